This is an optimization exercise on Yosys and OpenROAD, whose aim is small area, not a production implementation.
Function was checked by simulation only, so behaviour that the tests miss may differ from the original.
The runs stand in the order in which they began. Some may have run side by side, so a run need not build on the results above it, and the first need not be the original design.
Not every run is shown, and edits may drop behaviour that the tests do not exercise.
No driver is modelled on the clock port, so clock power and skew are understated where the tree is cut down; a real chip needs a root buffer or a tree.
Power is estimated from default activity; no workload was simulated.

File: flow/run.sh
#!/bin/bash
# synth_recipe.tcl (not shown) runs the flow's synth.tcl, then flattens the netlist and writes it again
# the make line also repeats each setting of config.mk as NAME=value (left out here)
make -C /OpenROAD-flow-scripts/flow DESIGN_CONFIG=/design/flow/config.mk WORK_HOME=/design/flow/orfs CLKGATE_MAP_FILE= SYNTH_SCRIPT=/design/flow/synth_recipe.tcl finish
File: flow/config.mk
export PLATFORM = sky130hd
export DESIGN_NAME = lcd_top
export DESIGN_NICKNAME = lcd_top
export VERILOG_FILES = /design/flow/design.v
export SDC_FILE = /design/flow/constraint.sdc
export NUM_CORES = 4
export LEC_CHECK = 0
export CAP_MARGIN = 20
export CORE_MARGIN = 2
export CORE_UTILIZATION = 40
export SLEW_MARGIN = 20
File: flow/constraint.sdc
create_clock -name core_clock -period 10.0 [get_ports {clk}]
set_input_delay 2.0000 -clock core_clock [delete_from_list [all_inputs] [get_ports {clk}]]
set_output_delay 2.0000 -clock core_clock [all_outputs]
set_load 0.01 [all_outputs]
File: flow/design.v
module bcd_incrementer(
	input wire[3:0] bcd_in,
	input wire enable,
	output wire[3:0] bcd_out,
	output wire carry
);
localparam nine = 4'b1001;
localparam one  = 4'b0001;
localparam zero = 4'b0000;
assign bcd_out = enable == 1'b1 ? bcd_in == nine ? zero : bcd_in + one : bcd_in;
assign carry = enable == 1'b1 ? bcd_in == nine ? 1'b1 : 1'b0 : 1'b0;
endmodule
module bcd_incrementer_5digit(
	bcd_in, 
	bcd_out,
	enable
);
input wire [19:0] bcd_in;
output wire [19:0] bcd_out;
input wire enable;
wire c3, c2, c1, c0;
wire temp;
bcd_incrementer bcd_digit4(
	.bcd_in(bcd_in[3:0]),
	.enable(enable), 
	.bcd_out(bcd_out[3:0]), 
	.carry(c3));
bcd_incrementer bcd_digit3(
	.bcd_in(bcd_in[7:4]),
	.enable(c3), 
	.bcd_out(bcd_out[7:4]), 
	.carry(c2));
bcd_incrementer bcd_digit2(
	.bcd_in(bcd_in[11:8]),
	.enable(c2), 
	.bcd_out(bcd_out[11:8]), 
	.carry(c1));
bcd_incrementer bcd_digit1(
	.bcd_in(bcd_in[15:12]),
	.enable(c1), 
	.bcd_out(bcd_out[15:12]), 
	.carry(c0));
bcd_incrementer bcd_digit0(
	.bcd_in(bcd_in[19:16]),
	.enable(c0), 
	.bcd_out(bcd_out[19:16]), 
	.carry(temp));
endmodule
module lcd_clock_divider(
	clk,
	rst,
	clk_div,
	tick);
input clk;
input rst;
output reg clk_div;
output wire tick;
localparam clk_div_ticks = 8 - 1;
reg  [2:0] counter; 
always @(posedge clk) begin
	if(!rst) begin
		counter <= 0;
		clk_div <= 0;
	end else begin
		counter <= counter+1; 
		if(counter == clk_div_ticks) begin										
			clk_div <= ~clk_div; 
		end
	end
end
assign tick = (counter == clk_div_ticks) && !clk_div;
endmodule
module ram(
	clk, 
	rst,
	read_address,
	d,
	write_address,
	q,
	we
);
	input wire clk;
	input wire rst;
	input [5:0] read_address;
	input [7:0] d;  
	input [5:0] write_address;
	output reg [7:0] q;  
	input  we;
	localparam [511:0] INIT = 512'h7e6e756620736920676f6c697265567e20534d202a30312a205952455645202020206465746e656d6572636e492020204843544157504f54532030302e303030;
	reg [511:0] mem;
	always @(posedge clk) begin
		if(!rst) begin
			mem <= INIT;
			q <= 8'h00;
		end else begin
			if(we) begin
				mem[write_address*8 +: 8] <= d;
			end
			q <= mem[read_address*8 +: 8];
		end
	end
endmodule
module LCD12864 (clk, rst, rs, rw, en, dat, address_out, data_in);  
 input clk;  
 input rst;
 output rs,rw,en;
 output [7:0] dat; 
 output reg [5:0] address_out;  
 input [7:0] data_in;       
 reg [7:0] dat; 
 reg rs;   
 reg [3:0] next;
 wire clk_display; 
 wire display_tick;
 reg [3:0] x;
 localparam  set0=4'h0; 
 localparam  set1=4'h1; 
 localparam  set2=4'h2; 
 localparam  set3=4'h3; 
 localparam  move_to_row1=4'h4; 
 localparam  move_to_row2=4'h5;
 localparam  move_to_row3=4'h6;  
 localparam  row0=4'h7; 
 localparam  row1=4'h8; 
 localparam  row2=4'h9; 
 localparam  row3=4'hA;    
 localparam  loop=4'hF; 
 localparam line0=8'h80;
 localparam line1=8'h90;
 localparam line2=8'h88;
 localparam line3=8'h98;
 localparam SET_8BIT_BASIC_INSTR = 8'b00110000;
 localparam SET_DISP_ON_CURSOR_OFF_BLINK_OFF = 8'b00001100;
 localparam SET_CURSOR_POS = 8'b00000110;
 localparam CLEAR = 8'h1;
 localparam STANDBY = 8'b00000000;
 localparam HOME = 8'b00000010;
 task write_characters_row;
	input [2:0] y;
	input [3:0] next_state;
	begin
		rs <= 1;
		dat <= data_in;
		address_out <= y*16 + x + 1;
		x <= x + 4'h1;
		if(x == 15) begin
			next <= next_state;
		end
	end
 endtask
 task command;
	input [7:0] data;
	input [3:0] next_state;
	begin
		rs <= 0;
		dat <= data;
		next <= next_state;
	end
 endtask
  lcd_clock_divider divider(
	.clk(clk),
	.rst(rst),
	.clk_div(clk_display),
	.tick(display_tick)
 );
always @(posedge clk) 
begin 
 if(!rst) begin
  next <= set0;
  x <= 0;
  address_out <= 0;
  rs <= 0;
  dat <= 0;
 end else if(display_tick) begin
  case(next) 
    set0: begin command(SET_8BIT_BASIC_INSTR, set1); end
    set1: begin command(SET_DISP_ON_CURSOR_OFF_BLINK_OFF, set2); end  
    set2: begin command(SET_CURSOR_POS, set3); end  
    set3: begin command(SET_8BIT_BASIC_INSTR, row0); x <= 0; address_out <= 0; end
	 row0: begin
		write_characters_row(0, move_to_row1);
	 end
    move_to_row1:   begin command(line1, row1); x <= 0; address_out <= 16; end 
	 row1: begin
		write_characters_row(1, move_to_row2);
	 end
    move_to_row2:   begin command(line2, row2); x <= 0; address_out <= 32; end 
	 row2: begin
		write_characters_row(2, move_to_row3);
	 end
    move_to_row3:   begin command(line3, row3); x <= 0; address_out <= 48; end
	 row3: begin
		write_characters_row(3, loop);
	 end
	 loop: begin command(HOME, set0);
	  end
   default:   next <= set0; 
    endcase 
 end 
end 
assign en=clk_display; 
assign rw=0; 
endmodule
module lcd_top (clk, rs, rw, en, dat, led, rst);  
 input clk;  
 output wire [7:0] dat; 
 output wire rs,rw,en; 
 output led;
 input rst;
 reg we;  
 reg [5:0] write_address;
 wire [5:0] read_address;
 reg [7:0] ram_in;
 wire [7:0] ram_out;
reg [19:0] bcd; 
wire [19:0] bcd_out;
reg [2:0] ram_update_address;
localparam PERIOD_10MS = 6;
localparam ASCII_ZERO = 8'h30;
localparam ASCII_DOT = 8'h2E;
reg [2:0] stopwatch_counter;
reg bcd_incrementer_enable;
  ram ram(
   .clk(clk),
	.rst(rst),
	.q(ram_out), 
	.d(ram_in), 
	.write_address(write_address), 
	.read_address(read_address), 
	.we(we)
	);
	LCD12864 lcd(
		.clk(clk),
		.rst(rst),
		.rs(rs), 
		.rw(rw), 
		.en(en), 
		.dat(dat),
		.address_out(read_address),
		.data_in(ram_out)
	);
	bcd_incrementer_5digit incrementer(
		.bcd_in(bcd), 
		.bcd_out(bcd_out),
		.enable(bcd_incrementer_enable)
	);
 always @(posedge clk)
 begin
	if(!rst) begin  
		bcd <= 0;
		stopwatch_counter <= 0;
		bcd_incrementer_enable <= 0;
	end else begin
		stopwatch_counter <= stopwatch_counter + 1;
		bcd_incrementer_enable <= 0;
		if(stopwatch_counter == PERIOD_10MS)
		begin
			stopwatch_counter <= 0;
			bcd_incrementer_enable <= 1;
		end
		bcd <= bcd_out;
	end
 end
 always @(posedge clk)
 begin
	if(!rst) begin
		we <= 0;
		ram_update_address <= 0;
		write_address <= 0;
		ram_in <= 0;
	end else begin
	we <= 1;
	ram_update_address <= ram_update_address + 1;
	write_address <= ram_update_address;
	case((ram_update_address))
		0: ram_in <= bcd[19:16] + ASCII_ZERO;
		1: ram_in <= bcd[15:12] + ASCII_ZERO;
		2: ram_in <= bcd[11:8] + ASCII_ZERO;
		3: ram_in <= ASCII_DOT;
		4: ram_in <= bcd[7:4] + ASCII_ZERO;
		5: ram_in <= bcd[3:0] + ASCII_ZERO;
		6: we <= 0;		
		7: we <= 0;
	endcase
	end
 end
 assign led = !rst;
endmodule  
==> results of run 1 <==
-- cell usage after synthesis, drive strengths merged (12+ instances only) --
cell	instances	area [µm²]
o211ai	15	128
nand3	23	115
dfxtp	584	11700
nor2	89	334
clkbuf	82	309
mux2	12	135
ha	15	188
nor3b	14	105
o21ai	46	230
nand2b	192	1200
a21oi	49	245
mux4	120	2790
nor2b	22	138
and2	258	1610
mux2i	38	380
a2bb2oi	17	149
buf	44	357
and3	23	144
inv	28	105
o22ai	22	138
a211oi	16	120
nand2	83	312
a22oi	20	150
-- worst register-to-register path, stage by stage (launching register included) --
cell,delay [ns]
dfxtp_1,0.46
inv_1,0.11
ha_1,0.23
ha_1,0.53
inv_1,0.17
or4_1,0.72
nand3b_1,0.49
a2bb2oi_1,0.26
nor2_1,0.06
-- final timing paths --
path / startpoint / to / slack, ns / cells after the start
setup / recovery: rst / led / 4.50 / 3
hold / removal: lcd.divider.counter[0] / lcd.divider.counter[0] / 0.42 / 1
setup reg to reg: write_address[0] / ram.mem[33] / 6.80 / 8
hold reg to reg: lcd.divider.counter[0] / lcd.divider.counter[0] / 0.42 / 1
-- flip-flops by register name, indices dropped and copies added, names as in the netlist --
signal                  count
ram.mem                   512
bcd                        20
lcd.dat                     8
ram.q                       8
lcd.address_out             6
ram_in                      6
lcd.next                    4
lcd.x                       4
lcd.divider.counter         3
ram_update_address          3
stopwatch_counter           3
write_address               3
bcd_incrementer_enable      1
lcd.divider.clk_div         1
lcd.rs                      1
we                          1
-- layout by cell type (no fill, tap or decap), types with 5 or more instances in the layout --
cell / instances
a211oi_1: 16
a22oi_1: 20
nand2b_1: 192
xnor2_1: 9
clkdlybuf4s50_1: 11
mux4_2: 97
clkbuf_1: 9
a2bb2oi_1: 17
nor3b_1: 14
nand3_1: 23
or3_1: 5
and3_1: 23
a21oi_1: 49
nor2_1: 89
nor3_1: 9
a31oi_1: 6
buf_4: 9
clkinv_2: 11
inv_1: 27
a221o_1: 11
mux2i_1: 38
mux4_1: 23
o211ai_1: 12
ha_1: 15
xor2_1: 8
o22ai_1: 22
clkbuf_16: 61
and2_1: 258
nor4_1: 6
dfxtp_1: 581
mux2_2: 12
nor2b_1: 22
clkbuf_8: 13
nand2_1: 83
o21ai_0: 44
-- area by class of cell --
| cell class | count | share of cell area [%] |
|---|---|---|
| Clock buffer | 83 | 7.12 |
| Clock inverter | 21 | 0.829 |
| Inverter | 28 | 0.430 |
| Multi-Input combinational cell | 1191 | 39.2 |
| Sequential cell | 584 | 47.9 |
| Timing Repair Buffer | 26 | 1.03 |
| Tap cell | 696 | 3.56 |
-- cell families after synthesis --
kind of cell / after synthesis / synth area share, %
AO/OA/AOI/OAI: 242 / 7.57
XOR/XNOR: 17 / 0.676
flip-flops: 584 / 53.1
multiplexers: 170 / 15.0
other: 1 / 0.0170
adder cells (fa/ha/maj): 15 / 0.852
buffers and inverters: 154 / 3.50
AND/OR/NAND/NOR: 746 / 19.3
-- stage by stage --
stage               instances  power, mW
floorplan                1929       2.46
global placement         2523       2.48
detailed placement       2525       2.48
CTS                      2629       4.67
global route             2629       4.78
finish                   2629       4.62
-- per-layer routing --
layer | vias up | track usage (%)
met5 | - | 0
met4 | 0 | 4.30
met3 | 71 | 2.89
met2 | 194 | 25.9
met1 | 6580 | 21.6
li1 | 6644 | -
-- power by group --
group          switching, mW  internal [mW]  total [mW]
Sequential            0.0115           2.33        2.35
Combinational         0.0645         0.0220      0.0866
Clock                  0.900           1.28        2.18
Total                  0.976           3.64        4.62
==> flow_metrics.tcl, run 1 <==
set metrics [dict create \
    status "complete, no violations" \
    die_w_um 239 \
    routed_via_density 5.13 \
    netlist_area_mm2 0.0220 \
    initial_utilization_pct 40.7 \
    wirelength_um 44300 \
    io_pins 14 \
    setup_tns_ns 0 \
    path_clk_slew_ns 0.06 \
    cts_root_buffer "clkbuf_16" \
    fin_ws_ns 4.50 \
    vias 13500 \
    diodes 0 \
    dieArea_mm2 0.0569 \
    cts_buffers 59 \
    dpl.hpwl_um 27000 \
    max_stage_delay_ns 0.58 \
    maxCapViolCount 0 \
    cts_setup_buffers 0 \
    arrival_ns 3.50 \
    max_slew_margin_pct 39.2 \
    core_mm2 0.0541 \
    timing_hold_violations_final 0 \
    syn_avg_cell_area_um2 11.4 \
    drive_gt1_share_pct 12.2 \
    cts_tree "yes" \
    ys_ff_latch 584 \
    critPathSlowestCell "clkdlybuf4s50_1" \
    seqCellArea_mm2 0.0117 \
    fillers 4902 \
    startpoint_type "input pin" \
    path_cells "buf_8 -> inv_2 -> clkdlybuf4s50_1" \
    place_ws_ns 4.51 \
    die_y_um 239 \
    yosysWarnings 4 \
    wl_per_cell_um 16.8 \
    multi_input_area_mm2 0.00957 \
    route.detailed.drc 0 \
    io_buffer_count 12 \
    core.rowCount 85 \
    ant_nets 0 \
    cts.path.max_buffers 3 \
    grt_overflow 0 \
    critPathBufInv 3 \
    drt_first_pass_iters 5 \
    period_share_pct 55.0 \
    worst_pin_slew_ns 0.912 \
    placed_area_mm2 0.0225 \
    met2WireLength_um 20500 \
    finalMaxSlewViolations 0 \
    worstSetupPathType "in -> out" \
    hp-class "reg -> reg" \
    syn_nets 1946 \
    rsz0062_at_grt "false" \
    synth_enable_flop_cells 0 \
    critPathMaxFanout 112 \
    finalSetupViolCount 0 \
    syn_inst 1929 \
    gp_congestion 0.801 \
    syn_to_final_growth_pct 11.0 \
    fin_util_pct 45.1 \
    cp.required_ns 8.00 \
    holdWs_ns 0.423 \
    fin_area_mm2 0.0244 \
    clock-sinks 584 \
    grt_pass1_wl_um 73200 \
    layout_min_cycle_time_ns 5.50 \
    ctsHoldBuffers 0 \
    met1Wirelength_um 21300 \
    vdd_ir_drop_max_mv 0.125 \
    grt_max_degree 139 \
    grt_pass1_vias 13500 \
    cts-resized-gates 0 \
    antenna_found_initial 0 \
    p_per_area_mw_per_mm2 189 \
    end_kind "output port" \
    power.leakage_nw 8.88 \
    nNetsFinal 1907 \
    wl_met3_um 1610 \
    synth.distinct_cells 70 \
    clock_latency_ns 0.61 \
    htree_levels 2 \
    routed.top_layer "met4" \
    ys_seq_area_share_pct 53.1 \
    fmax_mhz 182 \
    synthFlopType "dfxtp_1" \
    drt_iter0_markers 884 \
    worst_clock_skew_ns 0.0230 \
    synth_async_sr_flop_share_pct 0 \
    cp_top_family "buffers and inverters" \
    grt_usage_pct 15.8 \
]
==> run 2, diff against run 1 <==
==> flow/design.v (replaced) <==
module lcd_top (clk, rs, rw, en, dat, led, rst);
 input clk;
 output [7:0] dat;
 output rs, rw, en;
 output led;
 input rst;
 reg [3:0] s;       
 reg [6:0] p;       
 reg [2:0] c;       
 reg [19:0] B;      
 reg [3:0] D;       
 wire tick = (s == 4'd7);
 wire cnt = (c == 3'd7);
 wire [3:0] d0 = B[3:0], d1 = B[7:4], d2 = B[11:8], d3 = B[15:12], d4 = B[19:16];
 wire n0 = d0[3] & d0[0];
 wire n1 = d1[3] & d1[0];
 wire n2 = d2[3] & d2[0];
 wire n3 = d3[3] & d3[0];
 function [3:0] inc10; input [3:0] x; inc10 = (x[3] & x[0]) ? 4'd0 : x + 4'd1; endfunction
 wire e1 = n0, e2 = n0 & n1, e3 = n0 & n1 & n2, e4 = n0 & n1 & n2 & n3;
 wire z0 = (d0 == 0), z1 = (d1 == 0), z2 = (d2 == 0), z3 = (d3 == 0);
 reg [3:0] sel;
 reg [1:0] dec;
 always @* begin
  sel = d0; dec = 2'd0;
  case (p)
   7'd3: begin sel = d4; dec = {1'b0, z0 & z1 & z2 & z3}; end
   7'd4: begin sel = d3; dec = {1'b0, (c != 3'd7) & z0 & z1 & z2}; end
   7'd5: begin sel = d2; dec = {1'b0, (c != 3'd7) & (c != 3'd6) & z0 & z1}; end
   7'd7: begin sel = d1; dec = {1'b0, (c == 3'd1 || c == 3'd2 || c == 3'd3) & z0}; end
   default: begin sel = d0; dec = (c == 3'd1 || c == 3'd2 || c == 3'd3) ? 2'd2 : 2'd1; end
  endcase
 end
 wire [4:0] diff = {1'b0, sel} - {3'b0, dec};
 wire [3:0] dnext = diff[4] ? diff[3:0] + 4'd10 : diff[3:0];
 always @(posedge clk) begin
  if (!rst) begin
   s <= 0; p <= 7'd127; c <= 0; B <= 0;
  end else begin
   s <= s + 4'd1;
   if (tick) p <= (p == 7'd71) ? 7'd0 : p + 7'd1;
   c <= cnt ? 3'd1 : c + 3'd1;
   if (cnt) begin
    B[3:0] <= inc10(d0);
    if (e1) B[7:4] <= inc10(d1);
    if (e2) B[11:8] <= inc10(d2);
    if (e3) B[15:12] <= inc10(d3);
    if (e4) B[19:16] <= inc10(d4);
   end
  end
 end
 always @(posedge clk)
  if (tick && (p == 7'd3 || p == 7'd4 || p == 7'd5 || p == 7'd7 || p == 7'd8)) D <= dnext;
 reg [8:0] o;
 always @* begin
  case (p)
   7'd0: o = 9'h030; 7'd1: o = 9'h00C; 7'd2: o = 9'h006; 7'd3: o = 9'h030;
   7'd4, 7'd5, 7'd6, 7'd8, 7'd9: o = {5'b1_0011, D};
   7'd7: o = 9'h12E;
   7'd10: o = 9'h120; 7'd11: o = 9'h153; 7'd12: o = 9'h154; 7'd13: o = 9'h14F;
   7'd14: o = 9'h150; 7'd15: o = 9'h157; 7'd16: o = 9'h141; 7'd17: o = 9'h154;
   7'd18: o = 9'h143; 7'd19: o = 9'h148;
   7'd20: o = 9'h090;
   7'd21: o = 9'h120; 7'd22: o = 9'h120; 7'd23: o = 9'h120; 7'd24: o = 9'h149;
   7'd25: o = 9'h16E; 7'd26: o = 9'h163; 7'd27: o = 9'h172; 7'd28: o = 9'h165;
   7'd29: o = 9'h16D; 7'd30: o = 9'h165; 7'd31: o = 9'h16E; 7'd32: o = 9'h174;
   7'd33: o = 9'h165; 7'd34: o = 9'h164; 7'd35: o = 9'h120; 7'd36: o = 9'h120;
   7'd37: o = 9'h088;
   7'd38: o = 9'h120; 7'd39: o = 9'h120; 7'd40: o = 9'h145; 7'd41: o = 9'h156;
   7'd42: o = 9'h145; 7'd43: o = 9'h152; 7'd44: o = 9'h159; 7'd45: o = 9'h120;
   7'd46: o = 9'h12A; 7'd47: o = 9'h131; 7'd48: o = 9'h130; 7'd49: o = 9'h12A;
   7'd50: o = 9'h120; 7'd51: o = 9'h14D; 7'd52: o = 9'h153; 7'd53: o = 9'h120;
   7'd54: o = 9'h098;
   7'd55: o = 9'h17E; 7'd56: o = 9'h156; 7'd57: o = 9'h165; 7'd58: o = 9'h172;
   7'd59: o = 9'h169; 7'd60: o = 9'h16C; 7'd61: o = 9'h16F; 7'd62: o = 9'h167;
   7'd63: o = 9'h120; 7'd64: o = 9'h169; 7'd65: o = 9'h173; 7'd66: o = 9'h120;
   7'd67: o = 9'h166; 7'd68: o = 9'h175; 7'd69: o = 9'h16E; 7'd70: o = 9'h17E;
   7'd71: o = 9'h002;
   default: o = 9'h000;
  endcase
 end
 assign rs = o[8];
 assign dat = o[7:0];
 assign en = s[3];
 assign rw = 1'b0;
 assign led = !rst;
endmodule
==> flow_metrics.tcl, run 2 <==
set metrics [dict create \
    status "complete, no violations" \
    power.leakage_nw 1.34 \
    synth.top_cells.by_area "dfxtp_1, ha_1, nand2_1" \
    htree_levels 2 \
    vdd_ir_drop_max_mv 0.0806 \
    fmax_mhz 168 \
    clock_latency_ns 0.29 \
    yosysWarnings 1 \
    syn_inst 454 \
    gp_congestion 0.973 \
    synth_top_area_cell "dfxtp_1" \
    io_pins 14 \
    startpoint_type "input pin" \
    route.detailed.drc 0 \
    path_clk_slew_ns 0.08 \
    netlist_area_mm2 0.00341 \
    grt_pass1_vias 3123 \
    reg_top3 "B (20), p (7)" \
    final_cell_mix "nand2_1, nor2_1, dfxtp_1" \
    wirelength_um 9420 \
    timing_hold_violations_final 0 \
    multi_input_area_mm2 0.00235 \
    vias 3355 \
    syn_nets 479 \
    end_kind "output port" \
    initial_utilization_pct 41.3 \
    cts_root_buffer "clkbuf_8" \
    ant_nets 0 \
    hp-class "reg -> reg" \
    yosys.area_share.simple_pct 31.6 \
    io_buffer_count 12 \
    ys_seq_area_share_pct 23.5 \
    yosysMostFrequentCell "nand2_1" \
    seqCellArea_um2 801 \
    synth_top_family_by_area "simple AND/OR/NAND/NOR gates" \
    worst_pin_slew_ns 1.10 \
    grt_max_degree 42 \
    largest_reg_flops 20 \
    cts-resized-gates 0 \
    syn_to_final_growth_pct 5.10 \
    drt_iter0_markers 219 \
    dpl.hpwl_um 6720 \
    grt_usage_pct 21.3 \
    core.rowCount 33 \
    finalSetupViolCount 0 \
    arrival_ns 3.96 \
    antenna_found_initial 0 \
    critPathMaxFanout 22 \
    cp.required_ns 8.00 \
    cts_tree "yes" \
    cts_setup_buffers 0 \
    routed_via_density 6.14 \
    period_share_pct 59.6 \
    synth-adder-area-share_pct 8.66 \
    synth.distinct_cells 75 \
    rsz0062_at_grt "false" \
    die_w_um 96.3 \
    worst_clock_skew_ns 0.00396 \
    dieArea_mm2 0.00928 \
    synth_async_sr_flop_share_pct 0 \
    grt_overflow 0 \
    core_mm2 0.00826 \
    fin_ws_ns 4.04 \
    die_y_um 96.3 \
    max_slew_margin_pct 26.7 \
    synth_mux_area_share_pct 1.98 \
    clock-sinks 38 \
    ctsHoldBuffers 0 \
    largest-register "B" \
    p_per_area_mw_per_mm2 86.9 \
    nNetsFinal 465 \
    wl_per_cell_um 17.2 \
    diodes 0 \
    synth-compound-area-share_pct 22.9 \
    cts_buffers 5 \
    setup_tns_ns 0 \
    place_ws_ns 4.07 \
    final_common_cell "nand2_1" \
    ys_ff_latch 38 \
    syn_avg_cell_area_um2 7.51 \
    fillers 873 \
    drive_gt1_share_pct 6.58 \
    synth_commonest_cells "nand2_1, nor2_1, dfxtp_1" \
    maxCapViolCount 0 \
    worstSetupPathType "in -> out" \
    drt_first_pass_iters 5 \
    cts.path.max_buffers 2 \
    yosysTopAreaCellShare_pct 20.0 \
    grt_pass1_wl_um 15600 \
    layout_min_cycle_time_ns 5.96 \
    synthFlopType "dfxtp_1" \
    synth_xor_area_share_pct 3.60 \
    synth_enable_flop_cells 4 \
    finalMaxSlewViolations 0 \
]
==> run 2: changes by cell type after synthesis, moves of 29 or more <==
cell / change
dfxtp_1: -550
mux2i_1: -35
nor2_1: -43
mux4_2: -97
nand2b_1: -189
clkbuf_1: -69
and2_1: -255
a21oi_1: -30
nand2_1: -30
o21ai_0: -29
==> run 2: worst paths after layout <==
check | cells after the start | to | slack, ns | from
worst max-delay path | 3 | led | 4.04 | rst
worst min-delay path | 1 | s[0] | 0.46 | s[0]
worst max register to register | 16 | D[3] | 5.47 | p[1]
worst min register to register | 1 | s[0] | 0.46 | s[0]
==> run 2: final cells by class <==
class                   instances  share of cell area (%)
repair buffers                 14                    3.77
inverters                      22                    2.30
well taps                     105                    3.67
flip-flops and latches         38                    22.3
multi-input cells             359                    65.5
clock inverters                 2                   0.384
clock buffers                   6                    2.03
==> run 2: where the power goes <==
part / leakage (nW) / switching, mW / total, mW / internal, mW
clock network: 0.0452 / 0.0551 / 0.104 / 0.0492
logic: 0.988 / 0.0250 / 0.0457 / 0.0207
registers: 0.312 / 0.00319 / 0.161 / 0.158
total: 1.34 / 0.0833 / 0.312 / 0.228
==> run 2: critical path: stages <==
cell and delay, ns:
clkdlybuf4s50_1 0.66, inv_1 0.63, clkdlybuf4s50_1 0.66
==> run 2: logic make-up (layout without fill, tap and decap cells) <==
kind of cell / after synthesis / in the layout
muxes: 6 / 6
and+or+nand+nor: 203 / 203
DFF: 38 / 38
AOI/OAI and AO/OA: 112 / 112
buffers and inverters: 57 / 44
xor gates and xnor gates: 14 / 14
adders and majority gates: 23 / 23
other: 1 / 1
==> run 2: metrics by stage <==
stage               instance area [µm²]  cells  power (mW)  hold slack, ns  util [%]
floorplan                          3410    454       0.201           0.418         -
global placement                   3500    538       0.209           0.429      42.3
detailed placement                 3500    538       0.211           0.445      42.3
CTS                                3580    546       0.316           0.458      43.4
global route                       3580    546       0.329           0.475      43.4
finish                             3580    546       0.312           0.456      43.4
==> run 2: layer usage <==
metal	part of all wire, %	GRT usage (%)	vias to the layer above
met1	45	28.2	1568
met3	5.9	3.37	27
met4	3.3	8.80	0
li1	-	-	1621
met2	45	34.3	139
met5	0	0	-
==> run 3, diff against run 2 <==
==> flow/design.v (replaced) <==
module lcd_top (clk, rs, rw, en, dat, led, rst);
 input clk;
 output [7:0] dat;
 output rs, rw, en;
 output led;
 input rst;
 localparam [6:0] OFF = 7'd120;    
 localparam [6:0] IDLE = OFF - 7'd1;  
 localparam [6:0] LAST = OFF + 7'd71;
 reg [3:0] s;       
 reg [6:0] p;       
 reg [2:0] c;       
 reg [19:0] B;      
 reg [3:0] D;       
 wire tick = (s == 4'd7);
 wire cnt = (c == 3'd7);
 wire [3:0] d0 = B[3:0], d1 = B[7:4], d2 = B[11:8], d3 = B[15:12], d4 = B[19:16];
 function [3:0] inc10; input [3:0] x; inc10 = (x[3] & x[0]) ? 4'd0 : x + 4'd1; endfunction
 wire e1 = d0[3] & d0[0];
 wire e2 = e1 & d1[3] & d1[0];
 wire e3 = e2 & d2[3] & d2[0];
 wire e4 = e3 & d3[3] & d3[0];
 wire z0 = (d0 == 0), z1 = (d1 == 0), z2 = (d2 == 0), z3 = (d3 == 0);
 wire ph123 = (c == 3'd1) | (c == 3'd2) | (c == 3'd3);
 reg [3:0] sel;
 reg [1:0] dec;
 always @* begin
  case (p)
   OFF+7'd3: begin sel = d4; dec = {1'b0, z0 & z1 & z2 & z3}; end
   OFF+7'd4: begin sel = d3; dec = {1'b0, (c != 3'd7) & z0 & z1 & z2}; end
   OFF+7'd5: begin sel = d2; dec = {1'b0, (c != 3'd7) & (c != 3'd6) & z0 & z1}; end
   OFF+7'd7: begin sel = d1; dec = {1'b0, ph123 & z0}; end
   default: begin sel = d0; dec = ph123 ? 2'd2 : 2'd1; end
  endcase
 end
 wire [4:0] diff = {1'b0, sel} - {3'b0, dec};
 wire [3:0] dnext = diff[4] ? diff[3:0] + 4'd10 : diff[3:0];
 always @(posedge clk) begin
  if (!rst) begin
   s <= 0; p <= IDLE; c <= 0; B <= 0;
  end else begin
   s <= s + 4'd1;
   if (tick) p <= (p == LAST) ? OFF : p + 7'd1;
   c <= cnt ? 3'd1 : c + 3'd1;
   if (cnt) begin
    B[3:0] <= inc10(d0);
    if (e1) B[7:4] <= inc10(d1);
    if (e2) B[11:8] <= inc10(d2);
    if (e3) B[15:12] <= inc10(d3);
    if (e4) B[19:16] <= inc10(d4);
   end
  end
 end
 always @(posedge clk)
  if (tick) D <= dnext;
 reg [8:0] o;
 always @* begin
  case (p)
   OFF+7'd0: o = 9'h030;
   OFF+7'd1: o = 9'h00C;
   OFF+7'd2: o = 9'h006;
   OFF+7'd3: o = 9'h030;
   OFF+7'd7: o = 9'h12E;
   OFF+7'd10: o = 9'h120;
   OFF+7'd11: o = 9'h153;
   OFF+7'd12: o = 9'h154;
   OFF+7'd13: o = 9'h14F;
   OFF+7'd14: o = 9'h150;
   OFF+7'd15: o = 9'h157;
   OFF+7'd16: o = 9'h141;
   OFF+7'd17: o = 9'h154;
   OFF+7'd18: o = 9'h143;
   OFF+7'd19: o = 9'h148;
   OFF+7'd20: o = 9'h090;
   OFF+7'd21: o = 9'h120;
   OFF+7'd22: o = 9'h120;
   OFF+7'd23: o = 9'h120;
   OFF+7'd24: o = 9'h149;
   OFF+7'd25: o = 9'h16E;
   OFF+7'd26: o = 9'h163;
   OFF+7'd27: o = 9'h172;
   OFF+7'd28: o = 9'h165;
   OFF+7'd29: o = 9'h16D;
   OFF+7'd30: o = 9'h165;
   OFF+7'd31: o = 9'h16E;
   OFF+7'd32: o = 9'h174;
   OFF+7'd33: o = 9'h165;
   OFF+7'd34: o = 9'h164;
   OFF+7'd35: o = 9'h120;
   OFF+7'd36: o = 9'h120;
   OFF+7'd37: o = 9'h088;
   OFF+7'd38: o = 9'h120;
   OFF+7'd39: o = 9'h120;
   OFF+7'd40: o = 9'h145;
   OFF+7'd41: o = 9'h156;
   OFF+7'd42: o = 9'h145;
   OFF+7'd43: o = 9'h152;
   OFF+7'd44: o = 9'h159;
   OFF+7'd45: o = 9'h120;
   OFF+7'd46: o = 9'h12A;
   OFF+7'd47: o = 9'h131;
   OFF+7'd48: o = 9'h130;
   OFF+7'd49: o = 9'h12A;
   OFF+7'd50: o = 9'h120;
   OFF+7'd51: o = 9'h14D;
   OFF+7'd52: o = 9'h153;
   OFF+7'd53: o = 9'h120;
   OFF+7'd54: o = 9'h098;
   OFF+7'd55: o = 9'h17E;
   OFF+7'd56: o = 9'h156;
   OFF+7'd57: o = 9'h165;
   OFF+7'd58: o = 9'h172;
   OFF+7'd59: o = 9'h169;
   OFF+7'd60: o = 9'h16C;
   OFF+7'd61: o = 9'h16F;
   OFF+7'd62: o = 9'h167;
   OFF+7'd63: o = 9'h120;
   OFF+7'd64: o = 9'h169;
   OFF+7'd65: o = 9'h173;
   OFF+7'd66: o = 9'h120;
   OFF+7'd67: o = 9'h166;
   OFF+7'd68: o = 9'h175;
   OFF+7'd69: o = 9'h16E;
   OFF+7'd70: o = 9'h17E;
   OFF+7'd71: o = 9'h002;
   OFF+7'd4, OFF+7'd5, OFF+7'd6, OFF+7'd8, OFF+7'd9: o = {5'b1_0011, D};
   default: o = 9'h000;
  endcase
 end
 assign rs = o[8];
 assign dat = o[7:0];
 assign en = s[3];
 assign rw = 1'b0;
 assign led = !rst;
endmodule
==> flow/flow/run.sh (new file) <==
#!/bin/bash
# Own layout flow: the standard synthesis, then the combinational logic of
# that netlist re-mapped by ABC for area (registers kept as they are, same
# names and cells), then the standard layout from floorplan to finish.
set -euo pipefail
W=$PWD
F=$W/flow
R=$W/orfs/results/$FLOW_PLATFORM/lcd_top/base
LIB=$FLOW_HOME/platforms/$FLOW_PLATFORM/lib/sky130_fd_sc_hd__tt_025C_1v80.lib

# 1. standard synthesis
bash standard.sh synth > $W/log_synth_std.txt 2>&1
cp $R/1_2_yosys.v $W/netlist_std.v

# 2. area re-mapping of the combinational logic
DU=$(sed -n '/DONT_USE_CELLS += /,/^$/p' $FLOW_HOME/platforms/$FLOW_PLATFORM/config.mk \
     | grep -o 'sky130_fd_sc_hd__[a-z0-9_]*' | sed 's/^/-dont_use /' | tr '\n' ' ')
FFS=$(grep -o 'sky130_fd_sc_hd__[a-z0-9_]*' $W/netlist_std.v | sort -u | grep -E '__(e?dfxtp|dfrtp|dfstp|dfbbp|edfxbp|dfxbp|sdf)' | tr '\n' ' ' || true)
sed -e "s|@LIB@|$LIB|g" -e "s|@DU@|$DU|g" -e "s|@FFS@|$FFS|g" -e "s|@IN@|$W/netlist_std.v|g" \
    -e "s|@OUT@|$W/netlist_reopt.v|g" -e "s|@ABC@|$F/area.abc|g" -e "s|@STAT@|$W/reopt_stat.txt|g" \
    $F/reopt.ys > $W/reopt.ys
yosys -s $W/reopt.ys > $W/log_reopt.txt 2>&1
cp $W/netlist_reopt.v $R/1_2_yosys.v
rm -f $R/1_synth.odb $R/1_synth.sdc

# 3. standard layout from the re-mapped netlist
bash standard.sh "BUFFER_PORTS_ARGS=-buffer_cell sky130_fd_sc_hd__buf_1" finish > $W/log_layout.txt 2>&1
==> flow/flow/area.abc (new file) <==
strash
&get -n
&deepsyn -T 120
&put
dch
map -a
topo
==> flow/flow/reopt.ys (new file) <==
read_liberty -ignore_miss_func @LIB@
blackbox @FFS@
read_verilog @IN@
hierarchy -top lcd_top
flatten
delete t:$scopeinfo
opt -purge
abc -liberty @LIB@ @DU@ -script @ABC@
opt_clean -purge
setundef -zero
hilomap -singleton -hicell sky130_fd_sc_hd__conb_1 HI -locell sky130_fd_sc_hd__conb_1 LO
insbuf -buf sky130_fd_sc_hd__buf_4 A X
opt_clean -purge
read_liberty -lib @LIB@
tee -o @STAT@ stat -liberty @LIB@
write_verilog -noattr @OUT@
==> flow/standard.sh (new file) <==
#!/bin/bash
# synth_recipe.tcl (not shown) runs the flow's synth.tcl, then flattens the netlist and writes it again
# the make line also repeats each setting of config.mk as NAME=value (left out here)
make -C /OpenROAD-flow-scripts/flow DESIGN_CONFIG=/design/flow/config.mk WORK_HOME=/design/flow/orfs CLKGATE_MAP_FILE= SYNTH_SCRIPT=/design/flow/synth_recipe.tcl "${@:-finish}"
--- a/flow/config.mk
+++ b/flow/config.mk
@@ -7,5 +7,6 @@
 export LEC_CHECK = 0
 export CAP_MARGIN = 20
 export CORE_MARGIN = 2
-export CORE_UTILIZATION = 40
+export CORE_UTILIZATION = 65
+export PLACE_DENSITY = 0.75
 export SLEW_MARGIN = 20
removed: flow/run.sh
==> flow_metrics.tcl, run 3 <==
set metrics [dict create \
    layout_min_cycle_time_ns 8.30 \
    io_pins 14 \
    fmax_mhz 120 \
    end_kind "output port" \
    largest_reg_flops 20 \
    drive_gt1_share_pct 3.12 \
    yosysWarnings 1 \
    met1_usage_pct 42.8 \
    r2r_start "p[0]" \
    syn_to_final_growth_pct 7.34 \
    core_mm2 0.00328 \
    grt_overflow 0 \
    cp.required_ns 8.00 \
    wl_per_cell_um 14.8 \
    startpoint_type "register" \
    worstReg2RegEnd "D[3]" \
    p_per_area_mw_per_mm2 111 \
    grt_max_degree 19 \
    dieArea_mm2 0.00387 \
    reg_top3 "B (20), p (7)" \
    fin_util_pct 71.9 \
    clock_latency_ns 0.36 \
    arrival_ns 6.30 \
    clock-sinks 38 \
    syn_inst 334 \
    htree_levels 2 \
    netlist_area_mm2 0.00220 \
    hp-class "reg -> reg" \
    worst_pin_slew_ns 0.767 \
    gp_congestion 1.05 \
    finalMaxSlewViolations 0 \
    cts_setup_buffers 0 \
    max_slew_margin_pct 48.9 \
    finalSetupViolCount 0 \
    die_w_um 62.2 \
    die_y_um 62.2 \
    r2r_slack_ns 3.84 \
    hold_end "s[0]" \
    grt_usage_pct 33.1 \
    cts_buffers 5 \
    cts_tree "yes" \
    grt_pass1_vias 2261 \
    grt_pass1_wl_um 10300 \
    initial_utilization_pct 67.0 \
    drt_first_pass_iters 5 \
    vias 2386 \
    critPathMaxFanout 12 \
    antenna_found_initial 0 \
    worst_clock_skew_ns 0.00930 \
    diodes 0 \
    use_met2_pct 52.3 \
    nNetsFinal 354 \
    vdd_ir_drop_max_mv 0.0890 \
    ant_nets 0 \
    route.detailed.drc 0 \
    ctsHoldBuffers 0 \
    setup_tns_ns 0 \
    syn_avg_cell_area_um2 6.59 \
    cts-resized-gates 0 \
    period_share_pct 83.0 \
    worstSetupPathType "reg -> out" \
    use_met3_pct 9.60 \
    wirelength_um 5890 \
    io_buffer_count 12 \
    final_cell_mix "nor2_1, clkinv_1, nand2_1" \
    critPathSlowestCell "dfxtp_1" \
    status "complete, no violations" \
    reg2regPathDepth 27 \
    min_path_cells 1 \
    core.rowCount 21 \
    max_stage_delay_ns 0.57 \
    cts_root_buffer "clkbuf_4" \
    fillers 282 \
    maxCapViolCount 0 \
    routed_via_density 5.98 \
    dpl.hpwl_um 4560 \
    syn_nets 336 \
    cts.path.max_buffers 2 \
    path_clk_slew_ns 0.12 \
    power.leakage_nw 0.835 \
    min_from "s[0]" \
    final_common_cell "nor2_1" \
    timing_hold_violations_final 0 \
    largest-register "B" \
    rsz0062_at_grt "false" \
    busiest_layer "met2" \
    drt_iter0_markers 187 \
]
## run 3: critical path, delay by kind of cell, from the launching register on
family | cells | cell delay, ns
and+or+nand+nor | 10 | 1.56
AOI/OAI and AO/OA | 12 | 2.88
buffers and inverters | 6 | 0.93
DFF | 1 | 0.57
## run 3: metal layers
layer	wire length (µm)	vias up	share of wire [%]
met2	2630	146	45
li1	-	1173	-
met4	227	0	3.9
met1	2480	1041	42
met5	0	-	0
met3	550	26	9.3
## run 3: worst max-delay path by stage
stage | startpoint | endpoint | slack [ns] | cells after the start
after floorplan | p[0] | dat[4] | 3.34 | 30
after detailed placement | p[0] | dat[4] | 2.28 | 30
after global placement | p[0] | dat[4] | 2.31 | 30
after global routing | p[0] | dat[4] | 1.02 | 28
after CTS | p[0] | dat[4] | 1.87 | 30
final | p[0] | dat[4] | 1.70 | 28
## run 3: layout make-up
cell class,instances,area (µm²),share of cell area [%]
Tap cell,46,57.6,2.44
Clock buffer,6,51.3,2.17
Sequential cell,38,801,33.9
Clock inverter,2,15.0,0.636
Multi-Input combinational cell,238,1180,49.9
Inverter,57,214,9.06
Timing Repair Buffer,12,45.0,1.91
## run 3: where the power goes
part	total (mW)	internal (mW)	leakage [nW]	switching, mW
combinational	0.0141	0.00445	0.484	0.00970
sequential	0.157	0.156	0.312	0.00162
clock	0.0905	0.0353	0.0392	0.0552
total	0.262	0.196	0.835	0.0665
## run 3: through the flow
step / std cells / area (µm²) / worst slack [ns] / hold slack, ns / power (mW)
after floorplan: 334 / 2200 / 3.34 / 0.409 / 0.171
after global placement: 391 / 2290 / 2.31 / 0.421 / 0.174
after detailed placement: 391 / 2290 / 2.28 / 0.434 / 0.175
after CTS: 399 / 2360 / 1.87 / 0.457 / 0.263
after global routing: 399 / 2360 / 1.02 / 0.479 / 0.272
final: 399 / 2360 / 1.70 / 0.452 / 0.262
==> run 4, diff against run 3 <==
--- a/flow/design.v
+++ b/flow/design.v
@@ -13,42 +13,37 @@
  reg [19:0] B;      
  reg [3:0] D;       
  wire tick = (s == 4'd7);
- wire cnt = (c == 3'd7);
+ wire idle = p[6] & ~p[3];    
  wire [3:0] d0 = B[3:0], d1 = B[7:4], d2 = B[11:8], d3 = B[15:12], d4 = B[19:16];
  function [3:0] inc10; input [3:0] x; inc10 = (x[3] & x[0]) ? 4'd0 : x + 4'd1; endfunction
- wire e1 = d0[3] & d0[0];
- wire e2 = e1 & d1[3] & d1[0];
- wire e3 = e2 & d2[3] & d2[0];
- wire e4 = e3 & d3[3] & d3[0];
- wire z0 = (d0 == 0), z1 = (d1 == 0), z2 = (d2 == 0), z3 = (d3 == 0);
- wire ph123 = (c == 3'd1) | (c == 3'd2) | (c == 3'd3);
- reg [3:0] sel;
- reg [1:0] dec;
+ function [3:0] dec10; input [3:0] x; dec10 = (x == 4'd0) ? 4'd9 : x - 4'd1; endfunction
+ wire z0 = (d0 == 4'd0), z1 = (d1 == 4'd0), z2 = (d2 == 4'd0), z3 = (d3 == 4'd0);
+ wire t3 = (c == 3'd3) & ~idle;
+ wire t5 = (c == 3'd5) & ~idle;
+ wire t6 = (c == 3'd6) & ~idle;
+ wire t7 = (c == 3'd7) & ~idle;
+ reg [3:0] dnext;
  always @* begin
   case (p)
-   OFF+7'd3: begin sel = d4; dec = {1'b0, z0 & z1 & z2 & z3}; end
-   OFF+7'd4: begin sel = d3; dec = {1'b0, (c != 3'd7) & z0 & z1 & z2}; end
-   OFF+7'd5: begin sel = d2; dec = {1'b0, (c != 3'd7) & (c != 3'd6) & z0 & z1}; end
-   OFF+7'd7: begin sel = d1; dec = {1'b0, ph123 & z0}; end
-   default: begin sel = d0; dec = ph123 ? 2'd2 : 2'd1; end
+   OFF+7'd3: dnext = d4;
+   OFF+7'd4: dnext = d3;
+   OFF+7'd5: dnext = d2;
+   OFF+7'd7: dnext = d1;
+   default: dnext = dec10(d0);
   endcase
  end
- wire [4:0] diff = {1'b0, sel} - {3'b0, dec};
- wire [3:0] dnext = diff[4] ? diff[3:0] + 4'd10 : diff[3:0];
  always @(posedge clk) begin
   if (!rst) begin
    s <= 0; p <= IDLE; c <= 0; B <= 0;
   end else begin
    s <= s + 4'd1;
    if (tick) p <= (p == LAST) ? OFF : p + 7'd1;
-   c <= cnt ? 3'd1 : c + 3'd1;
-   if (cnt) begin
-    B[3:0] <= inc10(d0);
-    if (e1) B[7:4] <= inc10(d1);
-    if (e2) B[11:8] <= inc10(d2);
-    if (e3) B[15:12] <= inc10(d3);
-    if (e4) B[19:16] <= inc10(d4);
-   end
+   c <= (c == 3'd7) ? 3'd1 : c + 3'd1;
+   if (t3) B[3:0] <= inc10(d0);
+   if (t3 & d0[3] & d0[0]) B[7:4] <= inc10(d1);
+   if (t5 & z0 & z1) B[11:8] <= inc10(d2);
+   if (t6 & z0 & z1 & z2) B[15:12] <= inc10(d3);
+   if (t7 & z0 & z1 & z2 & z3) B[19:16] <= inc10(d4);
   end
  end
  always @(posedge clk)
==> flow/flow/run.sh (replaced) <==
#!/bin/bash
# Own layout flow: the standard synthesis, then the combinational logic of
# that netlist re-mapped by ABC for area (registers kept as they are, same
# names and cells), then the standard layout from floorplan to finish.
set -euo pipefail
W=$PWD
F=$W/flow
R=$W/orfs/results/$FLOW_PLATFORM/lcd_top/base
DS_T=${DS_T:-240}
LIB=$FLOW_HOME/platforms/$FLOW_PLATFORM/lib/sky130_fd_sc_hd__tt_025C_1v80.lib

# 1. standard synthesis
bash standard.sh synth > $W/log_synth_std.txt 2>&1
cp $R/1_2_yosys.v $W/netlist_std.v

# 2. area re-mapping of the combinational logic
DU=$(sed -n '/DONT_USE_CELLS += /,/^$/p' $FLOW_HOME/platforms/$FLOW_PLATFORM/config.mk \
     | grep -o 'sky130_fd_sc_hd__[a-z0-9_]*' | sed 's/^/-dont_use /' | tr '\n' ' ')
FFS=$(grep -o 'sky130_fd_sc_hd__[a-z0-9_]*' $W/netlist_std.v | sort -u | grep -E '__(e?dfxtp|dfrtp|dfstp|dfbbp|edfxbp|dfxbp|sdf)' | tr '\n' ' ' || true)
# several ABC runs (seeds and mappers) in parallel; the smallest netlist is kept
run_reopt() {  # $1 = tag, $2 = abc script
  sed -e "s|@LIB@|$LIB|g" -e "s|@DU@|$DU|g" -e "s|@FFS@|$FFS|g" -e "s|@IN@|$W/netlist_std.v|g" \
      -e "s|@OUT@|$W/netlist_reopt_$1.v|g" -e "s|@ABC@|$2|g" -e "s|@STAT@|$W/reopt_stat_$1.txt|g" \
      $F/reopt.ys > $W/reopt_$1.ys
  yosys -s $W/reopt_$1.ys > $W/log_reopt_$1.txt 2>&1 || true
}
for v in a b c d; do
  case $v in
    a) sed 's/@S@/0/; s/@T@/'$DS_T'/' $F/area_nf.abc > $W/area_$v.abc ;;
    b) sed 's/@S@/1/; s/@T@/'$DS_T'/' $F/area_nf.abc > $W/area_$v.abc ;;
    c) sed 's/@S@/2/; s/@T@/'$DS_T'/' $F/area_nf.abc > $W/area_$v.abc ;;
    d) sed 's/@S@/0/; s/@T@/'$DS_T'/' $F/area_map.abc > $W/area_$v.abc ;;
  esac
  run_reopt $v $W/area_$v.abc &
done
wait
best=""; bestA=1e18
for v in a b c d; do
  [[ -s $W/reopt_stat_$v.txt && -s $W/netlist_reopt_$v.v ]] || continue
  A=$(grep 'Chip area' $W/reopt_stat_$v.txt | awk '{print $NF}')
  if awk -v a=$A -v b=$bestA 'BEGIN{exit !(a<b)}'; then best=$v; bestA=$A; fi
done
echo "best reopt: $best $bestA" > $W/reopt_choice.txt
if [[ -n "$best" ]]; then cp $W/netlist_reopt_$best.v $W/netlist_reopt.v; else cp $W/netlist_std.v $W/netlist_reopt.v; fi
cp $W/netlist_reopt.v $R/1_2_yosys.v
rm -f $R/1_synth.odb $R/1_synth.sdc

# 3. standard layout from the re-mapped netlist
CTS="-sink_clustering_enable -repair_clock_nets -sink_clustering_size 8 -buf_list sky130_fd_sc_hd__clkbuf_4 -dont_use_dummy_load"
bash standard.sh "BUFFER_PORTS_ARGS=-buffer_cell sky130_fd_sc_hd__buf_1" "CTS_ARGS=$CTS" finish > $W/log_layout.txt 2>&1
==> flow/flow/area_map.abc (new file) <==
strash
&get -n
&deepsyn -T @T@ -S @S@
&put
dch
map -a
topo
==> flow/flow/area_nf.abc (new file) <==
strash
&get -n
&deepsyn -T @T@ -S @S@
&dch -f
&nf -R 1000 -p -C 32
&put
topo
--- a/flow/config.mk
+++ b/flow/config.mk
@@ -6,7 +6,7 @@
 export NUM_CORES = 4
 export LEC_CHECK = 0
 export CAP_MARGIN = 20
-export CORE_MARGIN = 2
-export CORE_UTILIZATION = 65
+export CORE_AREA = 2.3 2.72 57.96 59.84
+export DIE_AREA = 0 0 60.26 62.56
 export PLACE_DENSITY = 0.75
 export SLEW_MARGIN = 20
removed: flow/flow/area.abc
==> flow_metrics.tcl, run 4 <==
set metrics [dict create \
    dpl.hpwl_um 3780 \
    clock-sinks 38 \
    finalMaxSlewViolations 0 \
    max_slew_margin_pct 37.0 \
    maxCapViolCount 0 \
    cts_buffers 5 \
    drive_gt1_share_pct 1.74 \
    min_path_cells 1 \
    hp-class "reg -> reg" \
    period_share_pct 60.0 \
    cts_setup_buffers 0 \
    p_per_area_mw_per_mm2 109 \
    netlist_area_mm2 0.00204 \
    die_y_um 62.6 \
    reg_top3 "B (20), p (7)" \
    power.leakage_nw 0.797 \
    largest-register "B" \
    diodes 0 \
    grt_pass1_wl_um 8820 \
    io_pins 14 \
    drt_first_pass_iters 5 \
    pwr-share-comb_pct 4.1 \
    r2r_start "p[0]" \
    syn_inst 272 \
    syn_avg_cell_area_um2 7.50 \
    place_ws_ns 4.44 \
    hold_end "s[0]" \
    cts_tree "yes" \
    yosysWarnings 1 \
    worstReg2RegEnd "D[2]" \
    grt_usage_pct 30.5 \
    routed_via_density 6.13 \
    cts-resized-gates 0 \
    fin_ws_ns 4.00 \
    wl_per_cell_um 15.4 \
    end_kind "output port" \
    gp_congestion 0.951 \
    cts.path.max_buffers 2 \
    worst_pin_slew_ns 0.943 \
    route.detailed.drc 0 \
    drt_iter0_markers 191 \
    syn_nets 274 \
    fillers 261 \
    grt_max_degree 22 \
    intPower_mw 0.183 \
    largest_reg_flops 20 \
    critPathMaxFanout 19 \
    grt_overflow 0 \
    syn_to_final_growth_pct 6.50 \
    vias 2047 \
    startpoint_type "register" \
    worstSetupPathType "reg -> out" \
    core_mm2 0.00318 \
    layout_min_cycle_time_ns 6.00 \
    r2r_slack_ns 6.18 \
    io_buffer_count 12 \
    seq_power_share_pct 66.9 \
    final_cell_mix "nor2_1, nand2_1, dfxtp_1" \
    finalSetupViolCount 0 \
    switchingPower_mw 0.0537 \
    rsz0062_at_grt "false" \
    arrival_ns 4.00 \
    nNetsFinal 292 \
    path_clk_slew_ns 0.10 \
    dieArea_mm2 0.00377 \
    setup_tns_ns 0 \
    grt_pass1_vias 1899 \
    cp.required_ns 8.00 \
    worst_clock_skew_ns 0.0153 \
    cts_root_buffer "clkbuf_4" \
    antenna_found_initial 0 \
    wirelength_um 5160 \
    core.rowCount 21 \
    initial_utilization_pct 64.2 \
    clock_latency_ns 0.34 \
    fmax_mhz 167 \
    vdd_ir_drop_max_mv 0.124 \
    die_w_um 60.3 \
    min_from "s[0]" \
    status "complete, no violations" \
    final_common_cell "nor2_1" \
    fin_util_pct 68.4 \
    timing_hold_violations_final 0 \
    ctsHoldBuffers 0 \
    htree_levels 2 \
    ant_nets 0 \
    p_sw_share_pct 22.7 \
    holdWs_ns 0.468 \
    reg2regPathDepth 13 \
    p_clk_share_pct 29.0 \
]
## run 4: worst max-delay path, cell delays in order, from the launching register on
cell and delay (ns):
dfxtp_1 0.73, or2_0 0.24, nand2_1 0.15, a2111oi_0 0.55
o22ai_1 0.26, o21bai_1 0.27, nand3_1 0.11, o21ai_0 0.13
a22oi_1 0.39, a21oi_1 0.12, a31oi_1 0.19, a21boi_0 0.25
o21ai_0 0.14, buf_1 0.14
## run 4: metrics by stage
| stage | area, µm² | power, mW | cells |
|---|---|---|---|
| 6_report | 2170 | 0.236 | 334 |
| 5_1_grt | 2170 | 0.246 | 334 |
| 4_1_cts | 2170 | 0.237 | 334 |
| 3_5_place_dp | 2140 | 0.171 | 329 |
| 3_3_place_gp | 2140 | 0.171 | 329 |
| 2_1_floorplan | 2040 | 0.168 | 272 |
## run 4: final cells by class
cell class	count	area [µm²]	area share (%)
clock buffer	5	37.5	1.73
multi-input combinational	224	1200	55.2
inverter	9	33.8	1.55
tap	46	57.6	2.65
sequential	38	801	36.8
timing repair buffer	12	45.0	2.07
## run 4: how the worst max path moves through the flow
| stage | start | end | slack [ns] |
|---|---|---|---|
| after CTS | p[0] | dat[1] | 4.06 |
| after floorplan | p[0] | dat[1] | 5.02 |
| after global placement | p[0] | dat[1] | 4.32 |
| after global routing | p[0] | dat[1] | 3.64 |
| final | p[0] | dat[1] | 4.00 |
| after detailed placement | p[0] | dat[1] | 4.44 |
## run 4: layer usage
layer | global-route usage [%] | vias up | wire (µm)
li1 | - | 1019 | -
met1 | 44.1 | 894 | 2270
met2 | 42.8 | 116 | 2250
met3 | 7.45 | 18 | 490
met4 | 12.5 | 0 | 149
met5 | 0 | - | 0
## run 4: power by group through the flow
stage	Combinational [mW]	Sequential, mW	Clock, mW
2_1_floorplan	0.00688	0.161	0
3_3_place_gp	0.00946	0.161	0
3_5_place_dp	0.00942	0.162	0
4_1_cts	0.00959	0.158	0.0699
5_1_grt	0.0109	0.159	0.0763
6_report	0.00969	0.158	0.0685
==> run 5, diff against run 4 <==
--- a/flow/flow/run.sh
+++ b/flow/flow/run.sh
@@ -24,18 +24,15 @@
       $F/reopt.ys > $W/reopt_$1.ys
   yosys -s $W/reopt_$1.ys > $W/log_reopt_$1.txt 2>&1 || true
 }
-for v in a b c d; do
-  case $v in
-    a) sed 's/@S@/0/; s/@T@/'$DS_T'/' $F/area_nf.abc > $W/area_$v.abc ;;
-    b) sed 's/@S@/1/; s/@T@/'$DS_T'/' $F/area_nf.abc > $W/area_$v.abc ;;
-    c) sed 's/@S@/2/; s/@T@/'$DS_T'/' $F/area_nf.abc > $W/area_$v.abc ;;
-    d) sed 's/@S@/0/; s/@T@/'$DS_T'/' $F/area_map.abc > $W/area_$v.abc ;;
-  esac
+# seeds of ABC's deepsyn; each run is deterministic for its seed and time
+SEEDS="9 2 5 10"
+for v in $SEEDS; do
+  sed 's/@S@/'$v'/; s/@T@/'$DS_T'/' $F/area_nf.abc > $W/area_$v.abc
   run_reopt $v $W/area_$v.abc &
 done
 wait
 best=""; bestA=1e18
-for v in a b c d; do
+for v in $SEEDS; do
   [[ -s $W/reopt_stat_$v.txt && -s $W/netlist_reopt_$v.v ]] || continue
   A=$(grep 'Chip area' $W/reopt_stat_$v.txt | awk '{print $NF}')
   if awk -v a=$A -v b=$bestA 'BEGIN{exit !(a<b)}'; then best=$v; bestA=$A; fi
removed: flow/flow/area_map.abc
==> flow_metrics.tcl, run 5 <==
set metrics [dict create \
    status "complete, no violations" \
    setup_tns_ns 0 \
    cpMostUsedCell "nor2_1" \
    die_y_um 62.6 \
    drt_iter0_markers 176 \
    seq_power_share_pct 67.0 \
    diodes 0 \
    r2r_slack_ns 7.41 \
    ctsHoldBuffers 0 \
    clock-sinks 38 \
    grt_pass1_wl_um 8750 \
    cts_root_buffer "clkbuf_4" \
    finalSetupViolCount 0 \
    ant_nets 0 \
    largest_reg_flops 20 \
    grt_overflow 0 \
    nNetsFinal 295 \
    switchingPower_mw 0.0527 \
    holdWs_ns 0.481 \
    grt_pass1_vias 1865 \
    grt_usage_pct 30.4 \
    cts_buffers 5 \
    route.detailed.drc 0 \
    startpoint_type "register" \
    max_slew_margin_pct 44.4 \
    clock_latency_ns 0.34 \
    drt_first_pass_iters 6 \
    power.leakage_nw 0.821 \
    dpl.hpwl_um 3810 \
    maxCapViolCount 0 \
    p_per_area_mw_per_mm2 109 \
    fmax_mhz 183 \
    hp-class "reg -> reg" \
    initial_utilization_pct 64.1 \
    path_clk_slew_ns 0.10 \
    crit_end "dat[0]" \
    dieArea_mm2 0.00377 \
    wirelength_um 5190 \
    p_clk_share_pct 28.5 \
    r2r_start "p[3]" \
    cts_tree "yes" \
    wl_per_cell_um 15.4 \
    vias 2112 \
    worstSetupPathType "reg -> out" \
    final_common_cell "nor2_1" \
    io_pins 14 \
    arrival_ns 3.46 \
    core_mm2 0.00318 \
    worst_clock_skew_ns 0.0193 \
    yosysWarnings 1 \
    worstReg2RegEnd "B[6]" \
    startpoint "p[0]" \
    syn_avg_cell_area_um2 7.41 \
    routed_via_density 6.27 \
    cp.required_ns 8.00 \
    cts.path.max_buffers 2 \
    netlist_area_mm2 0.00204 \
    placed_area_mm2 0.00213 \
    syn_nets 277 \
    final_cell_mix "nor2_1, nand2_1, dfxtp_1" \
    antenna_found_initial 0 \
    critPathMaxFanout 17 \
    finalMaxSlewViolations 0 \
    critPathSlowestCell "dfxtp_1" \
    p_sw_share_pct 22.4 \
    syn_to_final_growth_pct 6.51 \
    period_share_pct 54.6 \
    core.rowCount 21 \
    fin_area_mm2 0.00217 \
    max_stage_delay_ns 0.71 \
    io_buffer_count 12 \
    timing_hold_violations_final 0 \
    rsz0062_at_grt "false" \
    largest-register "B" \
    cts_setup_buffers 0 \
    drive_gt1_share_pct 1.72 \
    vdd_ir_drop_max_mv 0.108 \
    htree_levels 2 \
    pwr-share-comb_pct 4.5 \
    syn_inst 275 \
    intPower_mw 0.183 \
    die_w_um 60.3 \
    end_kind "output port" \
    power_mw 0.236 \
    worst_pin_slew_ns 0.832 \
    gp_congestion 0.922 \
    reg2regPathDepth 7 \
    reg_top3 "B (20), p (7)" \
    path_cells "clkinv_1 -> nor2_1 -> a211oi_1 -> nand2b_1 -> o21ai_0 -> or2_0 -> a21boi_0 -> nor2_1 -> nor2_1 -> nand2_1 -> nand4_1 -> buf_1" \
    cts-resized-gates 0 \
    grt_max_degree 25 \
    layout_min_cycle_time_ns 5.46 \
]
## run 5: power groups by stage
stage               logic (mW)  registers [mW]  clock network [mW]
detailed placement      0.0104           0.161                   0
floorplan              0.00763           0.161                   0
CTS                     0.0105           0.158              0.0683
global route            0.0122           0.158              0.0754
finish                  0.0106           0.158              0.0670
global placement        0.0104           0.161                   0
## run 5: metal layers
layer  vias to the layer above  GRT usage, %  wire length, µm
met1                       972          42.2             2320
met2                        89          46.7             2400
met4                         0          9.72               76
met3                        11          6.42              395
li1                       1040             -                -
met5                         -             0                0
## run 5: through the flow
| step | cells | util (%) | setup slack [ns] |
|---|---|---|---|
| CTS | 337 | 68.3 | 4.63 |
| floorplan | 275 | - | 5.61 |
| global route | 337 | 68.3 | 4.20 |
| detailed placement | 332 | 67.1 | 4.78 |
| finish | 337 | 68.3 | 4.54 |
| global placement | 332 | 67.1 | 4.82 |
## run 5: critical path: cells and delay by family, from the launching register on
kind / cells / cell delay, ns
DFF: 1 / 0.71
buffers and inverters: 2 / 0.54
AOI/OAI and AO/OA: 3 / 0.68
and+or+nand+nor: 7 / 1.21
## run 5: cell type report
cell class	count	area (µm²)
multi-input combinational	227	1200
fill	289	1010
sequential	38	801
tap	46	57.6
timing repair buffer	12	45.0
clock buffer	5	37.5
inverter	9	33.8
## run 5: worst min path at each step
stage                     depth (start not counted)  endpoint  start  slack [ns]
final                                             1      s[0]   s[0]        0.48
after global routing                              1      s[0]   s[0]        0.50
after CTS                                         1      s[0]   s[0]        0.48
after detailed placement                          1      s[0]   s[0]        0.45
after global placement                            1      s[0]   s[0]        0.44
after floorplan                                   1      s[0]   s[0]        0.42
==> run 6, diff against run 5 <==
--- a/flow/flow/run.sh
+++ b/flow/flow/run.sh
@@ -6,7 +6,7 @@
 W=$PWD
 F=$W/flow
 R=$W/orfs/results/$FLOW_PLATFORM/lcd_top/base
-DS_T=${DS_T:-240}
+DS_T=${DS_T:-20}
 LIB=$FLOW_HOME/platforms/$FLOW_PLATFORM/lib/sky130_fd_sc_hd__tt_025C_1v80.lib
 
 # 1. standard synthesis
@@ -44,4 +44,7 @@
 
 # 3. standard layout from the re-mapped netlist
 CTS="-sink_clustering_enable -repair_clock_nets -sink_clustering_size 8 -buf_list sky130_fd_sc_hd__clkbuf_4 -dont_use_dummy_load"
-bash standard.sh "BUFFER_PORTS_ARGS=-buffer_cell sky130_fd_sc_hd__buf_1" "CTS_ARGS=$CTS" finish > $W/log_layout.txt 2>&1
+ARGS=("BUFFER_PORTS_ARGS=-buffer_cell sky130_fd_sc_hd__buf_1" "CTS_ARGS=$CTS")
+bash standard.sh "${ARGS[@]}" cts > $W/log_layout_to_cts.txt 2>&1
+CTS_DB=$R/4_cts.odb CLK_PORT=clk openroad -no_init -exit $F/noroot.tcl > $W/log_noroot.txt 2>&1 || true
+bash standard.sh "${ARGS[@]}" finish > $W/log_layout.txt 2>&1
==> flow/flow/noroot.tcl (new file) <==
read_db $::env(CTS_DB)
set block [ord::get_db_block]
set clk [$block findNet $::env(CLK_PORT)]
set loads {}
foreach it [$clk getITerms] { lappend loads $it }
set done 0
if {[llength $loads] == 1} {
  set root [[lindex $loads 0] getInst]
  set master [[$root getMaster] getName]
  set out ""
  foreach it [$root getITerms] {
    if {[$it isOutputSignal]} { set out [$it getNet] }
  }
  if {[string match "sky130_fd_sc_hd__clkbuf_*" $master] && $out ne "" && $out ne "NULL"} {
    set sinks {}
    foreach it [$out getITerms] { if {[$it getInst] ne $root} { lappend sinks $it } }
    set allbuf 1
    foreach it $sinks { if {![string match "sky130_fd_sc_hd__clkbuf_*" [[[$it getInst] getMaster] getName]]} { set allbuf 0 } }
    if {[llength $sinks] <= 4 && $allbuf && [llength [$out getBTerms]] == 0} {
      foreach it $sinks { $it disconnect; $it connect $clk }
      odb::dbInst_destroy $root
      odb::dbNet_destroy $out
      set done 1
    }
  }
}
puts "noroot: removed root buffer: $done"
write_db $::env(CTS_DB)
==> flow_metrics.tcl, run 6 <==
set metrics [dict create \
    netlist_area_mm2 0.00210 \
    clock-sinks 38 \
    die_y_um 62.6 \
    yosysWarnings 1 \
    syn_inst 277 \
    fmax_mhz 181 \
    grt_pass1_vias 1903 \
    drt_first_pass_iters 6 \
    wl_met3_um 434 \
    drt_iter0_markers 238 \
    met2WireLength_um 2260 \
    startpoint_type "input pin" \
    holdWs_ns 0.470 \
    largest_reg_flops 20 \
    worst_pin_slew_ns 0.888 \
    drive_gt1_share_pct 1.37 \
    status "complete, no violations" \
    fillers 269 \
    r2r_slack_ns 7.29 \
    routed.top_layer "met4" \
    nNetsFinal 296 \
    setup_tns_ns 0 \
    dieArea_mm2 0.00377 \
    core_mm2 0.00318 \
    wirelength_um 5190 \
    initial_utilization_pct 66.1 \
    dpl.hpwl_um 3780 \
    largest-register "B" \
    critPathMaxFanout 20 \
    grt_overflow 0 \
    met1Wirelength_um 2400 \
    core.rowCount 21 \
    cts-resized-gates 0 \
    io_pins 14 \
    period_share_pct 55.2 \
    path_clk_slew_ns 0.09 \
    routed_via_density 6.48 \
    finalSetupViolCount 0 \
    min_path_cells 1 \
    end_kind "output port" \
    grt_max_degree 22 \
    reg_top3 "B (20), p (7)" \
    syn_nets 279 \
    worstSetupPathType "in -> out" \
    cts_setup_buffers 0 \
    arrival_ns 3.52 \
    fin_util_pct 70.0 \
    layout_min_cycle_time_ns 5.52 \
    p_per_area_mw_per_mm2 110 \
    cp.required_ns 8.00 \
    wl_per_cell_um 15.3 \
    finalMaxSlewViolations 0 \
    power.leakage_nw 0.778 \
    final_cell_mix "nand2_1, nor2_1, dfxtp_1" \
    vdd_ir_drop_max_mv 0.110 \
    timing_hold_violations_final 0 \
    rsz0062_at_grt "false" \
    max_slew_margin_pct 40.6 \
    clock_latency_ns 0.17 \
    route.detailed.drc 0 \
    power_mw 0.244 \
    grt_usage_pct 29.4 \
    syn_avg_cell_area_um2 7.58 \
    antenna_found_initial 0 \
    vias 2190 \
    io_buffer_count 12 \
    gp_congestion 1.07 \
    ant_nets 0 \
    ctsHoldBuffers 0 \
    diodes 0 \
    final_common_cell "nand2_1" \
    reg2regPathDepth 9 \
    grt_pass1_wl_um 8740 \
    syn_to_final_growth_pct 5.96 \
    die_w_um 60.3 \
    maxCapViolCount 0 \
    hp-class "reg -> reg" \
    worst_clock_skew_ns 0.0352 \
]
run 6: changes by cell type in the layout (fill, tap and decap cells not counted), moves of 4 or more:
cell | previous run | this run
a32o_1 | 0 | 4
o21ai_0 | 27 | 22
nor4_1 | 1 | 6
and3_1 | 7 | 2
a21oi_1 | 30 | 24
nand2_1 | 36 | 41
run 6: critical path, cell delays in order:
cell and delay, ns:
buf_1 0.59, clkinv_1 0.65, buf_1 0.27
run 6: power by group:
group,switching [mW],internal [mW]
sequential,0.00757,0.160
clock,0.0362,0.0192
combinational,0.0125,0.00858
run 6: layout make-up:
class | count | area, µm² | area share [%]
Multi-Input combinational cell | 228 | 1250 | 56.4
Sequential cell | 38 | 801 | 36.0
Tap cell | 46 | 57.6 | 2.59
Timing Repair Buffer | 12 | 45.0 | 2.02
Inverter | 10 | 37.5 | 1.69
Clock buffer | 4 | 30.0 | 1.35
run 6: per-layer routing:
layer	up-vias	global-route usage, %
met3	12	6.00
met2	120	42.4
li1	1083	-
met5	-	0
met4	0	8.61
met1	975	44.0
run 6: path summary, 6_finish.rpt:
| path | from | end |
|---|---|---|
| setup reg to reg | p[3] | B[18] |
| hold reg to reg | s[0] | s[0] |
| setup / recovery | rst | led |
| hold / removal | s[0] | s[0] |
run 6: stage by stage:
stage	area, µm²	setup WS, ns	cells
5_1_grt	2230	4.37	338
3_3_place_gp	2200	4.57	334
4_1_cts	2230	4.52	339
6_report	2230	4.48	338
2_1_floorplan	2100	5.66	277
3_5_place_dp	2200	4.57	334
==> run 7, diff against run 6 <==
--- a/flow/flow/run.sh
+++ b/flow/flow/run.sh
@@ -6,7 +6,7 @@
 W=$PWD
 F=$W/flow
 R=$W/orfs/results/$FLOW_PLATFORM/lcd_top/base
-DS_T=${DS_T:-20}
+DS_T=${DS_T:-240}
 LIB=$FLOW_HOME/platforms/$FLOW_PLATFORM/lib/sky130_fd_sc_hd__tt_025C_1v80.lib
 
 # 1. standard synthesis
==> flow_metrics.tcl, run 7 <==
set metrics [dict create \
    vias 2115 \
    syn_nets 277 \
    worst_pin_slew_ns 0.827 \
    max_slew_margin_pct 44.8 \
    period_share_pct 52.7 \
    r2r_slack_ns 7.39 \
    antenna_found_initial 0 \
    arrival_ns 3.27 \
    hold_end "s[1]" \
    cp.required_ns 8.00 \
    intPower_mw 0.179 \
    fmax_mhz 190 \
    yosysWarnings 1 \
    wirelength_um 5170 \
    dpl.hpwl_um 3810 \
    path_clk_slew_ns 0.10 \
    largest-register "B" \
    clock-sinks 38 \
    gp_congestion 0.922 \
    worstReg2RegEnd "B[6]" \
    setup_tns_ns 0 \
    maxCapViolCount 0 \
    grt_usage_pct 29.9 \
    grt_max_degree 25 \
    grt_pass1_vias 1859 \
    timing_hold_violations_final 0 \
    worst_clock_skew_ns 0.0220 \
    end_kind "output port" \
    reg_top3 "B (20), p (7)" \
    drive_gt1_share_pct 1.38 \
    p_clk_share_pct 24.9 \
    final_cell_mix "nor2_1, nand2_1, dfxtp_1" \
    r2r_start "p[3]" \
    die_w_um 60.3 \
    io_pins 14 \
    syn_avg_cell_area_um2 7.41 \
    vdd_ir_drop_max_mv 0.109 \
    place_ws_ns 4.78 \
    dieArea_mm2 0.00377 \
    pwr-share-comb_pct 4.7 \
    power.leakage_nw 0.817 \
    startpoint_type "register" \
    routed_via_density 6.29 \
    wl_per_cell_um 15.4 \
    critPathMaxFanout 17 \
    grt_pass1_wl_um 8690 \
    ant_nets 0 \
    core.rowCount 21 \
    worstSetupPathType "reg -> out" \
    drt_iter0_markers 159 \
    reg2regPathDepth 7 \
    nNetsFinal 294 \
    route.detailed.drc 0 \
    cts_setup_buffers 0 \
    grt_overflow 0 \
    core_mm2 0.00318 \
    power_mw 0.225 \
    hp-class "reg -> reg" \
    syn_to_final_growth_pct 6.14 \
    seq_power_share_pct 70.3 \
    fin_ws_ns 4.73 \
    rsz0062_at_grt "false" \
    initial_utilization_pct 64.1 \
    p_sw_share_pct 20.5 \
    largest_reg_flops 20 \
    die_y_um 62.6 \
    netlist_area_mm2 0.00204 \
    p_per_area_mw_per_mm2 104 \
    diodes 0 \
    io_buffer_count 12 \
    ctsHoldBuffers 0 \
    clock_latency_ns 0.17 \
    min_path_cells 1 \
    switchingPower_mw 0.0460 \
    syn_inst 275 \
    finalSetupViolCount 0 \
    min_from "s[1]" \
    status "complete, no violations" \
    cts-resized-gates 0 \
    drt_first_pass_iters 5 \
    final_common_cell "nor2_1" \
    post-place-cells 332 \
    layout_min_cycle_time_ns 5.27 \
    finalMaxSlewViolations 0 \
    fin_cells 336 \
]
run 7: worst max-delay path: stages (launching register included):
cell and delay (ns):
dfxtp_1 0.70, clkinv_1 0.37, nor2_1 0.38, a211oi_1 0.19, nand2b_1 0.21, o21ai_0 0.15
or2_0 0.29, a21boi_0 0.34, nor2_1 0.08, nor2_1 0.10, nand2_1 0.06, nand4_1 0.09
buf_1 0.16
run 7: worst max-delay path by stage:
stage,slack (ns),endpoint,startpoint,cells past startpoint
CTS,4.63,dat[0],p[0],12
finish,4.73,dat[0],p[0],12
global route,4.39,dat[0],p[0],12
global placement,4.82,led,rst,3
floorplan,5.61,dat[0],p[0],10
detailed placement,4.78,led,rst,3
run 7: metal layers:
metal  vias up  wire length, µm  global-route usage, %
li1       1041                -                      -
met1       968             2320                   42.2
met2        95             2410                   46.7
met3        11              377                   4.55
met4         0               65                   8.89
met5         -                0                      0
run 7: power by group through the flow:
stage | registers (mW) | logic (mW) | clock network, mW
after floorplan | 0.161 | 0.00763 | 0
after global placement | 0.161 | 0.0104 | 0
after detailed placement | 0.161 | 0.0104 | 0
after CTS | 0.158 | 0.0105 | 0.0683
after global routing | 0.158 | 0.0122 | 0.0623
final | 0.158 | 0.0107 | 0.0560
run 7: area by class of cell:
class	instances	area, µm²
repair buffers	12	45.0
multi-input cells	227	1200
clock buffers	4	30.0
well taps	46	57.6
inverters	9	33.8
flip-flops and latches	38	801
fillers	289	1020
run 7: through the flow:
| step | area [µm²] | hold WS [ns] | utilization, % |
|---|---|---|---|
| after global routing | 2160 | 0.497 | 68.0 |
| after CTS | 2170 | 0.475 | 68.3 |
| after detailed placement | 2130 | 0.452 | 67.1 |
| after global placement | 2130 | 0.442 | 67.1 |
| after floorplan | 2040 | 0.419 | - |
| final | 2160 | 0.481 | 68.0 |
==> run 8, diff against run 7 <==
--- a/flow/design.v
+++ b/flow/design.v
@@ -15,8 +15,13 @@
  wire tick = (s == 4'd7);
  wire idle = p[6] & ~p[3];    
  wire [3:0] d0 = B[3:0], d1 = B[7:4], d2 = B[11:8], d3 = B[15:12], d4 = B[19:16];
- function [3:0] inc10; input [3:0] x; inc10 = (x[3] & x[0]) ? 4'd0 : x + 4'd1; endfunction
- function [3:0] dec10; input [3:0] x; dec10 = (x == 4'd0) ? 4'd9 : x - 4'd1; endfunction
+ function [3:0] inc10; input [3:0] x;
+  inc10 = {(x[2] & x[1] & x[0]) | (x[3] & ~x[0]), x[2] ^ (x[1] & x[0]), (x[1] ^ x[0]) & ~x[3], ~x[0]};
+ endfunction
+ function [3:0] dec10; input [3:0] x;
+  dec10 = {~(x[3] | x[2] | x[1] | x[0]) | (x[3] & x[0]), (x[2] & (x[1] | x[0])) | (x[3] & ~x[0]),
+           ~(x[1] ^ x[0]) & (x[3] | x[2] | x[1]), ~x[0]};
+ endfunction
  wire z0 = (d0 == 4'd0), z1 = (d1 == 4'd0), z2 = (d2 == 4'd0), z3 = (d3 == 4'd0);
  wire t3 = (c == 3'd3) & ~idle;
  wire t5 = (c == 3'd5) & ~idle;
--- a/flow/flow/run.sh
+++ b/flow/flow/run.sh
@@ -25,7 +25,7 @@
   yosys -s $W/reopt_$1.ys > $W/log_reopt_$1.txt 2>&1 || true
 }
 # seeds of ABC's deepsyn; each run is deterministic for its seed and time
-SEEDS="9 2 5 10"
+SEEDS="0 3 4 1"
 for v in $SEEDS; do
   sed 's/@S@/'$v'/; s/@T@/'$DS_T'/' $F/area_nf.abc > $W/area_$v.abc
   run_reopt $v $W/area_$v.abc &
==> flow_metrics.tcl, run 8 <==
set metrics [dict create \
    post-place-cells 324 \
    hp-class "reg -> reg" \
    grt_pass1_wl_um 9230 \
    met1_usage_pct 41.1 \
    initial_utilization_pct 63.8 \
    drt_first_pass_iters 5 \
    holdWs_ns 0.469 \
    critPathMaxFanout 20 \
    clock-sinks 38 \
    fin_util_pct 67.7 \
    busiest_layer "met2" \
    layout_min_cycle_time_ns 5.86 \
    use_met3_pct 4.97 \
    fin_cells 328 \
    syn_avg_cell_area_um2 7.59 \
    placed_area_mm2 0.00212 \
    grt_pass1_vias 2028 \
    die_w_um 60.3 \
    worstSetupPathType "reg -> out" \
    cp.required_ns 8.00 \
    power.leakage_nw 0.759 \
    worst_pin_slew_ns 0.847 \
    period_share_pct 58.6 \
    syn_nets 269 \
    cts-resized-gates 0 \
    io_pins 14 \
    die_y_um 62.6 \
    vdd_ir_drop_max_mv 0.0884 \
    path_clk_slew_ns 0.11 \
    status "complete, no violations" \
    final_common_cell "nor2_1" \
    clock_latency_ns 0.17 \
    vias 2053 \
    nNetsFinal 286 \
    netlist_area_mm2 0.00203 \
    fin_area_mm2 0.00215 \
    wirelength_um 5250 \
    yosysWarnings 1 \
    syn_to_final_growth_pct 6.17 \
    dpl.hpwl_um 3820 \
    power_mw 0.225 \
    worst_clock_skew_ns 0.0149 \
    core.rowCount 21 \
    drive_gt1_share_pct 1.42 \
    syn_inst 267 \
    maxCapViolCount 0 \
    core_mm2 0.00318 \
    ctsHoldBuffers 0 \
    p_per_area_mw_per_mm2 105 \
    antenna_found_initial 0 \
    route.detailed.drc 0 \
    drt_iter0_markers 186 \
    arrival_ns 3.86 \
    grt_max_degree 21 \
    finalSetupViolCount 0 \
    place_ws_ns 4.46 \
    end_kind "output port" \
    fmax_mhz 171 \
    routed_via_density 6.26 \
    fin_ws_ns 4.14 \
    gp_congestion 0.985 \
    rsz0062_at_grt "false" \
    cts_setup_buffers 0 \
    grt_usage_pct 31.5 \
    startpoint_type "register" \
    dieArea_mm2 0.00377 \
    grt_overflow 0 \
    max_slew_margin_pct 43.6 \
    setup_tns_ns 0 \
    timing_hold_violations_final 0 \
    use_met2_pct 51.5 \
    final_cell_mix "nor2_1, dfxtp_1, nand2_1" \
    io_buffer_count 12 \
    wl_per_cell_um 16.0 \
    ant_nets 0 \
    finalMaxSlewViolations 0 \
    diodes 0 \
]
## run 8: cell count changes in the layout (fill, tap and decap cells not counted), moves of 3 or more
cell      delta
a221o_1      +3
and3_1       -3
nand2_1      -4
nand3_1      -5
o21ai_0      -3
o211ai_1     +4
nor3b_1      +3
## run 8: cell type report
class,count,area [µm²]
Tap cell,46,57.6
Timing Repair Buffer,12,45.0
Fill cell,271,1030
Inverter,9,33.8
Clock buffer,4,30.0
Sequential cell,38,801
Multi-Input combinational cell,219,1180
## run 8: path summary, 6_finish.rpt
| kind | cells after the start | start | endpoint | slack (ns) |
|---|---|---|---|---|
| worst min-delay path | 2 | c[2] | c[2] | 0.47 |
| worst min register to register | 2 | c[2] | c[2] | 0.47 |
| worst max register to register | 8 | p[2] | D[0] | 7.21 |
| worst max-delay path | 14 | p[1] | dat[1] | 4.14 |
## run 8: power breakdown
part	total, mW	switching [mW]	internal, mW	leakage (nW)
registers	0.158	0.00228	0.156	0.311
logic	0.0108	0.00710	0.00369	0.429
clock network	0.0561	0.0369	0.0192	0.0184
## run 8: routing by layer
layer  part of all wire (%)  wire (µm)  vias to the layer above
met5                      0          0                        -
met4                    3.2        169                        0
met3                    6.1        319                       22
met2                     49       2570                       83
met1                     42       2200                      935
li1                       -          -                     1013
## run 8: critical path, stage by stage, from the launching register on
cell and delay (ns):
dfxtp_1 0.78, clkinv_1 0.29, a21oi_1 0.26, nor3_1 0.09
a21o_1 0.20, a21boi_0 0.14, nor2_1 0.21, o21ai_0 0.17
or2_0 0.32, a22o_1 0.22, a221o_1 0.37, nand2_1 0.10
o21ai_0 0.08, a211o_1 0.32, buf_1 0.14
==> run 9, diff against run 8 <==
--- a/flow/design.v
+++ b/flow/design.v
@@ -18,11 +18,8 @@
  function [3:0] inc10; input [3:0] x;
   inc10 = {(x[2] & x[1] & x[0]) | (x[3] & ~x[0]), x[2] ^ (x[1] & x[0]), (x[1] ^ x[0]) & ~x[3], ~x[0]};
  endfunction
- function [3:0] dec10; input [3:0] x;
-  dec10 = {~(x[3] | x[2] | x[1] | x[0]) | (x[3] & x[0]), (x[2] & (x[1] | x[0])) | (x[3] & ~x[0]),
-           ~(x[1] ^ x[0]) & (x[3] | x[2] | x[1]), ~x[0]};
- endfunction
- wire z0 = (d0 == 4'd0), z1 = (d1 == 4'd0), z2 = (d2 == 4'd0), z3 = (d3 == 4'd0);
+ wire n0 = d0[3] & d0[0];    
+ wire z1 = (d1 == 4'd0), z2 = (d2 == 4'd0), z3 = (d3 == 4'd0);
  wire t3 = (c == 3'd3) & ~idle;
  wire t5 = (c == 3'd5) & ~idle;
  wire t6 = (c == 3'd6) & ~idle;
@@ -34,21 +31,21 @@
    OFF+7'd4: dnext = d3;
    OFF+7'd5: dnext = d2;
    OFF+7'd7: dnext = d1;
-   default: dnext = dec10(d0);
+   default: dnext = d0;
   endcase
  end
  always @(posedge clk) begin
   if (!rst) begin
-   s <= 0; p <= IDLE; c <= 0; B <= 0;
+   s <= 0; p <= IDLE; c <= 0; B <= 20'h00009;
   end else begin
    s <= s + 4'd1;
    if (tick) p <= (p == LAST) ? OFF : p + 7'd1;
    c <= (c == 3'd7) ? 3'd1 : c + 3'd1;
    if (t3) B[3:0] <= inc10(d0);
-   if (t3 & d0[3] & d0[0]) B[7:4] <= inc10(d1);
-   if (t5 & z0 & z1) B[11:8] <= inc10(d2);
-   if (t6 & z0 & z1 & z2) B[15:12] <= inc10(d3);
-   if (t7 & z0 & z1 & z2 & z3) B[19:16] <= inc10(d4);
+   if (t3 & d0[3] & ~d0[0]) B[7:4] <= inc10(d1);
+   if (t5 & n0 & z1) B[11:8] <= inc10(d2);
+   if (t6 & n0 & z1 & z2) B[15:12] <= inc10(d3);
+   if (t7 & n0 & z1 & z2 & z3) B[19:16] <= inc10(d4);
   end
  end
  always @(posedge clk)
--- a/flow/flow/run.sh
+++ b/flow/flow/run.sh
@@ -25,7 +25,7 @@
   yosys -s $W/reopt_$1.ys > $W/log_reopt_$1.txt 2>&1 || true
 }
 # seeds of ABC's deepsyn; each run is deterministic for its seed and time
-SEEDS="0 3 4 1"
+SEEDS="0 4 5 6"
 for v in $SEEDS; do
   sed 's/@S@/'$v'/; s/@T@/'$DS_T'/' $F/area_nf.abc > $W/area_$v.abc
   run_reopt $v $W/area_$v.abc &
==> flow_metrics.tcl, run 9 <==
set metrics [dict create \
    drt_iter0_markers 187 \
    timing_hold_violations_final 0 \
    syn_avg_cell_area_um2 7.72 \
    min_path_cells 1 \
    reg2regPathDepth 23 \
    drt_first_pass_iters 5 \
    critPathBufInv 1 \
    route.detailed.drc 0 \
    worst_pin_slew_ns 0.641 \
    ctsHoldBuffers 0 \
    critPathSlowestCell "dfxtp_1" \
    io_pins 14 \
    r2r_start "p[1]" \
    grt_max_degree 22 \
    p_per_area_mw_per_mm2 104 \
    syn_to_final_growth_pct 6.58 \
    diodes 0 \
    cts-resized-gates 0 \
    setup_tns_ns 0 \
    fmax_mhz 119 \
    holdWs_ns 0.457 \
    gp_congestion 1.02 \
    cpMostUsedCell "a21oi_1" \
    yosysWarnings 1 \
    dpl.hpwl_um 3540 \
    die_w_um 60.3 \
    hp-class "reg -> reg" \
    drive_gt1_share_pct 1.81 \
    grt_usage_pct 27.7 \
    cp.required_ns 8.00 \
    hold_end "s[0]" \
    ant_nets 0 \
    nNetsFinal 281 \
    clock-sinks 38 \
    syn_inst 261 \
    max_stage_delay_ns 0.74 \
    worst_clock_skew_ns 0.0140 \
    min_from "s[0]" \
    rsz0062_at_grt "false" \
    cts_setup_buffers 0 \
    finalSetupViolCount 0 \
    final_common_cell "nand2_1" \
    cp_top_family "compound AO/OA/AOI/OAI gates" \
    wl_per_cell_um 14.9 \
    power.leakage_nw 0.775 \
    finalMaxSlewViolations 0 \
    die_y_um 62.6 \
    worstSetupPathType "reg -> out" \
    layout_min_cycle_time_ns 8.37 \
    worstReg2RegEnd "p[6]" \
    grt_pass1_wl_um 8210 \
    clock_latency_ns 0.16 \
    status "complete, no violations" \
    startpoint_type "register" \
    vias 1988 \
    dieArea_mm2 0.00377 \
    core.rowCount 21 \
    antenna_found_initial 0 \
    end_kind "output port" \
    maxCapViolCount 0 \
    period_share_pct 83.7 \
    path_clk_slew_ns 0.09 \
    critPathMaxFanout 19 \
    core_mm2 0.00318 \
    arrival_ns 6.37 \
    r2r_slack_ns 4.27 \
    vdd_ir_drop_max_mv 0.0739 \
    syn_nets 263 \
    routed_via_density 6.15 \
    wirelength_um 4830 \
    final_cell_mix "nand2_1, dfxtp_1, a21oi_1" \
    netlist_area_mm2 0.00202 \
    max_slew_margin_pct 57.2 \
    io_buffer_count 12 \
    initial_utilization_pct 63.4 \
    grt_pass1_vias 1788 \
    grt_overflow 0 \
]
[run 9: final cells by class]
| class | count | area (µm²) |
|---|---|---|
| well taps | 46 | 57.6 |
| repair buffers | 13 | 52.6 |
| inverters | 9 | 33.8 |
| clock buffers | 4 | 30.0 |
| fillers | 277 | 1030 |
| multi-input cells | 213 | 1170 |
| flip-flops and latches | 38 | 801 |
[run 9: worst max path at each step]
stage	start	to	slack, ns	depth (start not counted)
after floorplan	p[1]	dat[1]	2.90	24
after global placement	p[1]	dat[1]	2.01	25
after detailed placement	p[1]	dat[1]	2.04	25
after CTS	p[1]	dat[1]	1.64	25
after global routing	p[1]	dat[1]	1.16	25
final	p[1]	dat[1]	1.63	25
[run 9: where the power goes]
part	internal [mW]	switching, mW
Combinational	0.00358	0.00669
Sequential	0.156	0.00230
Clock	0.0192	0.0367
[run 9: per-stage QoR]
stage / area [µm²] / power [mW] / std cells / util (%) / setup slack, ns
after floorplan: 2020 / 0.168 / 261 / - / 2.90
after global placement: 2120 / 0.172 / 319 / 66.6 / 2.01
after detailed placement: 2120 / 0.172 / 319 / 66.6 / 2.04
after CTS: 2160 / 0.239 / 324 / 67.8 / 1.64
after global routing: 2150 / 0.232 / 323 / 67.6 / 1.16
final: 2150 / 0.224 / 323 / 67.6 / 1.63
[run 9: routing by layer]
layer | track usage (%) | vias up | wire length [µm]
met5 | 0 | - | 0
met4 | 7.50 | 0 | 70
met3 | 6.42 | 8 | 312
met2 | 40.4 | 77 | 2120
met1 | 40.9 | 910 | 2320
li1 | - | 993 | -
==> run 10, diff against run 9 <==
--- a/flow/design.v
+++ b/flow/design.v
@@ -13,17 +13,16 @@
  reg [19:0] B;      
  reg [3:0] D;       
  wire tick = (s == 4'd7);
- wire idle = p[6] & ~p[3];    
  wire [3:0] d0 = B[3:0], d1 = B[7:4], d2 = B[11:8], d3 = B[15:12], d4 = B[19:16];
  function [3:0] inc10; input [3:0] x;
   inc10 = {(x[2] & x[1] & x[0]) | (x[3] & ~x[0]), x[2] ^ (x[1] & x[0]), (x[1] ^ x[0]) & ~x[3], ~x[0]};
  endfunction
  wire n0 = d0[3] & d0[0];    
  wire z1 = (d1 == 4'd0), z2 = (d2 == 4'd0), z3 = (d3 == 4'd0);
- wire t3 = (c == 3'd3) & ~idle;
- wire t5 = (c == 3'd5) & ~idle;
- wire t6 = (c == 3'd6) & ~idle;
- wire t7 = (c == 3'd7) & ~idle;
+ wire t3 = (c == 3'd3);
+ wire t5 = (c == 3'd5);
+ wire t6 = (c == 3'd6);
+ wire t7 = (c == 3'd7);
  reg [3:0] dnext;
  always @* begin
   case (p)
@@ -36,7 +35,7 @@
  end
  always @(posedge clk) begin
   if (!rst) begin
-   s <= 0; p <= IDLE; c <= 0; B <= 20'h00009;
+   s <= 0; p <= IDLE; c <= 0; B <= 20'h99998;
   end else begin
    s <= s + 4'd1;
    if (tick) p <= (p == LAST) ? OFF : p + 7'd1;
--- a/flow/flow/run.sh
+++ b/flow/flow/run.sh
@@ -25,7 +25,7 @@
   yosys -s $W/reopt_$1.ys > $W/log_reopt_$1.txt 2>&1 || true
 }
 # seeds of ABC's deepsyn; each run is deterministic for its seed and time
-SEEDS="0 4 5 6"
+SEEDS="2 1 4 5"
 for v in $SEEDS; do
   sed 's/@S@/'$v'/; s/@T@/'$DS_T'/' $F/area_nf.abc > $W/area_$v.abc
   run_reopt $v $W/area_$v.abc &
==> flow_metrics.tcl, run 10 <==
set metrics [dict create \
    status "complete, no violations" \
    io_buffer_count 12 \
    dieArea_mm2 0.00377 \
    diodes 0 \
    wl_met3_um 298 \
    layout_min_cycle_time_ns 6.03 \
    path_cells "xnor2_1 -> nand2_1 -> a21oi_1 -> o21ai_0 -> nand2_1 -> o221ai_1 -> a31oi_1 -> nor4b_1 -> a211oi_1 -> o21a_1 -> a22oi_1 -> nand2_1 -> nand2_1 -> o21ai_0 -> nand3b_1 -> o221ai_1 -> buf_1" \
    yosysWarnings 1 \
    max_slew_margin_pct 40.7 \
    initial_utilization_pct 63.1 \
    gp_congestion 1.00 \
    vdd_ir_drop_max_mv 0.0817 \
    cp.required_ns 8.00 \
    drt_iter0_markers 173 \
    startpoint "p[0]" \
    final_common_cell "nor2_1" \
    drive_gt1_share_pct 1.45 \
    cts-resized-gates 0 \
    r2r_slack_ns 5.49 \
    met2WireLength_um 2030 \
    grt_pass1_vias 1806 \
    fillers 294 \
    routed.top_layer "met4" \
    syn_to_final_growth_pct 6.23 \
    routed_via_density 6.10 \
    io_pins 14 \
    grt_usage_pct 28.3 \
    netlist_area_mm2 0.00201 \
    core.rowCount 21 \
    drt_first_pass_iters 5 \
    wirelength_um 4780 \
    max_stage_delay_ns 0.70 \
    p_per_area_mw_per_mm2 111 \
    grt_max_degree 22 \
    placed_area_mm2 0.00210 \
    dpl.hpwl_um 3530 \
    syn_avg_cell_area_um2 7.72 \
    arrival_ns 4.03 \
    clock_latency_ns 0.16 \
    syn_inst 260 \
    timing_hold_violations_final 0 \
    rsz0062_at_grt "false" \
    die_y_um 62.6 \
    die_w_um 60.3 \
    vias 1958 \
    power_mw 0.236 \
    min_from "s[0]" \
    fmax_mhz 166 \
    end_kind "output port" \
    cts_setup_buffers 0 \
    maxCapViolCount 0 \
    syn_nets 262 \
    worst_pin_slew_ns 0.889 \
    power.leakage_nw 0.757 \
    critPathSlowestCell "dfxtp_1" \
    grt_pass1_wl_um 8310 \
    critPathMaxFanout 15 \
    core_mm2 0.00318 \
    fin_util_pct 67.1 \
    path_clk_slew_ns 0.10 \
    cpMostUsedCell "nand2_1" \
    ctsHoldBuffers 0 \
    nNetsFinal 279 \
    finalMaxSlewViolations 0 \
    setup_tns_ns 0 \
    clock-sinks 38 \
    grt_overflow 0 \
    final_cell_mix "nor2_1, nand2_1, dfxtp_1" \
    route.detailed.drc 0 \
    ant_nets 0 \
    worst_clock_skew_ns 0.0166 \
    hp-class "reg -> reg" \
    wl_per_cell_um 14.9 \
    startpoint_type "register" \
    antenna_found_initial 0 \
    met1Wirelength_um 2340 \
    fin_area_mm2 0.00213 \
    period_share_pct 60.3 \
    worstSetupPathType "reg -> out" \
    finalSetupViolCount 0 \
    r2r_start "p[0]" \
]
## run 10: layer usage
metal / up-vias / track usage, %
li1: 986 / -
met4: 0 / 9.72
met3: 10 / 5.18
met1: 883 / 45.1
met2: 79 / 37.8
met5: - / 0
## run 10: layout make-up
cell class,instances,area [µm²],area share [%]
Timing Repair Buffer,12,45.0,2.11
Multi-Input combinational cell,212,1160,54.6
Clock buffer,4,30.0,1.41
Sequential cell,38,801,37.6
Inverter,9,33.8,1.58
Tap cell,46,57.6,2.70
## run 10: final timing paths
check            to  cells past startpoint
max          dat[3]                     17
min            s[0]                      1
min reg2reg    s[0]                      1
max reg2reg    D[2]                     15
## run 10: power by group
part / internal (mW) / switching [mW] / total (mW)
Sequential: 0.159 / 0.00607 / 0.165
Clock: 0.0192 / 0.0360 / 0.0552
Combinational: 0.00615 / 0.0102 / 0.0164
## run 10: worst max-delay path, delay by kind of cell (launching register included)
kind,cells,cell delay [ns]
XOR/XNOR,1,0.31
AO/OA/AOI/OAI,9,1.90
AND/OR/NAND/NOR,6,0.78
buffers and inverters,1,0.18
flip-flops,1,0.70
## run 10: through the flow
step / hold slack, ns / setup slack, ns / instances
5_1_grt: 0.521 / 3.54 / 321
2_1_floorplan: 0.419 / 4.84 / 260
6_report: 0.466 / 3.97 / 321
4_1_cts: 0.466 / 3.87 / 322
3_3_place_gp: 0.437 / 4.29 / 317
3_5_place_dp: 0.450 / 4.30 / 317
==> run 11, diff against run 10 <==
==> flow/design.v (replaced) <==
module lcd_top (clk, rs, rw, en, dat, led, rst);
 input clk;
 output [7:0] dat;
 output rs, rw, en;
 output led;
 input rst;
 localparam [6:0] OFF = 7'd120;    
 localparam [6:0] IDLE = OFF - 7'd1;  
 localparam [6:0] LAST = OFF + 7'd71;
 reg [3:0] s;       
 reg [6:0] p;       
 reg [2:0] c;       
 reg [19:0] B;      
 reg [3:0] D;       
 wire tick = (s == 4'd7);
 wire [3:0] d0 = B[3:0], d1 = B[7:4], d2 = B[11:8], d3 = B[15:12], d4 = B[19:16];
 function [3:0] inc10; input [3:0] x;
  inc10 = {(x[2] & x[1] & x[0]) | (x[3] & ~x[0]), x[2] ^ (x[1] & x[0]), (x[1] ^ x[0]) & ~x[3], ~x[0]};
 endfunction
 wire n0 = d0[3] & d0[0];    
 wire z1 = (d1 == 4'd0), z2 = (d2 == 4'd0), z3 = (d3 == 4'd0);
 wire t3 = (c == 3'd3);
 wire t5 = (c == 3'd5);
 wire t6 = (c == 3'd6);
 wire t7 = (c == 3'd7);
 reg [3:0] dnext;
 always @* begin
  case (p)
   OFF+7'd3: dnext = d4;
   OFF+7'd4: dnext = d3;
   OFF+7'd5: dnext = d2;
   OFF+7'd7: dnext = d1;
   default: dnext = d0;
  endcase
 end
 always @(posedge clk) begin
  if (!rst) begin
   s <= 0; p <= IDLE; c <= 0; B <= 20'h99998;
  end else begin
   s <= s + 4'd1;
   if (tick) p <= (p == LAST) ? OFF : p + 7'd1;
   c <= (c == 3'd7) ? 3'd1 : c + 3'd1;
   if (t3) B[3:0] <= inc10(d0);
   if (t3 & d0[3] & ~d0[0]) B[7:4] <= inc10(d1);
   if (t5 & n0 & z1) B[11:8] <= inc10(d2);
   if (t6 & n0 & z1 & z2) B[15:12] <= inc10(d3);
   if (t7 & n0 & z1 & z2 & z3) B[19:16] <= inc10(d4);
  end
 end
 always @(posedge clk)
  if (tick) D <= dnext;
 localparam [575:0] FTAB = 576'h015FADD75B3482E7699059EDF6CB4DCACB56BF2624153A6C82553098CAA4159A9516AD4590481112090592CB74B7596DB65B958EDD49904824090A450EA941ABD429F54A9C826130;
 wire [8:0] f = FTAB[p[5:0]*9 +: 9];
 reg [8:0] g;
 always @* begin
  case (p[3:0])
   4'd8: g = 9'h030; 4'd9: g = 9'h00C; 4'd10: g = 9'h006; 4'd11: g = 9'h030;
   4'd12, 4'd13, 4'd14: g = {5'b1_0011, D};
   4'd15: g = 9'h12E;
   default: g = 9'h000;
  endcase
 end
 wire dig01 = ~p[6] & (p[5:1] == 5'd0);
 wire [8:0] o = p[6] ? g : {f[8:4], dig01 ? D : f[3:0]};
 assign rs = o[8];
 assign dat = o[7:0];
 assign en = s[3];
 assign rw = 1'b0;
 assign led = !rst;
endmodule
--- a/flow/flow/run.sh
+++ b/flow/flow/run.sh
@@ -25,7 +25,7 @@
   yosys -s $W/reopt_$1.ys > $W/log_reopt_$1.txt 2>&1 || true
 }
 # seeds of ABC's deepsyn; each run is deterministic for its seed and time
-SEEDS="2 1 4 5"
+SEEDS="2 3 4 5"
 for v in $SEEDS; do
   sed 's/@S@/'$v'/; s/@T@/'$DS_T'/' $F/area_nf.abc > $W/area_$v.abc
   run_reopt $v $W/area_$v.abc &
==> flow_metrics.tcl, run 11 <==
set metrics [dict create \
    netlist_area_mm2 0.00199 \
    nNetsFinal 281 \
    route.detailed.drc 0 \
    wirelength_um 4750 \
    seq_power_share_pct 70.5 \
    intPower_mw 0.181 \
    clock-sinks 38 \
    routed_via_density 6.30 \
    io_buffer_count 12 \
    clock_latency_ns 0.16 \
    yosysWarnings 1 \
    cts-resized-gates 0 \
    power_mw 0.228 \
    fillers 295 \
    worstSetupPathType "reg -> out" \
    finalSetupViolCount 0 \
    core.rowCount 21 \
    grt_max_degree 25 \
    post-place-cells 319 \
    syn_avg_cell_area_um2 7.62 \
    setup_tns_ns 0 \
    vias 2034 \
    drt_first_pass_iters 6 \
    dpl.hpwl_um 3440 \
    grt_overflow 0 \
    die_y_um 62.6 \
    max_slew_margin_pct 52.6 \
    syn_nets 263 \
    p_per_area_mw_per_mm2 107 \
    vdd_ir_drop_max_mv 0.102 \
    cp_top_family "simple AND/OR/NAND/NOR gates" \
    pwr-share-comb_pct 5.8 \
    fmax_mhz 172 \
    dieArea_mm2 0.00377 \
    rsz0062_at_grt "false" \
    antenna_found_initial 0 \
    cp.required_ns 8.00 \
    grt_usage_pct 27.0 \
    end_kind "output port" \
    core_mm2 0.00318 \
    critPathSlowestCell "dfxtp_1" \
    wl_per_cell_um 14.7 \
    startpoint_type "register" \
    cts_setup_buffers 0 \
    switchingPower_mw 0.0472 \
    layout_min_cycle_time_ns 5.80 \
    gp_congestion 1.04 \
    fin_cells 323 \
    p_sw_share_pct 20.7 \
    ant_nets 0 \
    final_cell_mix "nor2_1, nand2_1, dfxtp_1" \
    grt_pass1_wl_um 8020 \
    finalMaxSlewViolations 0 \
    diodes 0 \
    syn_inst 261 \
    initial_utilization_pct 62.6 \
    seqCellArea_um2 801 \
    critPathBufInv 3 \
    die_w_um 60.3 \
    fin_util_pct 66.9 \
    hp-class "reg -> reg" \
    timing_hold_violations_final 0 \
    power.leakage_nw 0.742 \
    ctsHoldBuffers 0 \
    fin_ws_ns 4.20 \
    cpMostUsedCell "nor3_1" \
    multi_input_area_mm2 0.00115 \
    drt_iter0_markers 296 \
    period_share_pct 58.0 \
    maxCapViolCount 0 \
    worst_clock_skew_ns 0.0149 \
    arrival_ns 3.80 \
    critPathMaxFanout 18 \
    path_cells "clkinv_1 -> nand2_1 -> nand4_1 -> nor3_1 -> nor3_1 -> a211oi_1 -> nor3b_1 -> o221ai_1 -> clkinv_1 -> nor3_1 -> a2111oi_0 -> a32oi_1 -> buf_1" \
    worst_pin_slew_ns 0.710 \
    status "complete, no violations" \
    max_stage_delay_ns 0.74 \
    place_ws_ns 4.54 \
    drive_gt1_share_pct 2.17 \
    path_clk_slew_ns 0.10 \
    p_clk_share_pct 23.8 \
    syn_to_final_growth_pct 6.98 \
    io_pins 14 \
    grt_pass1_vias 1763 \
]
## run 11: worst paths after layout
check | from | end | slack [ns] | cells after the start
setup reg to reg | p[0] | D[2] | 7.43 | 5
hold / removal | s[0] | s[0] | 0.47 | 1
setup / recovery | p[0] | dat[1] | 4.20 | 13
hold reg to reg | s[0] | s[0] | 0.47 | 1
## run 11: final cells by class
class                      count  area share (%)
tap                           46            2.70
multi-input combinational    213            54.2
timing repair buffer          13            2.47
inverter                       9            1.59
sequential                    38            37.6
clock buffer                   4            1.41
## run 11: layer usage
layer / vias up / global-route usage, % / share of wire, % / wire [µm]
li1: 998 / - / - / -
met1: 915 / 39.4 / 44 / 2070
met2: 105 / 40.9 / 46 / 2180
met3: 16 / 3.52 / 8.0 / 381
met4: 0 / 8.89 / 2.6 / 122
met5: - / 0 / 0 / 0
## run 11: worst register-to-register path: cells and delay by family (launching register included)
family	cells	cell delay [ns]
simple gates	3	0.96
flops	1	0.74
buf+inv	1	0.37
compound gates	1	0.21
## run 11: through the flow
step / hold WS (ns) / cell area (µm²)
6_report: 0.466 / 2130
5_1_grt: 0.514 / 2130
4_1_cts: 0.469 / 2130
3_5_place_dp: 0.446 / 2090
3_3_place_gp: 0.437 / 2090
2_1_floorplan: 0.419 / 1990
## run 11: power by group through the flow
stage,clock network [mW],logic [mW],registers (mW)
final,0.0543,0.0131,0.161
after global routing,0.0607,0.0150,0.162
after CTS,0.0687,0.0132,0.161
after detailed placement,0,0.0131,0.164
after global placement,0,0.0131,0.164
after floorplan,0,0.00963,0.163
==> run 12, diff against run 11 <==
--- a/flow/design.v
+++ b/flow/design.v
@@ -12,7 +12,7 @@
  reg [2:0] c;       
  reg [19:0] B;      
  reg [3:0] D;       
- wire tick = (s == 4'd7);
+ wire tick = (s == 4'd15);
  wire [3:0] d0 = B[3:0], d1 = B[7:4], d2 = B[11:8], d3 = B[15:12], d4 = B[19:16];
  function [3:0] inc10; input [3:0] x;
   inc10 = {(x[2] & x[1] & x[0]) | (x[3] & ~x[0]), x[2] ^ (x[1] & x[0]), (x[1] ^ x[0]) & ~x[3], ~x[0]};
@@ -35,10 +35,9 @@
  end
  always @(posedge clk) begin
   if (!rst) begin
-   s <= 0; p <= IDLE; c <= 0; B <= 20'h99998;
+   s <= 4'd8; p <= IDLE; c <= 0; B <= 20'h99998;
   end else begin
-   s <= s + 4'd1;
-   if (tick) p <= (p == LAST) ? OFF : p + 7'd1;
+   {p, s} <= {p, s} + 11'd1 | {1'b0, {3{tick & (p == LAST)}}, 7'b0};
    c <= (c == 3'd7) ? 3'd1 : c + 3'd1;
    if (t3) B[3:0] <= inc10(d0);
    if (t3 & d0[3] & ~d0[0]) B[7:4] <= inc10(d1);
@@ -64,7 +63,7 @@
  wire [8:0] o = p[6] ? g : {f[8:4], dig01 ? D : f[3:0]};
  assign rs = o[8];
  assign dat = o[7:0];
- assign en = s[3];
+ assign en = ~s[3];
  assign rw = 1'b0;
  assign led = !rst;
 endmodule
--- a/flow/flow/run.sh
+++ b/flow/flow/run.sh
@@ -25,7 +25,7 @@
   yosys -s $W/reopt_$1.ys > $W/log_reopt_$1.txt 2>&1 || true
 }
 # seeds of ABC's deepsyn; each run is deterministic for its seed and time
-SEEDS="2 3 4 5"
+SEEDS="2 1 4 5"
 for v in $SEEDS; do
   sed 's/@S@/'$v'/; s/@T@/'$DS_T'/' $F/area_nf.abc > $W/area_$v.abc
   run_reopt $v $W/area_$v.abc &
==> flow_metrics.tcl, run 12 <==
set metrics [dict create \
    status "complete, no violations" \
    fmax_mhz 180 \
    hp-class "reg -> reg" \
    routed_via_density 6.06 \
    worst_clock_skew_ns 0.0153 \
    route.detailed.drc 0 \
    fin_util_pct 66.4 \
    yosysWarnings 1 \
    io_buffer_count 12 \
    path_clk_slew_ns 0.11 \
    r2r_start "p[0]" \
    drt_iter0_markers 128 \
    p_per_area_mw_per_mm2 109 \
    syn_inst 260 \
    power_mw 0.229 \
    gp_congestion 1.01 \
    initial_utilization_pct 62.4 \
    grt_pass1_wl_um 7970 \
    place_ws_ns 4.62 \
    r2r_slack_ns 7.58 \
    final_cell_mix "nand2_1, dfxtp_1, nor2_1" \
    syn_nets 262 \
    cp.required_ns 8.00 \
    worstSetupPathType "reg -> out" \
    critPathMaxFanout 19 \
    nNetsFinal 279 \
    fin_cells 321 \
    period_share_pct 55.7 \
    routed.top_layer "met4" \
    worstReg2RegEnd "p[5]" \
    startpoint_type "register" \
    clock_latency_ns 0.16 \
    syn_avg_cell_area_um2 7.63 \
    worst_pin_slew_ns 0.832 \
    layout_min_cycle_time_ns 5.57 \
    reg2regPathDepth 7 \
    max_slew_margin_pct 44.5 \
    end_kind "output port" \
    wl_per_cell_um 14.6 \
    io_pins 14 \
    power.leakage_nw 0.736 \
    holdWs_ns 0.495 \
    post-place-cells 317 \
    dpl.hpwl_um 3430 \
    cts-resized-gates 0 \
    diodes 0 \
    vias 1945 \
    core.rowCount 21 \
    fin_ws_ns 4.43 \
    finalSetupViolCount 0 \
    drive_gt1_share_pct 1.45 \
    vdd_ir_drop_max_mv 0.0942 \
    final_common_cell "nand2_1" \
    crit_end "dat[0]" \
    maxCapViolCount 0 \
    ctsHoldBuffers 0 \
    arrival_ns 3.57 \
    grt_max_degree 23 \
    antenna_found_initial 0 \
    met1Wirelength_um 2070 \
    drt_first_pass_iters 4 \
    placed_area_mm2 0.00208 \
    met2WireLength_um 2330 \
    startpoint "p[0]" \
    dieArea_mm2 0.00377 \
    ant_nets 0 \
    core_mm2 0.00318 \
    netlist_area_mm2 0.00198 \
    die_w_um 60.3 \
    setup_tns_ns 0 \
    cts_setup_buffers 0 \
    rsz0062_at_grt "false" \
    clock-sinks 38 \
    grt_overflow 0 \
    finalMaxSlewViolations 0 \
    syn_to_final_growth_pct 6.31 \
    wl_met3_um 200 \
    timing_hold_violations_final 0 \
    wirelength_um 4680 \
    grt_usage_pct 27.3 \
    fin_area_mm2 0.00211 \
    grt_pass1_vias 1789 \
    die_y_um 62.6 \
]
==> run 12: routing by layer <==
layer	track usage, %	vias to the layer above
met1	35.4	897
met5	0	-
li1	-	981
met3	4.14	11
met4	8.61	0
met2	45.8	56
==> run 12: layout make-up <==
| type | count | area [µm²] |
|---|---|---|
| inverters | 7 | 26.3 |
| well taps | 46 | 57.6 |
| clock buffers | 4 | 30.0 |
| repair buffers | 12 | 45.0 |
| flip-flops and latches | 38 | 801 |
| fillers | 281 | 1070 |
| multi-input cells | 214 | 1150 |
==> run 12: worst min-delay path by stage <==
| stage | from | endpoint | slack, ns | cells past startpoint |
|---|---|---|---|---|
| global placement | s[0] | s[0] | 0.47 | 1 |
| global route | register | register | 0.53 | 2 |
| finish | register | register | 0.50 | 2 |
| floorplan | register | register | 0.45 | 1 |
| CTS | register | register | 0.49 | 2 |
| detailed placement | s[0] | s[0] | 0.47 | 1 |
==> run 12: worst max-delay path, stage by stage, from the launching register on <==
cell and delay [ns]:
dfxtp_1 0.74, and2_0 0.50, nand3_1 0.13, a21oi_1 0.17
a21oi_1 0.07, o311ai_0 0.15, o21bai_1 0.26, a21oi_1 0.12
a21oi_1 0.19, nor3_1 0.11, nand2_1 0.11, nand2_1 0.05
a211o_1 0.33, nor2_1 0.10, nor2_1 0.05, nor3_1 0.16
buf_1 0.17
==> run 12: power by group <==
| group | internal (mW) | switching, mW | total (mW) |
|---|---|---|---|
| Clock | 0.0192 | 0.0363 | 0.0555 |
| Sequential | 0.157 | 0.00386 | 0.161 |
| Combinational | 0.00467 | 0.00810 | 0.0128 |
| Total | 0.181 | 0.0483 | 0.229 |
==> run 13, diff against run 12 <==
--- a/flow/flow/run.sh
+++ b/flow/flow/run.sh
@@ -25,7 +25,7 @@
   yosys -s $W/reopt_$1.ys > $W/log_reopt_$1.txt 2>&1 || true
 }
 # seeds of ABC's deepsyn; each run is deterministic for its seed and time
-SEEDS="2 1 4 5"
+SEEDS="9 2 1 3"
 for v in $SEEDS; do
   sed 's/@S@/'$v'/; s/@T@/'$DS_T'/' $F/area_nf.abc > $W/area_$v.abc
   run_reopt $v $W/area_$v.abc &
==> flow_metrics.tcl, run 13 <==
set metrics [dict create \
    intPower_mw 0.181 \
    wirelength_um 4790 \
    wl_per_cell_um 15.2 \
    worstSetupPathType "in -> out" \
    netlist_area_mm2 0.00197 \
    die_y_um 62.6 \
    final_common_cell "nand2_1" \
    clock-sinks 38 \
    nNetsFinal 274 \
    cp.required_ns 8.00 \
    critPathSlowestCell "buf_1" \
    p_sw_share_pct 21.3 \
    max_stage_delay_ns 0.61 \
    io_pins 14 \
    hp-class "reg -> reg" \
    seq_power_share_pct 69.9 \
    syn_avg_cell_area_um2 7.72 \
    finalSetupViolCount 0 \
    die_w_um 60.3 \
    cts-resized-gates 0 \
    ctsHoldBuffers 0 \
    syn_nets 257 \
    setup_tns_ns 0 \
    rsz0062_at_grt "false" \
    busiest_layer "met2" \
    dieArea_mm2 0.00377 \
    final_cell_mix "nand2_1, dfxtp_1, nor2_1" \
    diodes 0 \
    arrival_ns 3.36 \
    yosysWarnings 1 \
    io_buffer_count 12 \
    initial_utilization_pct 61.9 \
    drt_iter0_markers 235 \
    antenna_found_initial 0 \
    grt_max_degree 22 \
    worst_clock_skew_ns 0.0212 \
    use_met3_pct 5.18 \
    vdd_ir_drop_max_mv 0.129 \
    cts_setup_buffers 0 \
    gp_congestion 0.935 \
    ant_nets 0 \
    finalMaxSlewViolations 0 \
    route.detailed.drc 0 \
    met1_usage_pct 41.0 \
    end_kind "output port" \
    routed_via_density 6.23 \
    drive_gt1_share_pct 1.48 \
    p_per_area_mw_per_mm2 110 \
    syn_to_final_growth_pct 6.35 \
    grt_overflow 0 \
    critPathMaxFanout 21 \
    path_clk_slew_ns 0.11 \
    vias 1970 \
    grt_pass1_vias 1767 \
    max_slew_margin_pct 37.7 \
    layout_min_cycle_time_ns 5.36 \
    switchingPower_mw 0.0491 \
    use_met2_pct 42.1 \
    path_cells "buf_1 -> clkinv_1 -> buf_1" \
    dpl.hpwl_um 3490 \
    power.leakage_nw 0.762 \
    cpMostUsedCell "buf_1" \
    maxCapViolCount 0 \
    grt_pass1_wl_um 8280 \
    clock_latency_ns 0.17 \
    startpoint_type "input pin" \
    syn_inst 255 \
    fmax_mhz 187 \
    power_mw 0.230 \
    p_clk_share_pct 24.2 \
    status "complete, no violations" \
    period_share_pct 53.6 \
    grt_usage_pct 28.2 \
    core_mm2 0.00318 \
    core.rowCount 21 \
    worst_pin_slew_ns 0.929 \
    timing_hold_violations_final 0 \
    drt_first_pass_iters 6 \
    pwr-share-comb_pct 5.8 \
]
==> run 13: final timing paths <==
kind / from / end / slack (ns) / depth (start not counted)
max: rst / led / 4.64 / 3
min: register / register / 0.52 / 2
max reg2reg: p[0] / p[4] / 7.59 / 5
min reg2reg: register / register / 0.52 / 2
==> run 13: layout make-up <==
type | count | area [µm²]
Clock buffer | 4 | 30.0
Fill cell | 300 | 1080
Inverter | 9 | 33.8
Multi-Input combinational cell | 207 | 1130
Sequential cell | 38 | 801
Tap cell | 46 | 57.6
Timing Repair Buffer | 12 | 45.0
==> run 13: critical path: cells and delay by family <==
family                 cells  cell delay [ns]
buffers and inverters      3             1.35
==> run 13: stage by stage <==
stage | setup slack (ns) | hold WS, ns | cells | cell area [µm²] | util [%]
after floorplan | 5.30 | 0.445 | 255 | 1970 | -
after global placement | 4.70 | 0.478 | 312 | 2060 | 64.9
after detailed placement | 4.65 | 0.485 | 312 | 2060 | 64.9
after CTS | 4.63 | 0.509 | 317 | 2100 | 66.1
after global routing | 4.38 | 0.512 | 316 | 2090 | 65.9
final | 4.64 | 0.516 | 316 | 2090 | 65.9
==> run 13: power groups by stage <==
stage / combinational [mW] / clock [mW] / sequential (mW)
after global routing: 0.0154 / 0.0637 / 0.162
after global placement: 0.0132 / 0 / 0.165
final: 0.0135 / 0.0557 / 0.161
after CTS: 0.0134 / 0.0697 / 0.161
after detailed placement: 0.0133 / 0 / 0.165
after floorplan: 0.0101 / 0 / 0.164
==> run 13: layer usage <==
layer  vias to the layer above  routed length [µm]
met4                         0                  80
li1                        986                   -
met1                       880                2180
met2                        95                2200
met3                         9                 330
met5                         -                   0

==> separate check: timing with driven ports <==
No port has a modelled driver above. Below, the same layouts with a new extraction and two added sets of constraints. Step 1: set_driving_cell puts a clkbuf_16 on clk and a buf_2 on each other input, an assumption about the parent block. Step 2 adds t to the input delays and takes it off the output delays; t is the mean of the earliest and latest rising clock arrival at the registers after step 1. Input paths then give back, and output paths get back, about the clock's delay inside the block. Slacks: ideal ports / drivers / drivers and shift; pairs: ideal ports / drivers.
| run | t, ns | setup slack, ns | hold slack, ns | slew at the worst register clock pin (ns) | cell pins on the clock port's net |
|---|---|---|---|---|---|
| run 1 | 0.655 | 4.500 / 4.444 / 4.444 | 0.423 / 0.423 / 0.423 | 0.07 / 0.07 | 1 |
| run 2 | 0.318 | 4.039 / 4.019 / 4.019 | 0.456 / 0.456 / 0.456 | 0.08 / 0.08 | 1 |
| run 3 | 0.382 | 1.701 / 1.678 / 2.060 | 0.452 / 0.452 / 0.452 | 0.12 / 0.12 | 1 |
| run 4 | 0.359 | 3.995 / 3.970 / 4.330 | 0.468 / 0.468 / 0.468 | 0.11 / 0.11 | 1 |
| run 5 | 0.360 | 4.536 / 4.510 / 4.728 | 0.481 / 0.481 / 0.481 | 0.11 / 0.11 | 1 |
| run 6 | 0.199 | 4.476 / 4.451 / 4.451 | 0.470 / 0.470 / 0.470 | 0.12 / 0.12 | 4 |
| run 7 | 0.203 | 4.725 / 4.682 / 4.712 | 0.481 / 0.481 / 0.481 | 0.11 / 0.11 | 4 |
| run 8 | 0.201 | 4.141 / 4.098 / 4.299 | 0.469 / 0.469 / 0.469 | 0.11 / 0.11 | 4 |
| run 9 | 0.200 | 1.629 / 1.586 / 1.786 | 0.457 / 0.457 / 0.457 | 0.10 / 0.10 | 4 |
| run 10 | 0.196 | 3.967 / 3.926 / 4.121 | 0.466 / 0.466 / 0.466 | 0.10 / 0.10 | 4 |
| run 11 | 0.195 | 4.203 / 4.162 / 4.357 | 0.466 / 0.466 / 0.466 | 0.10 / 0.10 | 4 |
| run 12 | 0.203 | 4.433 / 4.386 / 4.574 | 0.495 / 0.495 / 0.495 | 0.11 / 0.11 | 4 |
| run 13 | 0.198 | 4.642 / 4.616 / 4.616 | 0.516 / 0.516 / 0.516 | 0.11 / 0.11 | 4 |
After both steps setup and hold are still met in every run listed. For run 1, which loses most, drivers alone change the setup slack by -0.056 ns; drivers and shift together by -0.056 ns.
